Source: an optimization exercise on an open RTL-to-GDS flow (aim: a short achievable clock period and few clock cycles). Production flows keep margins and buffers that such runs may drop.
Only simulation tests tie the RTL to the original design; equivalence was not proved.
Runs are listed by start time; runs that overlapped did not see each other's results, and the first one shown may already differ from the original design.
Not every run is shown, and edits may drop behaviour that the tests do not exercise.
Power and IR drop assume default switching activity.

<file path="flow/run.sh">
#!/bin/bash
# synth_recipe.tcl (not shown) runs the flow's synth.tcl, then flattens the netlist and writes it again
# the make line also repeats each setting of config.mk as NAME=value (left out here)
make -C /OpenROAD-flow-scripts/flow DESIGN_CONFIG=/design/flow/config.mk WORK_HOME=/design/flow/orfs CLKGATE_MAP_FILE= SYNTH_SCRIPT=/design/flow/synth_recipe.tcl finish
</file>
<file path="flow/config.mk">
export PLATFORM = sky130hd
export DESIGN_NAME = CPU
export DESIGN_NICKNAME = CPU
export VERILOG_FILES = /design/flow/design.v
export SDC_FILE = /design/flow/constraint.sdc
export NUM_CORES = 4
export LEC_CHECK = 0
export CAP_MARGIN = 20
export CORE_AREA = 5 5 415 415
export DIE_AREA = 0 0 420 420
export PLACE_DENSITY = 0.6
export SLEW_MARGIN = 20
</file>
<file path="flow/constraint.sdc">
create_clock -name core_clock -period 12.0 [get_ports {clk}]
set_input_delay 2.4000 -clock core_clock [delete_from_list [all_inputs] [get_ports {clk}]]
set_output_delay 2.4000 -clock core_clock [all_outputs]
set_load 0.01 [all_outputs]
</file>
<file path="flow/design.v">
module programCounter (
  input wire clk,     
  input wire clk_en,  
  input wire rst_n,   
  input wire [31:0] programCounterIn,
  output reg [31:0] programCounterOut
);
always @(posedge clk, posedge rst_n) 
  begin
    if(rst_n)
        programCounterOut <= 0;
    else
        programCounterOut <= programCounterIn;
  end
endmodule
module registerBank (
  input wire clk,     
  input wire rst_n,   
  input wire [4:0] readReg1, 
  input wire [4:0] readReg2,
  output reg [31:0] readData1,
  output reg [31:0] readData2,
  input wire [4:0] writeReg,
  input wire regWrite,
  input wire [31:0] writeData
);
reg [31:0] Reg [31:0];  
integer i;
always @(posedge clk, posedge rst_n)
  begin
    if(rst_n)
      begin
        for(i = 0; i < 32; i = i + 1)
          Reg[i] <= i;
      end
    else 
      begin 
        if(regWrite)
          Reg[writeReg] <= writeData;
      end 
  end 
always @(*)
  begin 
    readData1 = Reg[readReg1];
    readData2 = Reg[readReg2];
  end 
endmodule
module immGen (
  input wire [31:0] instr,
  input wire [1:0] immSel, 
  output wire [31:0] immOut
);
reg [11:0] imm;
localparam [2:0] I_type = 2'b00, S_type = 2'b01, B_type = 2'b10;
always @(*)
  begin
    case(immSel)
      I_type: 
        imm = instr[31:20];
      S_type: 
        imm = {instr[31:25],instr[11:7]};
      B_type: 
        imm = {instr[31],instr[7],instr[30:25],instr[11:8]};
      default: 
        imm = 12'bx;
    endcase
  end
assign immOut = {{20{imm[11]}}, imm[11:0]};
endmodule
module controlUnit (
  input wire [6:0] opcode,
  output reg [1:0] immSel,
  output reg [1:0] aluOp,
  output reg regWrite,
  output reg memToReg,
  output reg aluSrc, 
  output reg memRead, memWrite, 
  output reg branch  
);
localparam [6:0] R_type = 7'b0110011, I_type = 7'b0000011, S_type = 7'b0100011, B_type = 7'b1100011;
always @(*)
  begin
    case(opcode)
      R_type:
        begin
          regWrite = 1'b1;
          aluSrc = 1'b0;
          immSel = 2'bxx;
          aluOp = 2'b10;
          memToReg = 1'b0;
          memWrite = 1'b0;
          memRead = 1'b0;
          branch = 1'b0;
        end 
      I_type:
        begin
          regWrite = 1'b1;
          aluSrc = 1'b1;
          immSel = 2'b00;
          aluOp = 2'b00;
          memToReg = 1'b1;
          memWrite = 1'b0;
          memRead = 1'b1;
          branch = 1'b0;
        end
      S_type:
        begin 
          regWrite = 1'b0;
          aluSrc = 1'b1;
          immSel = 2'b01;
          aluOp = 2'b00;
          memToReg = 1'b1;
          memWrite = 1'b1;
          memRead = 1'b0;
          branch = 1'b0;
        end 
      B_type:
        begin 
          regWrite = 1'b0;
          aluSrc = 1'b0;
          immSel = 2'b10;
          aluOp = 2'b01;
          memToReg = 1'b0;
          memWrite = 1'b0;
          memRead = 1'b0;
          branch = 1'b1;
        end 
      default:
        begin
          regWrite = 1'b1;
          aluSrc = 1'b0;
          immSel = 2'bxx;
          aluOp = 2'b10;
          memToReg = 1'b0;
          memWrite = 1'b0;
          memRead = 1'b0;
          branch = 1'b0; 
        end
    endcase  
  end 
endmodule
module ALUControl (
  input wire [1:0] aluOp,
  input wire [2:0] funct3,
  input wire [6:0] funct7,  
  output reg [3:0] aluControl
);
localparam [3:0] ADD = 4'b0000, SUB = 4'b1000, AND = 4'b0111, OR = 4'b0110;
localparam [1:0] I_type = 2'b00, B_type = 2'b01, R_type = 2'b10;
wire [3:0] funct;
assign funct = {funct7[5], funct3};
always @(*)
  begin 
    case(aluOp)
      I_type:
        aluControl = 4'b0010;
      B_type:
        aluControl = 4'b0110;
      R_type: 
        begin
          case(funct)
            AND: 
              aluControl = 4'b0000;
            OR:
              aluControl = 4'b0001;
            ADD: 
              aluControl = 4'b0010;
            SUB: 
              aluControl = 4'b0110;
            default: 
              aluControl = 4'b0010;
          endcase
        end 
      default: 
        aluControl = 4'bx;
    endcase
  end
endmodule
module ALU (
  input [3:0] aluControl,
  input wire [31:0] data1,
  input wire [31:0] data2,
  output reg [31:0] aluResult,
  output wire zero
);
localparam [3:0] AND = 4'b0000, OR = 4'b0001, ADD = 4'b0010, SUB = 4'b0110, SLT = 4'b1000;
always @(*)
  begin
    case(aluControl)
      AND: 
        aluResult = data1 & data2;
      OR:
        aluResult = data1 | data2;
      ADD:
        aluResult = data1 + data2;
      SUB:
        aluResult = data1 - data2;
      SLT:
        aluResult = (data1 < data2)? 32'b1 : 32'b0;
      default:
        aluResult = 32'bx;
    endcase  
  end
assign zero = (aluResult == 32'b0)? 1'b1 : 1'b0;
endmodule
module CPU (
  input wire clk,     
  input wire rst_n,   
  output wire [31:0] imem_addr,
  input  wire [31:0] imem_rdata,
  output wire [31:0] dmem_addr,
  output wire [31:0] dmem_wdata,
  output wire        dmem_we,
  input  wire [31:0] dmem_rdata
);
wire [31:0] instr;
wire [31:0] pcIn, pcOut;
wire pcSrc, zero, branch;
assign pcSrc = branch & zero;
wire [31:0] readRegData1, readRegData2, writeRegData; 
wire [4:0] rs1, rs2, rd;
wire regWrite;
assign rs1 = instr[19:15];
assign rs2 = instr[24:20];
assign rd = instr[11:7];
wire [31:0] immOut, immShift;
wire [1:0] immSel;
assign immShift= immOut << 1;
wire aluSrc;
wire [3:0] aluCtrl;
wire [31:0] aluResult, aluCtrl2;
wire [1:0] aluOp;
wire [31:0] memData;
wire memToReg;
wire memRead; 
wire memWrite;
assign pcIn = pcSrc? (pcOut + immShift): (pcOut + 4);
programCounter pc (.clk(clk), .clk_en(1'b1), .rst_n(rst_n), .programCounterIn(pcIn), .programCounterOut(pcOut));
assign imem_addr = pcOut;
assign instr = imem_rdata;
controlUnit ctrlUnit (.opcode(instr[6:0]), .immSel(immSel), .aluOp(aluOp), .regWrite(regWrite), .memToReg(memToReg), .aluSrc(aluSrc), .memRead(memRead), .memWrite(memWrite), .branch(branch));
registerBank regFile (.clk(clk), .rst_n(rst_n), .readReg1(rs1), .readReg2(rs2), .readData1(readRegData1), .readData2(readRegData2), .writeReg(rd), .regWrite(regWrite), .writeData(writeRegData));
immGen immgen (.instr(instr), .immSel(immSel), .immOut(immOut));
assign aluCtrl2 = aluSrc? immOut : readRegData2;
ALUControl aluControl (.aluOp(aluOp), .funct3(instr[14:12]), .funct7(instr[31:25]), .aluControl(aluCtrl));
ALU alu (.aluControl(aluCtrl), .data1(readRegData1), .data2(aluCtrl2), .aluResult(aluResult), .zero(zero));
assign dmem_addr = aluResult;
assign dmem_wdata = readRegData2;
assign dmem_we = memWrite;
assign memData = dmem_rdata;
assign writeRegData = memToReg ? memData : aluResult;
endmodule
</file>
==> results of run 1 <==
[power by group through the flow]
| stage | clock network [mW] | registers, mW | logic (mW) |
|---|---|---|---|
| after floorplan | 0 | 6.04 | 3.63 |
| after global placement | 0 | 6.77 | 6.22 |
| after detailed placement | 0 | 6.77 | 6.32 |
| after CTS | 3.81 | 6.73 | 6.34 |
| after global routing | 3.95 | 6.93 | 7.04 |
| final | 3.82 | 6.90 | 6.57 |
[layout make-up]
type / instances / share of cell area
multi-input combinational: 5121 / 0.431
clock buffer: 168 / 0.0492
antenna: 15 / 0.000552
tap: 2204 / 0.0406
inverter: 57 / 0.00320
timing repair buffer: 591 / 0.0754
sequential: 1055 / 0.390
clock inverter: 44 / 0.00978
[layer usage]
layer	wire (um)	up-vias	part of all wire	GRT usage
li1	-	25100	-	-
met1	116000	29600	0.36	0.441
met2	126000	5510	0.39	0.490
met3	50800	1650	0.16	0.145
met4	28300	18	0.088	0.235
met5	116	-	0.00036	0
[state kept, by name, summed over array words and instances (netlist names)]
signal                cells
regFile.Reg            1024
pc.programCounterOut     31
[cells by family after synthesis]
| logic type | Yosys count | share of synthesized area |
|---|---|---|
| DFF | 1055 | 0.458 |
| xor gates and xnor gates | 101 | 0.0154 |
| buffers and inverters | 689 | 0.0484 |
| adders and majority gates | 89 | 0.0187 |
| other | 1 | 0.0000647 |
| AOI/OAI and AO/OA | 2085 | 0.224 |
| muxes | 46 | 0.00834 |
| and+or+nand+nor | 2798 | 0.228 |
[how the worst min path moves through the flow]
stage	start	end	slack (ns)
finish	regFile.Reg[24][4]	regFile.Reg[24][4]	0.50
CTS	regFile.Reg[24][4]	regFile.Reg[24][4]	0.49
detailed placement	regFile.Reg[22][4]	regFile.Reg[22][4]	0.49
global route	regFile.Reg[17][4]	regFile.Reg[17][4]	0.51
floorplan	regFile.Reg[15][6]	regFile.Reg[15][6]	0.46
global placement	regFile.Reg[22][4]	regFile.Reg[22][4]	0.48
[critical path, cell delays in order]
cell and delay [ns]:
clkdlybuf4s50_1 0.91, nor2_1 0.34, and2_2 0.47, a22oi_1 0.25
nand2_1 0.11, a2111oi_0 0.56, nand3_1 0.20, o22ai_1 0.52
buf_4 0.22, inv_1 0.05, ha_1 0.37, and3_1 0.20
and3_1 0.15, a211oi_1 0.05, buf_4 0.17, o211ai_1 0.30
nand4_1 0.15, a21oi_1 0.20, nor2_1 0.07, a211o_1 0.29
xnor2_2 0.22, buf_4 0.16, mux2i_1 0.27, o21ai_2 0.09
clkdlybuf4s50_1 0.51
[layout by cell type, fill, tap and decap left out, types with 62 or more instances in the layout]
cell type and count:
clkbuf_16 114, clkdlybuf4s50_1 154, dfstp_2 80, nor2_1 178, ha_1 68, o21ai_0 1101, a21oi_1 125, nand2_1 1260
dfrtp_1 975, xnor2_1 62, buf_4 405, nand3_1 563, a22oi_1 443, a2111oi_0 64, and3_1 240, nand4_1 194
[through the flow]
stage	worst slack [ns]	hold slack, ns	setup TNS [ns]
floorplan	-4.88	0.455	-4818.12
global placement	0.408	0.479	0
detailed placement	0.378	0.488	0
CTS	0.362	0.493	0
global route	0.0289	0.514	0
finish	0.343	0.495	0
[synth_stat cells, types with 45 or more instances]
library cell	instances	area, um2
nor2_1	203	762
buf_2	78	390
a22oi_1	443	3330
o21ai_0	1108	5550
a21oi_1	131	656
clkbuf_1	492	1850
nand3_1	563	2820
ha_1	68	851
dfrtp_1	975	24400
inv_1	57	214
xnor2_1	62	543
nor3_1	56	280
nand2_1	1294	4860
a221oi_1	45	394
and3_1	240	1500
nand4_1	194	1210
a2111oi_0	67	587
dfstp_2	80	2100
nor4_1	56	350
==> metrics.md, run 1 <==
| Metric | Value |
|---|---|
| Status | no timing/DRC/antenna violations |
| Post-route insts no fill | 9,255 |
| Vias per cell | 6.68 |
| Worst Tran Pin Value | 1.40 ns |
| Warnings from Yosys | 7 |
| Die width | 420 um |
| Die H | 420 um |
| Clk_skew | 0.0835 ns |
| Routed len/inst | 34.7 um |
| Count of cell types in the netlist | 101 |
| Clock Tree Buf Depth | 3 |
| Register share of total power | 0.399 |
| GRT Util Overall | 0.351 |
| WP data required | 9.60 ns |
| Synth async-reset ratio | 1.00 |
| Initial antenna violation count | 24 |
| Area grow syn2layout | 17.3% |
| Final HPWL DP | 211,000 um |
| Peak Freq | 0.0858 GHz |
| Synthesized flop and latch total | 1,055 |
| Core area | 0.167 mm2 |
| Port-buffer cells | 161 |
| Crit-path max FO | 10 |
| R2r endpoint | pc.programCounterOut[9] |
| DRC viols | 0 |
| Clock Pin Slew Worst Setup and Hold Paths | 0.06 ns |
| Post-CTS sizing | 0 |
| Worst-Skew Late Latency | 0.82 ns |
| Switching Share | 0.454 |
| CTS sink cnt | 1,055 |
| Post-layout util | 0.406 |
| Reg2Reg Setup Slack | 4.47 ns |
| Congestion Overflow GR | 0 |
| Lkg Pwr | 30.3 nW |
| Critical R2R Launch | regFile.Reg[2][9] |
| First-pass DRT Iterations | 13 |
| Post-Route WL | 321,000 um |
| Sequential-to-total area share from yosys stat | 0.458 |
| Antenna Violating Nets Remaining | 0 |
| Synth Cell Area | 0.0579 mm2 |
| Setup Fix Bufs, Post-CTS | 0 |
| Hold path cells | 2 |
| Sw Pwr | 7.85 mW |
| Clock power frac | 0.221 |
| Overall power consumption | 17.3 mW |
| Net count, final | 7,075 |
| Critical path endpoint | dmem_addr[31] |
| Vias in the first global route | 56,900 |
| Setup violators final | 0 |
| Via count | 61,800 |
| VDD IR max | 311 uV |
| Global-route wire length before repair | 444,000 um |
| WP data arrival | 9.26 ns |
| Max-cap viol count | 0 |
| Fin. max-slew vios | 0 |
| Placed Instances | 9,026 |
| Die ar. | 0.176 mm2 |
| RSZ-0062 raised after global routing | no |
| Initial Util | 0.346 |
| CTS tree | built |
| Final hold violation count | 0 |
| P_int | 9.43 mW |
| Min-delay worst type | flip-flop to flip-flop |
| Storage cell area | 0.0265 mm2 |
| Total CTS buffers | 113 |
| Multi-input gate area | 0.0293 mm2 |
| Critical path class | primary input to output pin |
| Combinational power share | 0.380 |
| Reg2Reg Depth | 29 |
| Layout cells sized above 1 | 0.128 |
| Largest net degree at the start of global routing | 166 |
| Setup crit start | imem_rdata[19] |
| CP Capture Type | output pin |
| Io pins | 163 |
| Gpl congestion | 1.07 |
| Placed Instance Area | 0.0638 mm2 |
| Ys flop type | dfrtp_1 |
| Period utilization | 0.971 |
| CP Launch Type | primary input |
| Slew margin rel. | 0.0658 |
| Final Critical Period | 11.66 ns |
| Site row count | 150 |
| Detailed Route Iter0 Violations | 11,800 |
| Design area | 0.0679 mm2 |
| CTS Hold Bufs | 0 |
| Pwr dens | 254 mW/mm2 |
| Post-synth EDFFs | 0 |
| Clk Tree Root Cell | clkbuf_16 |
| Syn Inst Count | 6,864 |
| Number of fill cells | 16,700 |
| H-tree level count | 3 |
| Avg Inst Size Synth | 8.44 um2 |
Testbench counts, summed over its fixed seeds: cycles 29,577.
==> run 2: changes to the inputs <==
==> flow/design.v (replaced) <==
module CPU (
  input  wire        clk,
  input  wire        rst_n,    
  output wire [31:0] imem_addr,
  input  wire [31:0] imem_rdata,
  output wire [31:0] dmem_addr,
  output wire [31:0] dmem_wdata,
  output wire        dmem_we,
  input  wire [31:0] dmem_rdata
);
localparam [6:0] OP_LD = 7'b0000011, OP_ST = 7'b0100011, OP_BR = 7'b1100011;
reg  [31:0] pc_f;
reg         v_d;
reg  [31:0] ir_d;
reg  [31:0] pc_d;
reg         v_e;
reg  [31:0] a_e, b_e, imm_e, tgt_e;
reg  [4:0]  rd_e;
reg         ld_e, st_e, br_e, wr_e;    
reg  [1:0]  op_e;                      
reg         wfwd_e;                    
reg  [31:0] addr_m, wdata_m, res_m;
reg         we_m, ld_m, wr_m;
reg  [4:0]  rd_m;
reg  [31:0] val_w;
reg         wr_w;
reg  [4:0]  rd_w;
reg  [31:0] rf [0:31];
assign imem_addr  = pc_f;
assign dmem_addr  = addr_m;
assign dmem_wdata = wdata_m;
assign dmem_we    = we_m;
wire [6:0]  opc_d  = ir_d[6:0];
wire [4:0]  rs1_d  = ir_d[19:15];
wire [4:0]  rs2_d  = ir_d[24:20];
wire [4:0]  rd_d   = ir_d[11:7];
wire        isld_d = opc_d == OP_LD;
wire        isst_d = opc_d == OP_ST;
wire        isbr_d = opc_d == OP_BR;
wire        isal_d = !isld_d && !isst_d && !isbr_d;
wire        same_d = rs1_d == rs2_d;
wire        jmp_d  = v_d && isbr_d && same_d;       
wire        cbr_d  = isbr_d && !same_d;             
wire [31:0] boff_d = {{20{ir_d[31]}}, ir_d[7], ir_d[30:25], ir_d[11:8], 1'b0};
wire [31:0] tgt_d  = pc_d + boff_d;
wire [31:0] imm_d  = isst_d ? {{20{ir_d[31]}}, ir_d[31:25], ir_d[11:7]}
                            : {{20{ir_d[31]}}, ir_d[31:20]};
wire [3:0]  f_d    = {ir_d[30], ir_d[14:12]};
wire [1:0]  aop_d  = (f_d == 4'b1000) ? 2'd1 :
                     (f_d == 4'b0111) ? 2'd2 :
                     (f_d == 4'b0110) ? 2'd3 : 2'd0;
wire        use1_d = !(isbr_d && same_d);
wire        use2_d = isal_d || cbr_d;
wire [31:0] sum_e = a_e + b_e;
wire [31:0] dif_e = a_e - b_e;
reg  [31:0] alu_e;
always @(*)
  case (op_e)
    2'd0: alu_e = sum_e;
    2'd1: alu_e = dif_e;
    2'd2: alu_e = a_e & b_e;
    default: alu_e = a_e | b_e;
  endcase
wire        fe1 = v_e && wr_e && rd_e == rs1_d;
wire        fe2 = v_e && wr_e && rd_e == rs2_d;
wire        le1 = v_e && ld_e && rd_e == rs1_d;
wire        le2 = v_e && ld_e && rd_e == rs2_d;
wire [31:0] val_m = ld_m ? dmem_rdata : res_m;
wire        fm1 = wr_m && rd_m == rs1_d;
wire        fm2 = wr_m && rd_m == rs2_d;
wire        fw1 = wr_w && rd_w == rs1_d;
wire        fw2 = wr_w && rd_w == rs2_d;
wire [31:0] op1_d = fe1 ? alu_e : fm1 ? val_m : fw1 ? val_w : rf[rs1_d];
wire [31:0] op2_d = fe2 ? alu_e : fm2 ? val_m : fw2 ? val_w : rf[rs2_d];
wire stall = v_d && ((use1_d && le1) || (use2_d && le2));
wire [31:0] addr_e  = a_e + imm_e;
wire        redir_e = v_e && br_e && (a_e == b_e);
wire        redir_d = jmp_d && !redir_e;
always @(posedge clk, posedge rst_n)
  if (rst_n) begin
    pc_f <= 32'd0;
    v_d  <= 1'b0;
    v_e  <= 1'b0;
    we_m <= 1'b0;
    wr_m <= 1'b0;
    wr_w <= 1'b0;
  end else begin
    if (redir_e)      pc_f <= tgt_e;
    else if (redir_d) pc_f <= tgt_d;
    else if (!stall)  pc_f <= pc_f + 32'd4;
    if (redir_e || redir_d) v_d <= 1'b0;
    else if (!stall)        v_d <= 1'b1;
    v_e  <= v_d && !stall && !redir_e && !jmp_d;
    we_m <= v_e && st_e;
    wr_m <= v_e && (wr_e || ld_e);
    wr_w <= wr_m;
  end
always @(posedge clk) begin
  if (!stall) begin
    ir_d <= imem_rdata;
    pc_d <= pc_f;
  end
  a_e    <= op1_d;
  b_e    <= op2_d;
  imm_e  <= imm_d;
  tgt_e  <= tgt_d;
  rd_e   <= rd_d;
  ld_e   <= isld_d;
  st_e   <= isst_d;
  br_e   <= cbr_d;
  wr_e   <= isal_d;
  op_e   <= aop_d;
  wfwd_e <= isst_d && le2 && !(use1_d && le1);
  addr_m  <= addr_e;
  wdata_m <= wfwd_e ? dmem_rdata : b_e;
  res_m   <= alu_e;
  ld_m    <= ld_e;
  rd_m    <= rd_e;
  val_w   <= val_m;
  rd_w    <= rd_m;
end
integer i;
always @(posedge clk, posedge rst_n)
  if (rst_n) begin
    for (i = 0; i < 32; i = i + 1)
      rf[i] <= i;
  end else if (wr_w)
    rf[rd_w] <= val_w;
endmodule
==> flow/flow/run.sh (new file) <==
#!/bin/bash
set -euo pipefail
cd "$(dirname "$0")/.."
bash standard.sh SETUP_SLACK_MARGIN=8.3 finish > flow_make.log 2>&1
==> flow/standard.sh (new file) <==
#!/bin/bash
# synth_recipe.tcl (not shown) runs the flow's synth.tcl, then flattens the netlist and writes it again
# the make line also repeats each setting of config.mk as NAME=value (left out here)
make -C /OpenROAD-flow-scripts/flow DESIGN_CONFIG=/design/flow/config.mk WORK_HOME=/design/flow/orfs CLKGATE_MAP_FILE= SYNTH_SCRIPT=/design/flow/synth_recipe.tcl "${@:-finish}"
--- a/flow/config.mk
+++ b/flow/config.mk
@@ -10,2 +10,3 @@
 export DIE_AREA = 0 0 420 420
+export GPL_TIMING_DRIVEN = 1
 export PLACE_DENSITY = 0.6
removed: flow/run.sh
==> metrics.md, run 2 <==
| Metric | Value |
|---|---|
| Status | no timing/DRC/antenna violations |
| Max reg flops | 1,024 (unchanged) |
| First-pass DRT Iterations | 9 (-4) |
| Final Critical Period | 3.85 ns (-7.80 ns) |
| Switching Share | 0.378 (-0.0764) |
| Crit-path max FO | 21 (+11) |
| VDD IR max | 149 uV (-52%) |
| Met2 Wirelength | 130,000 um (+3.1%) |
| Reg2Reg Depth | 11 (-62%) |
| Post-synth EDFFs | 64 (+64) |
| P_int | 12.2 mW (+29%) |
| Detailed Route Iter0 Violations | 11,400 (-3.5%) |
| Clock Pin Slew Worst Setup and Hold Paths | 0.06 ns (about the same) |
| Max-cap viol count | 0 (unchanged) |
| Synth async-reset ratio | 0.767 (-0.233) |
| Core area | 0.167 mm2 (unchanged) |
| Period utilization | 0.321 (-0.650) |
| Antenna Violating Nets Remaining | 0 (unchanged) |
| Initial antenna violation count | 11 (-54%) |
| Area grow syn2layout | 15.2% |
| Highest metal used | met5 |
| Post-synth top area cell | dfrtp_1 |
| Slew margin rel. | 0.181 (+0.115) |
| Clock power frac | 0.251 (+0.030) |
| RSZ-0062 raised after global routing | yes |
| Combinational power share | 0.306 (-0.074) |
| Initial Util | 0.426 (+0.0798) |
| Worst-Skew Late Latency | 0.84 ns (+0.02 ns) |
| Clock Tree Buf Depth | 3 (unchanged) |
| Top cell type's share of synthesized area | 0.344 (-0.0768) |
| Worst path cell trace | buf_4 -> or3b_1 -> nor2_4 -> buf_4 -> a22o_1 -> a221oi_1 -> nand3_1 -> nor4_2 -> o31ai_1 -> a21oi_1 -> o21ai_0 |
| Io pins | 163 (unchanged) |
| Worst path max stage delay | 0.82 ns (-0.09 ns) |
| WP data required | 12.72 ns (+3.12 ns) |
| Syn Inst Count | 6,616 (-3.6%) |
| Vias per cell | 7.05 (+5.5%) |
| Min-Delay Startpoint | pc_d[0] |
| Most instantiated cells after synthesis | mux2_2, dfrtp_1, a22oi_1, nand2_1, clkbuf_1 |
| Via count | 63,600 (+2.9%) |
| Reg2Reg Setup Slack | 8.15 ns (+3.68 ns) |
| Ys flop type | dfrtp_1 |
| Routed len/inst | 36.5 um (+5.2%) |
| Die width | 420 um (unchanged) |
| Fin. max-slew vios | 0 (unchanged) |
| CTS sink cnt | 1,384 (+31%) |
| GRT Util Overall | 0.363 (+0.0123) |
| Peak Freq | 0.259 GHz (+200%) |
| R2r endpoint | b_e[29] |
| Commonest cells after routing, fill and taps aside | mux2_2, dfrtp_1, a22oi_1 |
| Lkg Pwr | 36.1 nW (+19%) |
| Port-buffer cells | 162 (+0.62%) |
| Synthesized flop and latch total | 1,384 (+31%) |
| WP data arrival | 4.58 ns (-4.68 ns) |
| Clk_skew | 0.0431 ns (-0.0404 ns) |
| Largest cells by area after synthesis | dfrtp_1, mux2_2, a22oi_1, dfxtp_1, nand2_1 |
| Layout cells sized above 1 | 0.301 (+0.173) |
| Critical R2R Launch | ir_d[23] |
| Congestion Overflow GR | 0 (unchanged) |
| Final WS setup | 8.15 ns (+7.80 ns) |
| CP Capture Type | flip-flop |
| Post-layout util | 0.491 (+0.0846) |
| Global-route wire length before repair | 458,000 um (+3.2%) |
| Warnings from Yosys | 2 (-5) |
| CP dominant cell by count | buf_4 |
| CP Launch Type | flip-flop |
| Final HPWL DP | 190,000 um (-10%) |
| WP buf/inv | 2 (-4) |
| Register share of total power | 0.443 (+0.044) |
| Crit-path slowest cell | o31ai_1 |
| Top delay family on crit path | compound AO/OA/AOI/OAI gates |
| Site row count | 150 (unchanged) |
| Biggest register | rf |
| Sw Pwr | 7.40 mW (-5.7%) |
| CTS Hold Bufs | 0 (unchanged) |
| Synth Cell Area | 0.0713 mm2 (+23%) |
| Clk Tree Root Cell | clkbuf_16 |
| Setup violators final | 0 (unchanged) |
| Vias in the first global route | 60,100 (+5.7%) |
| Die ar. | 0.176 mm2 (unchanged) |
| Pre-CTS WS | 6.34 ns (+5.96 ns) |
| Total CTS buffers | 150 (+33%) |
| Most frequent cell after synthesis | mux2_2 |
| Worst-case hold path end point | tgt_e[0] |
| Sequential-to-total area share from yosys stat | 0.474 (+0.0161) |
| H-tree level count | 4 (+1) |
| Critical path class | flip-flop to flip-flop |
| Final hold violation count | 0 (unchanged) |
| Die H | 420 um (unchanged) |
| Min-delay worst type | flip-flop to flip-flop |
| Met1 wire length | 126,000 um (+8.6%) |
| Avg Inst Size Synth | 10.8 um2 (+28%) |
| Most common cell after layout, fill and taps aside | mux2_2 |
| CTS tree | built |
| Overall power consumption | 19.6 mW (+13%) |
| Hold path cells | 0 (-2) |
| Pwr dens | 239 mW/mm2 (-6.2%) |
| DRC viols | 0 (unchanged) |
| Fin Hold WS | 0.366 ns (-0.130 ns) |
| Net count, final | 6,917 (-2.2%) |
| Post-Route WL | 329,000 um (+2.6%) |
| Gpl congestion | 0.973 (-9.4%) |
| Largest net degree at the start of global routing | 153 (-7.8%) |
| Metal3 WL | 46,500 um (-8.6%) |
| Worst Tran Pin Value | 1.23 ns (-0.172 ns) |
| Count of cell types in the netlist | 105 (+4.0%) |
[run 2: cell count changes in the layout (fill, tap and decap cells not counted), sizes merged, moves of 213 or more]
cell,delta
mux2,+1048
o21ai,-943
nand2,-729
nand3,-463
a22oi,+413
dfxtp,+259
and3,-213
[run 2: kinds of logic (layout without fill, tap and decap cells)]
logic type                 count (synthesis)  after routing  synth area share
and+or+nand+nor                         1384           1384            0.0913
other                                      0             14                 0
muxes                                   1109           1109             0.174
AOI/OAI and AO/OA                       1778           1778             0.178
xor gates and xnor gates                 121            121            0.0149
adders and majority gates                164            164            0.0292
buffers and inverters                    676            873            0.0383
DFF                                     1384           1384             0.474
[run 2: through the flow]
step | std cells | cell area [um2] | setup TNS [ns]
3_5_place_dp | 8607 | 75400 | 0
5_1_grt | 9017 | 82100 | 0
2_1_floorplan | 6616 | 71300 | -4934.48
6_report | 9031 | 82100 | 0
4_1_cts | 8977 | 81400 | 0
3_3_place_gp | 8607 | 75400 | 0
[run 2: area by class of cell]
type,count,area [um2]
Antenna cell,14,35.0
Clock buffer,232,4590
Clock inverter,46,589
Fill cell,15000,85100
Inverter,136,514
Multi-Input combinational cell,4556,35900
Sequential cell,1384,33800
Tap cell,2204,2760
Timing Repair Buffer,458,3930
Timing Repair inverter,1,5.00
[run 2: routing by layer]
metal | up-vias | track usage
met5 | - | 0.00139
met4 | 11 | 0.225
met3 | 1638 | 0.140
met2 | 5449 | 0.497
met1 | 31600 | 0.479
li1 | 24900 | -
[run 2: power groups by stage]
stage,registers (mW),logic (mW),clock network (mW)
global placement,8.58,5.54,0
global route,8.80,6.40,5.13
CTS,8.54,5.70,4.94
finish,8.69,5.99,4.92
floorplan,7.83,4.06,0
detailed placement,8.61,5.65,0
[run 2: how the worst max path moves through the flow]
| stage | from | end | slack, ns | depth (start not counted) |
|---|---|---|---|---|
| after floorplan | rst_n | pc_f[0] | -4.97 | 1 |
| after global placement | rst_n | rf[10][27] | 6.42 | 5 |
| after detailed placement | rst_n | rf[10][27] | 6.34 | 5 |
| after CTS | pc_f[4] | imem_addr[4] | 8.17 | 1 |
| after global routing | pc_f[28] | imem_addr[28] | 8.17 | 1 |
| final | ir_d[23] | b_e[29] | 8.15 | 11 |
[run 2: repair_timing]
item / 4_1_cts / 5_1_grt
endpoints found under the setup margin: 768 / 99
pin swaps: 36 / 24
gates cloned: 4 / 0
setup buffers: 88 / 40
resized for setup: 523 / 70
Testbench counts for the RTL of run 2, summed over its fixed seeds: cycles 33,871.
==> run 3: changes to the inputs <==
--- a/flow/design.v
+++ b/flow/design.v
@@ -15,2 +15,3 @@
 reg  [31:0] pc_d;
+reg  [31:0] s1_d, s2_d;                
 reg         v_e;
@@ -72,4 +73,14 @@
 wire        fw2 = wr_w && rd_w == rs2_d;
-wire [31:0] op1_d = fe1 ? alu_e : fm1 ? val_m : fw1 ? val_w : rf[rs1_d];
-wire [31:0] op2_d = fe2 ? alu_e : fm2 ? val_m : fw2 ? val_w : rf[rs2_d];
+reg  [31:0] r1_d, r2_d;
+integer k;
+always @(*) begin
+  r1_d = 32'd0;
+  r2_d = 32'd0;
+  for (k = 0; k < 32; k = k + 1) begin
+    r1_d = r1_d | (rf[k] & {32{s1_d[k]}});
+    r2_d = r2_d | (rf[k] & {32{s2_d[k]}});
+  end
+end
+wire [31:0] op1_d = fe1 ? alu_e : fm1 ? val_m : fw1 ? val_w : r1_d;
+wire [31:0] op2_d = fe2 ? alu_e : fm2 ? val_m : fw2 ? val_w : r2_d;
 wire stall = v_d && ((use1_d && le1) || (use2_d && le2));
@@ -101,2 +112,4 @@
     pc_d <= pc_f;
+    s1_d <= 32'd1 << imem_rdata[19:15];
+    s2_d <= 32'd1 << imem_rdata[24:20];
   end
==> metrics.md, run 3 <==
| Metric | Value |
|---|---|
| Multi-input gate area | 0.0340 mm2 (-5.2%) |
| Crit-path max FO | 23 (+9.5%) |
| Gpl congestion | 0.924 (-5.1%) |
| Slew margin rel. | 0.114 (-0.0670) |
| Io pins | 163 (unchanged) |
| Min-delay worst type | flip-flop to flip-flop |
| Combinational power share | 0.296 (-0.010) |
| Pwr dens | 241 mW/mm2 (+0.92%) |
| Most instantiated cells after synthesis | mux2_2, dfrtp_1, a22oi_1, clkbuf_1, nor2_1 |
| Most frequent cell after synthesis | mux2_2 |
| First-pass DRT Iterations | 12 (+3) |
| Via count | 61,000 (-4.1%) |
| CTS tree | built |
| Largest net degree at the start of global routing | 133 (-13%) |
| Sequential-to-total area share from yosys stat | 0.499 (+0.0254) |
| Worst-Skew Late Latency | 0.80 ns (-0.04 ns) |
| VDD IR max | 154 uV (+3.5%) |
| Congestion Overflow GR | 0 (unchanged) |
| Syn Inst Count | 6,347 (-4.1%) |
| Clock Tree Buf Depth | 3 (unchanged) |
| WP data required | 12.65 ns (-0.07 ns) |
| Top cell type's share of synthesized area | 0.343 (-0.00109) |
| CTS Hold Bufs | 0 (unchanged) |
| Final hold violation count | 0 (unchanged) |
| Overall power consumption | 19.7 mW (+0.32%) |
| Min-Delay Startpoint | pc_d[0] |
| Fin. max-slew vios | 0 (unchanged) |
| Max reg flops | 1,024 (unchanged) |
| H-tree level count | 4 (unchanged) |
| Post-layout util | 0.488 (-0.00291) |
| Hold path cells | 0 (unchanged) |
| Switching Share | 0.365 (-0.0125) |
| Initial Util | 0.428 (+0.00135) |
| Critical path class | flip-flop to flip-flop |
| Synthesized flop and latch total | 1,448 (+4.6%) |
| Peak Freq | 0.263 GHz (+1.4%) |
| Biggest register | rf |
| Post-synth EDFFs | 128 (+100%) |
| Fin Hold WS | 0.373 ns (+0.00702 ns) |
| Detailed Route Iter0 Violations | 10,600 (-6.7%) |
| Placed Instance Area | 0.0757 mm2 (+0.39%) |
| Vias in the first global route | 58,700 (-2.4%) |
| Reg2Reg Setup Slack | 8.20 ns (+0.05 ns) |
| Die ar. | 0.176 mm2 (unchanged) |
| Placed Instances | 8,371 (-2.7%) |
| CP Capture Type | flip-flop |
| Clock Pin Slew Worst Setup and Hold Paths | 0.06 ns (about the same) |
| Period utilization | 0.317 (-0.00455) |
| Total CTS buffers | 154 (+2.7%) |
| Largest cells by area after synthesis | dfrtp_1, mux2_2, a22oi_1, dfxtp_1, edfxtp_1 |
| Pre-CTS WS | 6.74 ns (+0.404 ns) |
| R2r endpoint | b_e[16] |
| Worst path max stage delay | 1.06 ns (+0.24 ns) |
| Net count, final | 6,604 (-4.5%) |
| Max-cap viol count | 0 (unchanged) |
| Post-route insts no fill | 8,715 (-3.5%) |
| Final HPWL DP | 175,000 um (-8.2%) |
| WP data arrival | 4.45 ns (-0.13 ns) |
| Port-buffer cells | 162 (unchanged) |
| Status | no timing/DRC/antenna violations |
| P_int | 12.5 mW (+2.3%) |
| Lkg Pwr | 34.7 nW (-4.1%) |
| CP dominant cell by count | a211oi_1 |
| Sw Pwr | 7.18 mW (-3.0%) |
| Commonest cells after routing, fill and taps aside | mux2_2, dfrtp_1, a22oi_1 |
| Register share of total power | 0.454 (+0.011) |
| DRC viols | 0 (unchanged) |
| Synth Cell Area | 0.0715 mm2 (+0.32%) |
| Vias per cell | 7.00 (-0.59%) |
| Post-synth top area cell | dfrtp_1 |
| Initial antenna violation count | 11 (unchanged) |
| Final Critical Period | 3.80 ns (-0.0546 ns) |
| Worst Tran Pin Value | 1.32 ns (+0.0913 ns) |
| Crit-path slowest cell | nor4_1 |
| Ys flop type | dfrtp_1 |
| Number of fill cells | 14,900 (-1.1%) |
| Die width | 420 um (unchanged) |
| Count of cell types in the netlist | 79 (-25%) |
| Site row count | 150 (unchanged) |
| RSZ-0062 raised after global routing | yes |
| Routed len/inst | 36.2 um (-0.70%) |
| Post-Route WL | 315,000 um (-4.2%) |
| Critical R2R Launch | s2_d[18] |
| CP Launch Type | flip-flop |
| Die H | 420 um (unchanged) |
| Warnings from Yosys | 2 (unchanged) |
| Storage cell area | 0.0358 mm2 (+5.7%) |
| Clock power frac | 0.249 (-0.002) |
| Worst-case hold path end point | tgt_e[0] |
| GRT Util Overall | 0.347 (-0.0155) |
| CTS sink cnt | 1,448 (+4.6%) |
| Setup violators final | 0 (unchanged) |
| Avg Inst Size Synth | 11.3 um2 (+4.6%) |
| Antenna Violating Nets Remaining | 0 (unchanged) |
| Final WS setup | 8.20 ns (+0.0546 ns) |
| Clk_skew | 0.0203 ns (-0.0227 ns) |
| Core area | 0.167 mm2 (unchanged) |
| Area grow syn2layout | 14.2% |
| Synth async-reset ratio | 0.733 (-0.0339) |
| Most common cell after layout, fill and taps aside | mux2_2 |
| Sum Neg Setup Slack | 0 ns (unchanged) |
| Worst path cell trace | buf_4 -> a22o_1 -> a221oi_1 -> nand3_1 -> nor4_1 -> a211oi_1 -> a211oi_1 -> a21oi_1 |
| Layout cells sized above 1 | 0.294 (-0.00752) |
| Clk Tree Root Cell | clkbuf_16 |
| Global-route wire length before repair | 439,000 um (-4.2%) |
| Design area | 0.0816 mm2 (-0.59%) |
| Reg2Reg Depth | 8 (-3) |
==> run 3: power groups by stage <==
stage	sequential (mW)	combinational (mW)	clock (mW)
5_1_grt	9.08	6.26	5.14
3_3_place_gp	8.82	5.39	0
2_1_floorplan	8.19	3.94	0
6_report	8.93	5.83	4.90
4_1_cts	8.80	5.54	4.94
3_5_place_dp	8.87	5.52	0
==> run 3: cell families (layout without fill, tap and decap cells) <==
family,Yosys count,after routing,share of synthesized area
AOI/OAI and AO/OA,1783,1783,0.179
DFF,1448,1448,0.499
and+or+nand+nor,1096,1096,0.0748
muxes,1073,1073,0.169
buffers and inverters,673,823,0.0356
adders and majority gates,161,161,0.0286
xor gates and xnor gates,113,113,0.0138
other,0,14,0
==> run 3: cell type report <==
type / count / area share
inverters: 144 / 0.00676
repair inverters: 1 / 0.0000613
multi-input cells: 4226 / 0.417
clock buffers: 219 / 0.0542
repair buffers: 402 / 0.0420
diodes: 14 / 0.000429
clock inverters: 57 / 0.00809
well taps: 2204 / 0.0338
flip-flops and latches: 1448 / 0.438
==> run 3: worst max-delay path by stage <==
stage,from,to,slack [ns]
after CTS,pc_f[21],imem_addr[21],8.16
final,s2_d[18],b_e[16],8.20
after global placement,rst_n,rf[19][24],6.77
after floorplan,rst_n,pc_f[0],-4.97
after detailed placement,rst_n,rf[18][0],6.74
after global routing,pc_f[20],imem_addr[20],8.18
==> run 3: timing repair <==
action                                  in CTS  in global routing
cloned                                       3                  2
endpoints found under the setup margin     918                696
setup buffers                               32                 14
resized for setup                          486                 62
pin swaps                                    2                 12
==> run 3: worst max-delay path: cells and delay by family (launching register included) <==
kind	cells	cell delay, ns
AOI/OAI and AO/OA	5	1.13
DFF	1	0.76
buffers and inverters	1	0.57
and+or+nand+nor	2	1.17
==> run 3: per-layer routing <==
metal / wire length, um / global-route usage / up-vias
li1: - / - / 24200
met1: 117000 / 0.447 / 30400
met2: 127000 / 0.484 / 4987
met3: 45500 / 0.138 / 1463
met4: 26000 / 0.222 / 11
met5: 209 / 0.00306 / -
Testbench counts for the RTL of run 3, summed over its fixed seeds: cycles 33,871.
==> run 4: changes to the inputs <==
--- a/flow/design.v
+++ b/flow/design.v
@@ -1 +1,109 @@
+module jtarget (
+  input  wire [31:0] pc,
+  input  wire [31:0] ir,
+  output wire [11:0] lo,     
+  output wire        cy,     
+  output wire        sg,     
+  output wire [18:0] hip,    
+  output wire [18:0] him     
+);
+wire [12:0] off = {ir[31], ir[7], ir[30:25], ir[11:8], 1'b0};
+ksh #(.W(12)) tadd (.a(pc[12:1]), .b(off[12:1]), .cin(1'b0), .s(lo), .cout(cy));
+incdec #(.W(19)) hid (.x(pc[31:13]), .inc(hip), .dec(him));
+assign sg = off[12];
+endmodule
+module jdet (input wire [31:0] ir, output wire j);
+assign j = ir[6:0] == 7'b1100011 && ir[19:15] == ir[24:20];
+endmodule
+module pcsel (
+  input  wire [31:0] pc,
+  input  wire [11:0] lo,
+  input  wire        cy,
+  input  wire        sg,
+  input  wire [18:0] hip,
+  input  wire [18:0] him,
+  input  wire [31:0] other,
+  input  wire        jsel,
+  output wire [31:0] pc_n
+);
+wire [18:0] hi = pc[31:13];
+wire [18:0] th = cy ? (sg ? hi : hip) : (sg ? him : hi);
+assign pc_n = jsel ? {th, lo, pc[0]} : other;
+endmodule
+module incdec #(parameter W = 19) (
+  input  wire [W-1:0] x,
+  output wire [W-1:0] inc,
+  output wire [W-1:0] dec
+);
+genvar i;
+generate
+  for (i = 0; i < W; i = i + 1) begin : b
+    if (i == 0) begin : lsb
+      assign inc[i] = ~x[i];
+      assign dec[i] = ~x[i];
+    end else begin : upper
+      assign inc[i] = x[i] ^ (&x[i-1:0]);
+      assign dec[i] = x[i] ^ ~(|x[i-1:0]);
+    end
+  end
+endgenerate
+endmodule
+module ksh #(parameter W = 12) (
+  input  wire [W-1:0] a,
+  input  wire [W-1:0] b,
+  input  wire         cin,
+  output wire [W-1:0] s,
+  output wire         cout
+);
+localparam L = (W <= 2) ? 1 : (W <= 4) ? 2 : (W <= 8) ? 3 : (W <= 16) ? 4 : (W <= 32) ? 5 : 6;
+wire [W-1:0] g [0:L];
+wire [W-1:0] p [0:L];
+wire [W-1:0] h;
+genvar l, i;
+generate
+  for (i = 0; i < W; i = i + 1) begin : base
+    if (i == 0) begin : c0
+      gen2c u (.a(a[i]), .b(b[i]), .c(cin), .g(g[0][i]), .t(p[0][i]));
+    end else begin : cn
+      gen2 u (.a(a[i]), .b(b[i]), .g(g[0][i]), .t(p[0][i]));
+    end
+    xr   x (.a(a[i]), .b(b[i]), .y(h[i]));
+  end
+  for (l = 0; l < L; l = l + 1) begin : lvl
+    for (i = 0; i < W; i = i + 1) begin : bt
+      if (i >= (1 << l)) begin : m
+        pgc u (.g(g[l][i]), .p(p[l][i]), .gl(g[l][i-(1<<l)]), .pl(p[l][i-(1<<l)]),
+               .go(g[l+1][i]), .po(p[l+1][i]));
+      end else begin : pass
+        assign g[l+1][i] = g[l][i];
+        assign p[l+1][i] = p[l][i];
+      end
+    end
+  end
+  for (i = 0; i < W; i = i + 1) begin : sm
+    if (i == 0) begin : z
+      xr x (.a(h[i]), .b(cin), .y(s[i]));
+    end else begin : nz
+      xr x (.a(h[i]), .b(g[L][i-1]), .y(s[i]));
+    end
+  end
+endgenerate
+assign cout = g[L][W-1];
+endmodule
+module gen2 (input wire a, input wire b, output wire g, output wire t);
+assign g = a & b;
+assign t = a | b;
+endmodule
+module gen2c (input wire a, input wire b, input wire c, output wire g, output wire t);
+assign g = (a & b) | ((a | b) & c);
+assign t = a | b;
+endmodule
+module pgc (input wire g, input wire p, input wire gl, input wire pl,
+            output wire go, output wire po);
+assign go = g | (p & gl);
+assign po = p & pl;
+endmodule
+module xr (input wire a, input wire b, output wire y);
+assign y = a ^ b;
+endmodule
 module CPU (
@@ -12,2 +120,3 @@
 reg  [31:0] pc_f;
+reg  [31:0] pc_o;                      
 reg         v_d;
@@ -22,2 +131,3 @@
 reg         wfwd_e;                    
+reg         lf1_e, lf2_e;              
 reg  [31:0] addr_m, wdata_m, res_m;
@@ -29,3 +139,3 @@
 reg  [31:0] rf [0:31];
-assign imem_addr  = pc_f;
+assign imem_addr  = pc_o;
 assign dmem_addr  = addr_m;
@@ -41,5 +151,3 @@
 wire        isal_d = !isld_d && !isst_d && !isbr_d;
-wire        same_d = rs1_d == rs2_d;
-wire        jmp_d  = v_d && isbr_d && same_d;       
-wire        cbr_d  = isbr_d && !same_d;             
+wire        cbr_d  = isbr_d;                        
 wire [31:0] boff_d = {{20{ir_d[31]}}, ir_d[7], ir_d[30:25], ir_d[11:8], 1'b0};
@@ -52,6 +160,10 @@
                      (f_d == 4'b0110) ? 2'd3 : 2'd0;
-wire        use1_d = !(isbr_d && same_d);
+wire        use1_d = 1'b1;
 wire        use2_d = isal_d || cbr_d;
-wire [31:0] sum_e = a_e + b_e;
-wire [31:0] dif_e = a_e - b_e;
+wire        late_d = isal_d && aop_d[1];
+wire [31:0] al_e  = lf1_e ? dmem_rdata : a_e;
+wire [31:0] bl_e  = lf2_e ? dmem_rdata : b_e;
+wire [31:0] sum_e, dif_e;
+ksh #(.W(32)) sadd (.a(a_e), .b(b_e),  .cin(1'b0), .s(sum_e), .cout());
+ksh #(.W(32)) dsub (.a(a_e), .b(~b_e), .cin(1'b1), .s(dif_e), .cout());
 reg  [31:0] alu_e;
@@ -61,4 +173,4 @@
     2'd1: alu_e = dif_e;
-    2'd2: alu_e = a_e & b_e;
-    default: alu_e = a_e | b_e;
+    2'd2: alu_e = al_e & bl_e;
+    default: alu_e = al_e | bl_e;
   endcase
@@ -85,6 +197,19 @@
 wire [31:0] op2_d = fe2 ? alu_e : fm2 ? val_m : fw2 ? val_w : r2_d;
-wire stall = v_d && ((use1_d && le1) || (use2_d && le2));
-wire [31:0] addr_e  = a_e + imm_e;
+wire stall = v_d && !late_d && ((use1_d && le1) || (use2_d && le2));
+wire [31:0] addr_e;
+ksh #(.W(32)) aadd (.a(a_e), .b(imm_e), .cin(1'b0), .s(addr_e), .cout());
 wire        redir_e = v_e && br_e && (a_e == b_e);
-wire        redir_d = jmp_d && !redir_e;
+wire        jmp_f;
+jdet jd (.ir(imem_rdata), .j(jmp_f));
+wire [11:0] lo_f;
+wire        cy_f, sg_f;
+wire [18:0] hip_f, him_f;
+wire [31:0] pc_n, pc_n2;
+wire [31:0] pc_oth = redir_e ? tgt_e : stall ? pc_f : pc_f + 32'd4;
+wire        jsel_f = jmp_f && !redir_e && !stall;
+jtarget jt  (.pc(pc_f), .ir(imem_rdata), .lo(lo_f), .cy(cy_f), .sg(sg_f), .hip(hip_f), .him(him_f));
+pcsel   ps  (.pc(pc_f), .lo(lo_f), .cy(cy_f), .sg(sg_f), .hip(hip_f), .him(him_f),
+             .other(pc_oth), .jsel(jsel_f), .pc_n(pc_n));
+pcsel   ps2 (.pc(pc_f), .lo(lo_f), .cy(cy_f), .sg(sg_f), .hip(hip_f), .him(him_f),
+             .other(pc_oth), .jsel(jsel_f), .pc_n(pc_n2));
 always @(posedge clk, posedge rst_n)
@@ -92,2 +217,3 @@
     pc_f <= 32'd0;
+    pc_o <= 32'd0;
     v_d  <= 1'b0;
@@ -98,8 +224,7 @@
   end else begin
-    if (redir_e)      pc_f <= tgt_e;
-    else if (redir_d) pc_f <= tgt_d;
-    else if (!stall)  pc_f <= pc_f + 32'd4;
-    if (redir_e || redir_d) v_d <= 1'b0;
-    else if (!stall)        v_d <= 1'b1;
-    v_e  <= v_d && !stall && !redir_e && !jmp_d;
+    pc_f <= pc_n;
+    pc_o <= pc_n2;
+    if (redir_e)     v_d <= 1'b0;
+    else if (!stall) v_d <= !jmp_f;
+    v_e  <= v_d && !stall && !redir_e;
     we_m <= v_e && st_e;
@@ -126,2 +251,4 @@
   wfwd_e <= isst_d && le2 && !(use1_d && le1);
+  lf1_e  <= late_d && use1_d && le1;
+  lf2_e  <= late_d && use2_d && le2;
   addr_m  <= addr_e;
--- a/flow/config.mk
+++ b/flow/config.mk
@@ -13 +13,3 @@
 export SLEW_MARGIN = 20
+export SYNTH_HIERARCHICAL = 1
+export SYNTH_MINIMUM_KEEP_SIZE = 0
==> metrics.md, run 4 <==
| Metric | Value |
|---|---|
| Clock Tree Buf Depth | 3 (unchanged) |
| Slew margin rel. | 0.0923 (-0.0213) |
| Final hold violation count | 0 (unchanged) |
| H-tree level count | 4 (unchanged) |
| Avg Inst Size Synth | 11.0 um2 (-2.3%) |
| Post-route insts no fill | 9,604 (+10%) |
| Initial Util | 0.473 (+0.0456) |
| Core area | 0.167 mm2 (unchanged) |
| Status | no timing/DRC/antenna violations |
| Placed Instance Area | 0.0833 mm2 (+10%) |
| Area grow syn2layout | 13.5% |
| Crit-path max FO | 23 (unchanged) |
| CTS Hold Bufs | 0 (unchanged) |
| DRC viols | 0 (unchanged) |
| CTS tree | built |
| Final Critical Period | 3.92 ns (+0.118 ns) |
| Pwr dens | 241 mW/mm2 (+0.22%) |
| Fin Hold WS | 0.353 ns (-0.0199 ns) |
| Layout cells sized above 1 | 0.286 (-0.00721) |
| Critical path class | flip-flop to flip-flop |
| Clock Pin Slew Worst Setup and Hold Paths | 0.06 ns (about the same) |
| Gpl congestion | 0.950 (+2.8%) |
| First-pass DRT Iterations | 10 (-2) |
| Worst Tran Pin Value | 1.36 ns (+0.0441 ns) |
| Clk_skew | 0.0323 ns (+0.0119 ns) |
| Final WS setup | 8.08 ns (-0.118 ns) |
| VDD IR max | 213 uV (+38%) |
| Number of fill cells | 14,500 (-2.2%) |
| Setup violators final | 0 (unchanged) |
| Die H | 420 um (unchanged) |
| Period utilization | 0.326 (+0.00981) |
| Pre-CTS WS | 6.14 ns (-0.601 ns) |
| Max-cap viol count | 0 (unchanged) |
| Fin. max-slew vios | 0 (unchanged) |
| Min-delay worst type | flip-flop to flip-flop |
| Lkg Pwr | 40.3 nW (+16%) |
| Biggest register | rf |
| Worst-case hold path end point | tgt_e[0] |
| Warnings from Yosys | 10 (+8) |
| Multi-input gate area | 0.0408 mm2 (+20%) |
| Commonest cells after routing, fill and taps aside | mux2_2, dfrtp_1, a22oi_1 |
| Net count, final | 7,358 (+11%) |
| Post-layout util | 0.537 (+0.0492) |
| RSZ-0062 raised after global routing | yes |
| CTS sink cnt | 1,482 (+2.3%) |
| Total CTS buffers | 162 (+5.2%) |
| Storage cell area | 0.0366 mm2 (+2.2%) |
| Design area | 0.0898 mm2 (+10%) |
| Min-Delay Startpoint | pc_d[0] |
| Vias per cell | 7.06 (+0.77%) |
| Hold path cells | 0 (unchanged) |
| Congestion Overflow GR | 0 (unchanged) |
| Die ar. | 0.176 mm2 (unchanged) |
| Synth Cell Area | 0.0791 mm2 (+11%) |
| Max reg flops | 1,024 (unchanged) |
| Vias in the first global route | 65,600 (+12%) |
| Global-route wire length before repair | 492,000 um (+12%) |
| Overall power consumption | 21.7 mW (+10%) |
| Placed Instances | 9,228 (+10%) |
| Port-buffer cells | 162 (unchanged) |
| Clk Tree Root Cell | clkbuf_16 |
| Final HPWL DP | 200,000 um (+15%) |
| Post-Route WL | 353,000 um (+12%) |
| Site row count | 150 (unchanged) |
| Antenna Violating Nets Remaining | 0 (unchanged) |
| Reg2Reg Setup Slack | 8.08 ns (-0.12 ns) |
| GRT Util Overall | 0.390 (+0.0421) |
| Initial antenna violation count | 8 (-3) |
| Routed len/inst | 36.7 um (+1.4%) |
| Largest net degree at the start of global routing | 166 (+25%) |
| Reg2Reg Depth | 7 (-1) |
| WP data arrival | 4.66 ns (+0.21 ns) |
| Peak Freq | 0.255 GHz (-3.0%) |
| WP data required | 12.74 ns (+0.09 ns) |
| Die width | 420 um (unchanged) |
| Detailed Route Iter0 Violations | 11,400 (+6.9%) |
| CP Capture Type | flip-flop |
| R2r endpoint | a_e[22] |
| Sum Neg Setup Slack | 0 ns (unchanged) |
| Most common cell after layout, fill and taps aside | mux2_2 |
| Worst-Skew Late Latency | 0.84 ns (+0.04 ns) |
| CP Launch Type | flip-flop |
| Via count | 67,800 (+11%) |
| Io pins | 163 (unchanged) |
| Critical R2R Launch | s1_d[11] |
| Syn Inst Count | 7,187 (+13%) |
run 4: changes by cell type in the layout (fill, tap and decap cells not counted), sizes merged, moves of 30 or more:
cell	change
nor2	-104
a21o	+366
o221ai	+30
dfrtp	+32
a21oi	-108
mux2	+89
ha	-116
clkbuf	+44
xor2	+270
or2	+97
a22oi	+33
nand2	+35
and2	+406
inv	-34
run 4: worst max-delay path by stage:
| stage | start | end | slack (ns) | depth (start not counted) |
|---|---|---|---|---|
| after floorplan | rst_n | pc_f[0] | -5.41 | 1 |
| after global placement | imem_rdata[15] | pc_o[31] | 6.14 | 10 |
| after detailed placement | imem_rdata[15] | pc_o[19] | 6.14 | 10 |
| after CTS | pc_o[9] | imem_addr[9] | 8.17 | 1 |
| after global routing | pc_o[5] | imem_addr[5] | 8.19 | 1 |
| final | s1_d[11] | a_e[22] | 8.08 | 7 |
run 4: power by group:
| group | leakage, nW | switching [mW] | internal, mW |
|---|---|---|---|
| clock network | 2.65 | 2.19 | 2.94 |
| registers | 17.4 | 2.37 | 7.18 |
| logic | 20.3 | 3.67 | 3.34 |
| total | 40.3 | 8.23 | 13.5 |
run 4: repair_timing:
item,CTS,global route
setup endpoints to repair,937,780
pin swaps,28,27
cloned,16,2
setup buffers,26,15
resized for setup,577,68
run 4: layer usage:
metal	vias to the layer above	global-route usage	wire (um)
met3	1552	0.148	49100
met1	33800	0.504	132000
li1	27000	-	-
met2	5423	0.550	144000
met5	-	0.00583	144
met4	6	0.238	27500
run 4: area by class of cell:
class / count / share of cell area
antenna: 13 / 0.000362
clock buffer: 256 / 0.0549
tap: 2204 / 0.0307
inverter: 111 / 0.00471
multi-input combinational: 5083 / 0.455
timing repair inverter: 1 / 0.0000557
timing repair buffer: 409 / 0.0425
sequential: 1482 / 0.407
clock inverter: 45 / 0.00519
run 4: worst max-delay path, stage by stage, from the launching register on:
cell	delay, ns
edfxtp_1	1.26
buf_4	0.77
a22oi_1	0.23
nand4_1	0.19
nor4_1	0.08
a211oi_1	0.99
a21oi_1	0.10
o21ai_0	0.19
Testbench counts for the RTL of run 4, summed over its fixed seeds: cycles 31,563.
==> run 5: changes to the inputs <==
--- a/flow/design.v
+++ b/flow/design.v
@@ -16,2 +16,5 @@
 assign j = ir[6:0] == 7'b1100011 && ir[19:15] == ir[24:20];
+endmodule
+module dec5 (input wire [4:0] a, output wire [31:0] y);
+assign y = 32'd1 << a;
 endmodule
@@ -124,3 +127,3 @@
 reg  [31:0] pc_d;
-reg  [31:0] s1_d, s2_d;                
+reg  [31:0] s1l_d, s1h_d, s2l_d, s2h_d;
 reg         v_e;
@@ -191,4 +194,4 @@
   for (k = 0; k < 32; k = k + 1) begin
-    r1_d = r1_d | (rf[k] & {32{s1_d[k]}});
-    r2_d = r2_d | (rf[k] & {32{s2_d[k]}});
+    r1_d = r1_d | (rf[k] & {{16{s1h_d[k]}}, {16{s1l_d[k]}}});
+    r2_d = r2_d | (rf[k] & {{16{s2h_d[k]}}, {16{s2l_d[k]}}});
   end
@@ -201,4 +204,10 @@
 wire        redir_e = v_e && br_e && (a_e == b_e);
-wire        jmp_f;
-jdet jd (.ir(imem_rdata), .j(jmp_f));
+wire [31:0] s1l_f, s1h_f, s2l_f, s2h_f;
+dec5 d1l (.a(imem_rdata[19:15]), .y(s1l_f));
+dec5 d1h (.a(imem_rdata[19:15]), .y(s1h_f));
+dec5 d2l (.a(imem_rdata[24:20]), .y(s2l_f));
+dec5 d2h (.a(imem_rdata[24:20]), .y(s2h_f));
+wire        jmp_f, jmp2_f;
+jdet jd  (.ir(imem_rdata), .j(jmp_f));
+jdet jd2 (.ir(imem_rdata), .j(jmp2_f));
 wire [11:0] lo_f;
@@ -208,3 +217,4 @@
 wire [31:0] pc_oth = redir_e ? tgt_e : stall ? pc_f : pc_f + 32'd4;
-wire        jsel_f = jmp_f && !redir_e && !stall;
+wire        jsel_f  = jmp_f && !redir_e && !stall;
+wire        jsel2_f = jmp2_f && !redir_e && !stall;
 jtarget jt  (.pc(pc_f), .ir(imem_rdata), .lo(lo_f), .cy(cy_f), .sg(sg_f), .hip(hip_f), .him(him_f));
@@ -213,3 +223,3 @@
 pcsel   ps2 (.pc(pc_f), .lo(lo_f), .cy(cy_f), .sg(sg_f), .hip(hip_f), .him(him_f),
-             .other(pc_oth), .jsel(jsel_f), .pc_n(pc_n2));
+             .other(pc_oth), .jsel(jsel2_f), .pc_n(pc_n2));
 always @(posedge clk, posedge rst_n)
@@ -237,4 +247,6 @@
     pc_d <= pc_f;
-    s1_d <= 32'd1 << imem_rdata[19:15];
-    s2_d <= 32'd1 << imem_rdata[24:20];
+    s1l_d <= s1l_f;
+    s1h_d <= s1h_f;
+    s2l_d <= s2l_f;
+    s2h_d <= s2h_f;
   end
==> flow/flow/run.sh (replaced) <==
#!/bin/bash
set -euo pipefail
cd "$(dirname "$0")/.."
bash standard.sh SETUP_SLACK_MARGIN=8.6 finish > flow_make.log 2>&1
==> metrics.md, run 5 <==
| Metric | Value |
|---|---|
| Status | no timing/DRC/antenna violations |
| Post-Route WL | 358,000 um (+1.4%) |
| Io pins | 163 (unchanged) |
| Commonest cells after routing, fill and taps aside | mux2_2, a22oi_1, dfrtp_1 |
| CP Capture Type | output pin |
| Net count, final | 7,627 (+3.7%) |
| Min-delay worst type | flip-flop to flip-flop |
| Crit-path slowest cell | dfrtp_1 |
| Placed Instances | 9,463 (+2.5%) |
| Area grow syn2layout | 14.6% |
| Warnings from Yosys | 10 (unchanged) |
| Setup violators final | 0 (unchanged) |
| Gpl congestion | 0.967 (+1.8%) |
| Avg Inst Size Synth | 11.0 um2 (-0.40%) |
| First-pass DRT Iterations | 10 (unchanged) |
| Largest net degree at the start of global routing | 140 (-16%) |
| Crit-path max FO | 1 (-96%) |
| Worst Tran Pin Value | 1.24 ns (-0.124 ns) |
| Final HPWL DP | 209,000 um (+4.3%) |
| Via count | 69,600 (+2.6%) |
| RSZ-0062 raised after global routing | yes |
| DRC viols | 0 (unchanged) |
| Die H | 420 um (unchanged) |
| CTS Hold Bufs | 0 (unchanged) |
| Clock Tree Buf Depth | 3 (unchanged) |
| Clk_skew | 0.0267 ns (-0.00556 ns) |
| Fin. max-slew vios | 0 (unchanged) |
| Biggest register | rf |
| Synth Cell Area | 0.0819 mm2 (+3.5%) |
| Max-cap viol count | 0 (unchanged) |
| Number of fill cells | 14,200 (-2.4%) |
| CP Launch Type | flip-flop |
| Most common cell after layout, fill and taps aside | mux2_2 |
| Max reg flops | 1,024 (unchanged) |
| Total CTS buffers | 163 (+0.62%) |
| Clk Tree Root Cell | clkbuf_16 |
| Post-route insts no fill | 9,872 (+2.8%) |
| Detailed Route Iter0 Violations | 12,100 (+6.1%) |
| WP data required | 9.60 ns (-3.14 ns) |
| H-tree level count | 4 (unchanged) |
| Final Critical Period | 3.80 ns (-0.113 ns) |
| Peak Freq | 0.263 GHz (+3.0%) |
| Syn Inst Count | 7,470 (+3.9%) |
| Global-route wire length before repair | 500,000 um (+1.6%) |
| Core area | 0.167 mm2 (unchanged) |
| VDD IR max | 175 uV (-18%) |
| Port-buffer cells | 162 (unchanged) |
| Top delay family on crit path | flip-flops |
| Period utilization | 0.317 (-0.00939) |
| Storage cell area | 0.0385 mm2 (+5.4%) |
| Slew margin rel. | 0.170 (+0.0779) |
| Routed len/inst | 36.2 um (-1.4%) |
| GRT Util Overall | 0.394 (+0.00492) |
| Lkg Pwr | 41.4 nW (+2.7%) |
| Vias per cell | 7.05 (-0.14%) |
| Final hold violation count | 0 (unchanged) |
| CTS tree | built |
| Sum Neg Setup Slack | 0 ns (unchanged) |
| Multi-input gate area | 0.0418 mm2 (+2.3%) |
| Post-layout util | 0.561 (+0.0239) |
| Critical path class | flip-flop to output pin |
| Layout cells sized above 1 | 0.298 (+0.0116) |
| Initial antenna violation count | 16 (+8) |
| Initial Util | 0.490 (+0.0167) |
| Antenna Violating Nets Remaining | 0 (unchanged) |
| Site row count | 150 (unchanged) |
| Placed Instance Area | 0.0860 mm2 (+3.2%) |
| Worst path cell trace | buf_2 |
| Vias in the first global route | 66,900 (+1.9%) |
| Overall power consumption | 22.1 mW (+2.1%) |
| Design area | 0.0938 mm2 (+4.5%) |
| WP data arrival | 1.40 ns (-3.26 ns) |
| Worst path max stage delay | 0.43 ns (-0.83 ns) |
| Congestion Overflow GR | 0 (unchanged) |
| Die width | 420 um (unchanged) |
| Pwr dens | 236 mW/mm2 (-2.3%) |
| Clock Pin Slew Worst Setup and Hold Paths | 0.06 ns (about the same) |
| Worst-Skew Late Latency | 0.83 ns (about the same) |
| Die ar. | 0.176 mm2 (unchanged) |
| WP buf/inv | 1 (unchanged) |
| CTS sink cnt | 1,546 (+4.3%) |
## run 5: report_power, final
| part | switching (mW) | internal [mW] |
|---|---|---|
| logic | 3.58 | 3.36 |
| clock network | 2.27 | 3.04 |
| registers | 2.42 | 7.46 |
## run 5: through the flow
| step | setup slack [ns] | hold WS, ns |
|---|---|---|
| floorplan | -5.41 | 0.323 |
| global placement | 5.42 | 0.329 |
| detailed placement | 5.42 | 0.342 |
| CTS | 8.14 | 0.372 |
| global route | 8.18 | 0.385 |
| finish | 8.20 | 0.369 |
## run 5: timing repair
item / in CTS / in global routing
endpoints found under the setup margin: 1067 / 735
gates cloned: 23 / 3
setup buffers: 51 / 17
gates resized for setup: 710 / 138
pin swaps: 48 / 33
## run 5: area by class of cell
class,instances,area share
multi-input combinational,5232,0.445
sequential,1546,0.411
timing repair buffer,470,0.0506
clock buffer,225,0.0492
tap,2204,0.0294
clock inverter,81,0.0103
inverter,105,0.00428
antenna,8,0.000213
timing repair inverter,1,0.0000533
## run 5: per-layer routing
layer	vias up	global-route usage	wire length, um
met5	-	0.00389	142
met4	16	0.231	26200
met3	1551	0.157	49200
met2	5367	0.551	145000
met1	34700	0.515	137000
li1	28000	-	-
## run 5: worst paths after layout
check,start,to,slack (ns),depth (start not counted)
worst max-delay path,pc_o[8],imem_addr[8],8.20,1
worst min-delay path,pc_d[0],tgt_e[0],0.37,0
worst max register to register,a_e[2],pc_f[22],8.40,13
worst min register to register,pc_d[0],tgt_e[0],0.37,0
max in group asynchronous,rst_n,rf[8][25],8.71,5
min in group asynchronous,rst_n,rf[3][10],2.13,2
Testbench counts for the RTL of run 5, summed over its fixed seeds: cycles 31,563.
==> run 6: changes to the inputs <==
--- a/flow/design.v
+++ b/flow/design.v
@@ -204,7 +204,9 @@
 wire        redir_e = v_e && br_e && (a_e == b_e);
+wire [4:0]  rs1_n = stall ? rs1_d : imem_rdata[19:15];
+wire [4:0]  rs2_n = stall ? rs2_d : imem_rdata[24:20];
 wire [31:0] s1l_f, s1h_f, s2l_f, s2h_f;
-dec5 d1l (.a(imem_rdata[19:15]), .y(s1l_f));
-dec5 d1h (.a(imem_rdata[19:15]), .y(s1h_f));
-dec5 d2l (.a(imem_rdata[24:20]), .y(s2l_f));
-dec5 d2h (.a(imem_rdata[24:20]), .y(s2h_f));
+dec5 d1l (.a(rs1_n), .y(s1l_f));
+dec5 d1h (.a(rs1_n), .y(s1h_f));
+dec5 d2l (.a(rs2_n), .y(s2l_f));
+dec5 d2h (.a(rs2_n), .y(s2h_f));
 wire        jmp_f, jmp2_f;
@@ -247,7 +249,7 @@
     pc_d <= pc_f;
-    s1l_d <= s1l_f;
-    s1h_d <= s1h_f;
-    s2l_d <= s2l_f;
-    s2h_d <= s2h_f;
-  end
+  end
+  s1l_d  <= s1l_f;
+  s1h_d  <= s1h_f;
+  s2l_d  <= s2l_f;
+  s2h_d  <= s2h_f;
   a_e    <= op1_d;
==> metrics.md, run 6 <==
| Metric | Value |
|---|---|
| Routed len/inst | 36.4 um (+0.51%) |
| CTS sink cnt | 1,546 (unchanged) |
| GRT Util Overall | 0.393 (-0.00189) |
| Clk Tree Root Cell | clkbuf_16 |
| Combinational power share | 0.322 (+0.008) |
| Fin. max-slew vios | 0 (unchanged) |
| Initial Util | 0.484 (-0.00596) |
| CP Capture Type | output pin |
| WP data arrival | 1.44 ns (+0.04 ns) |
| H-tree level count | 4 (unchanged) |
| Vias in the first global route | 66,900 (+0.037%) |
| Biggest register | rf |
| Syn Inst Count | 7,503 (+0.44%) |
| Die H | 420 um (unchanged) |
| Avg Inst Size Synth | 10.8 um2 (-1.7%) |
| Final HPWL DP | 206,000 um (-1.3%) |
| Worst path max stage delay | 0.43 ns (about the same) |
| Most common cell after layout, fill and taps aside | mux2_2 |
| Warnings from Yosys | 10 (unchanged) |
| CTS Hold Bufs | 0 (unchanged) |
| Global-route wire length before repair | 496,000 um (-0.78%) |
| Pre-CTS WS | 6.36 ns (+0.942 ns) |
| Critical R2R Launch | b_e[19] |
| Period utilization | 0.320 (+0.00272) |
| Fin Hold WS | 0.341 ns (-0.0282 ns) |
| Vias per cell | 7.06 (+0.17%) |
| Crit. path cell count | 1 (unchanged) |
| WP buf/inv | 1 (unchanged) |
| First-pass DRT Iterations | 11 (+1) |
| Clk_skew | 0.0588 ns (+0.0321 ns) |
| Post-layout util | 0.550 (-0.0115) |
| Sw Pwr | 8.66 mW (+4.7%) |
| Commonest cells after routing, fill and taps aside | mux2_2, dfrtp_1, a22oi_1 |
| P_int | 14.1 mW (+1.5%) |
| Core area | 0.167 mm2 (unchanged) |
| Max reg flops | 1,024 (unchanged) |
| Placed Instance Area | 0.0844 mm2 (-1.8%) |
| Worst Tran Pin Value | 1.27 ns (+0.0301 ns) |
| Layout cells sized above 1 | 0.299 (+0.000735) |
| Setup violators final | 0 (unchanged) |
| Number of fill cells | 14,500 (+2.5%) |
| Antenna Violating Nets Remaining | 0 (unchanged) |
| Min-delay worst type | flip-flop to flip-flop |
| Die width | 420 um (unchanged) |
| WP data required | 9.60 ns (about the same) |
| Reg2Reg Depth | 12 (-1) |
| Synth Cell Area | 0.0809 mm2 (-1.2%) |
| Lkg Pwr | 41.0 nW (-0.92%) |
| Crit-path slowest cell | dfrtp_1 |
| Status | no timing/DRC/antenna violations |
| DRC viols | 0 (unchanged) |
| Min-Delay Startpoint | pc_d[0] |
| Gpl congestion | 0.957 (-1.1%) |
| RSZ-0062 raised after global routing | yes |
| Initial antenna violation count | 19 (+3) |
| Critical path class | flip-flop to output pin |
| Site row count | 150 (unchanged) |
| Max-cap viol count | 0 (unchanged) |
| Area grow syn2layout | 13.6% |
| Final hold violation count | 0 (unchanged) |
| Hold path cells | 0 (unchanged) |
| CP Launch Type | flip-flop |
| Crit-path max FO | 1 (unchanged) |
| Top delay family on crit path | flip-flops |
| Port-buffer cells | 162 (unchanged) |
| Final Critical Period | 3.84 ns (+0.0326 ns) |
| Clock Tree Buf Depth | 3 (unchanged) |
| Post-Route WL | 358,000 um (about the same) |
| Congestion Overflow GR | 0 (unchanged) |
| Via count | 69,400 (-0.26%) |
| Sum Neg Setup Slack | 0 ns (unchanged) |
| CTS tree | built |
| Worst-Skew Late Latency | 0.88 ns (+0.05 ns) |
| Total CTS buffers | 167 (+2.5%) |
| Pwr dens | 247 mW/mm2 (+4.9%) |
| Final WS setup | 8.16 ns (-0.0326 ns) |
| Switching Share | 0.381 (+0.00721) |
| Largest net degree at the start of global routing | 94 (-33%) |
| Clock power frac | 0.238 (-0.002) |
| Net count, final | 7,577 (-0.66%) |
| Register share of total power | 0.440 (-0.006) |
| Clock Pin Slew Worst Setup and Hold Paths | 0.06 ns (about the same) |
| Die ar. | 0.176 mm2 (unchanged) |
| Worst path cell trace | buf_2 |
| Setup crit start | pc_o[31] |
| Slew margin rel. | 0.155 (-0.0151) |
| Io pins | 163 (unchanged) |
| Peak Freq | 0.261 GHz (-0.85%) |
| VDD IR max | 159 uV (-8.7%) |
| Design area | 0.0919 mm2 (-2.0%) |
| Detailed Route Iter0 Violations | 10,500 (-13%) |
run 6: area by class of cell:
class | instances | area [um2] | area share
repair inverters | 1 | 5.00 | 0.0000544
repair buffers | 371 | 3630 | 0.0395
multi-input cells | 5274 | 41900 | 0.456
well taps | 2204 | 2760 | 0.0300
diodes | 15 | 37.5 | 0.000408
flip-flops and latches | 1546 | 37400 | 0.407
clock buffers | 235 | 4800 | 0.0522
inverters | 108 | 435 | 0.00474
clock inverters | 76 | 966 | 0.0105
run 6: worst register-to-register path, cell delays in order (launching register included):
cell	delay, ns
dfxtp_1	0.63
inv_1	0.31
or2_1	0.33
and2_1	0.17
and2_1	0.18
and2_1	0.20
and2_1	0.17
a21o_1	0.18
xor2_1	0.16
a211oi_1	0.52
a31oi_1	0.18
nand2_1	0.09
o21ai_0	0.09
run 6: power groups by stage:
stage | sequential, mW | combinational, mW | clock, mW
3_3_place_gp | 9.84 | 6.99 | 0
4_1_cts | 9.83 | 7.10 | 5.44
5_1_grt | 10.2 | 7.87 | 5.66
6_report | 10.0 | 7.32 | 5.42
2_1_floorplan | 8.82 | 5.29 | 0
3_5_place_dp | 9.88 | 7.08 | 0
run 6: what timing repair did:
item	4_1_cts	5_1_grt
cloned	21	13
setup buffers	34	12
pin swaps	28	58
setup endpoints to repair	1087	915
gates resized for setup	582	204
endpoints found under the hold margin	0	0
run 6: through the flow:
stage               instances  total power [mW]
floorplan                7508              14.1
global placement         9423              16.8
detailed placement       9423              17.0
CTS                      9789              22.4
global route             9815              23.7
finish                   9830              22.7
run 6: final timing paths:
check | to | slack (ns)
setup / recovery | imem_addr[31] | 8.16
hold / removal | tgt_e[0] | 0.34
setup reg to reg | b_e[21] | 8.62
hold reg to reg | tgt_e[0] | 0.34
max in group asynchronous | rf[2][24] | 8.63
min in group asynchronous | pc_o[11] | 2.23
run 6: per-layer routing:
metal  track usage  vias up  share of wire
li1              -    27800              -
met1         0.502    34500           0.38
met2         0.557     5314           0.41
met3         0.159     1706           0.14
met4         0.230       14          0.076
met5       0.00750        -        0.00049
Testbench counts for the RTL of run 6, summed over its fixed seeds: cycles 31,563.
==> run 7: changes to the inputs <==
--- a/flow/design.v
+++ b/flow/design.v
@@ -135,2 +135,5 @@
 reg         lf1_e, lf2_e;              
+reg         lsa_e;                     
+reg         lsa_m, lsub_m, lpa_m;      
+reg  [31:0] oth_m;                     
 reg  [31:0] addr_m, wdata_m, res_m;
@@ -165,2 +168,5 @@
 wire        use2_d = isal_d || cbr_d;
+wire        dep1_d = use1_d && le1;
+wire        dep2_d = use2_d && le2;
+wire        lsa_d  = isal_d && !aop_d[1] && (dep1_d ^ dep2_d);
 wire        late_d = isal_d && aop_d[1];
@@ -183,3 +189,6 @@
 wire        le2 = v_e && ld_e && rd_e == rs2_d;
-wire [31:0] val_m = ld_m ? dmem_rdata : res_m;
+wire [31:0] lsum_m, ldif_m;
+ksh #(.W(32)) msadd (.a(val_w),                  .b(oth_m),                   .cin(1'b0), .s(lsum_m), .cout());
+ksh #(.W(32)) mssub (.a(lpa_m ? val_w : oth_m), .b(lpa_m ? ~oth_m : ~val_w), .cin(1'b1), .s(ldif_m), .cout());
+wire [31:0] val_m = ld_m ? dmem_rdata : lsa_m ? (lsub_m ? ldif_m : lsum_m) : res_m;
 wire        fm1 = wr_m && rd_m == rs1_d;
@@ -200,3 +209,3 @@
 wire [31:0] op2_d = fe2 ? alu_e : fm2 ? val_m : fw2 ? val_w : r2_d;
-wire stall = v_d && !late_d && ((use1_d && le1) || (use2_d && le2));
+wire stall = v_d && ((!late_d && !lsa_d && (dep1_d || dep2_d)) || (lsa_e && (fe1 || fe2)));
 wire [31:0] addr_e;
@@ -204,9 +213,7 @@
 wire        redir_e = v_e && br_e && (a_e == b_e);
-wire [4:0]  rs1_n = stall ? rs1_d : imem_rdata[19:15];
-wire [4:0]  rs2_n = stall ? rs2_d : imem_rdata[24:20];
 wire [31:0] s1l_f, s1h_f, s2l_f, s2h_f;
-dec5 d1l (.a(rs1_n), .y(s1l_f));
-dec5 d1h (.a(rs1_n), .y(s1h_f));
-dec5 d2l (.a(rs2_n), .y(s2l_f));
-dec5 d2h (.a(rs2_n), .y(s2h_f));
+dec5 d1l (.a(imem_rdata[19:15]), .y(s1l_f));
+dec5 d1h (.a(imem_rdata[19:15]), .y(s1h_f));
+dec5 d2l (.a(imem_rdata[24:20]), .y(s2l_f));
+dec5 d2h (.a(imem_rdata[24:20]), .y(s2h_f));
 wire        jmp_f, jmp2_f;
@@ -249,7 +256,7 @@
     pc_d <= pc_f;
-  end
-  s1l_d  <= s1l_f;
-  s1h_d  <= s1h_f;
-  s2l_d  <= s2l_f;
-  s2h_d  <= s2h_f;
+    s1l_d <= s1l_f;
+    s1h_d <= s1h_f;
+    s2l_d <= s2l_f;
+    s2h_d <= s2h_f;
+  end
   a_e    <= op1_d;
@@ -265,4 +272,9 @@
   wfwd_e <= isst_d && le2 && !(use1_d && le1);
-  lf1_e  <= late_d && use1_d && le1;
-  lf2_e  <= late_d && use2_d && le2;
+  lf1_e  <= (late_d || lsa_d) && dep1_d;
+  lf2_e  <= late_d && dep2_d;
+  lsa_e  <= lsa_d;
+  lsa_m  <= v_e && lsa_e;
+  lsub_m <= op_e[0];
+  lpa_m  <= lf1_e;
+  oth_m  <= lf1_e ? b_e : a_e;
   addr_m  <= addr_e;
==> metrics.md, run 7 <==
| Metric | Value |
|---|---|
| Status | no timing/DRC/antenna violations |
| Met1 wire length | 152,000 um (+13%) |
| Avg Inst Size Synth | 10.5 um2 (-2.6%) |
| Clk_skew | 0.0433 ns (-0.0155 ns) |
| Detailed Route Iter0 Violations | 13,300 (+26%) |
| Final HPWL DP | 240,000 um (+17%) |
| H-tree level count | 4 (unchanged) |
| Global-route wire length before repair | 560,000 um (+13%) |
| CP Launch Type | flip-flop |
| Die ar. | 0.176 mm2 (unchanged) |
| Initial Util | 0.535 (+0.0510) |
| Port-buffer cells | 162 (unchanged) |
| Slew margin rel. | 0.152 (-0.00364) |
| Gpl congestion | 0.979 (+2.4%) |
| Lkg Pwr | 47.9 nW (+17%) |
| Initial antenna violation count | 9 (-10) |
| Placed Instance Area | 0.0938 mm2 (+11%) |
| Overall power consumption | 26.0 mW (+14%) |
| Most common cell after layout, fill and taps aside | mux2_2 |
| First-pass DRT Iterations | 14 (+3) |
| Congestion Overflow GR | 0 (unchanged) |
| Number of fill cells | 13,900 (-4.8%) |
| Fin. max-slew vios | 0 (unchanged) |
| Io pins | 163 (unchanged) |
| Die width | 420 um (unchanged) |
| Sw Pwr | 10.5 mW (+21%) |
| Period utilization | 0.318 (-0.00146) |
| Syn Inst Count | 8,519 (+14%) |
| Setup violators final | 0 (unchanged) |
| CP Capture Type | flip-flop |
| Biggest register | rf |
| Clock Tree Buf Depth | 3 (unchanged) |
| Worst-Skew Late Latency | 0.87 ns (about the same) |
| WP data arrival | 4.57 ns (+3.13 ns) |
| Min-delay worst type | flip-flop to flip-flop |
| Peak Freq | 0.262 GHz (+0.46%) |
| Met2 Wirelength | 164,000 um (+13%) |
| Largest net degree at the start of global routing | 87 (-7.4%) |
| Max-cap viol count | 0 (unchanged) |
| DRC viols | 0 (unchanged) |
| Clk Tree Root Cell | clkbuf_16 |
| Warnings from Yosys | 10 (unchanged) |
| Post-route insts no fill | 11,100 (+12%) |
| Highest metal used | met5 |
| Pwr dens | 249 mW/mm2 (+0.55%) |
| Layout cells sized above 1 | 0.303 (+0.00402) |
| Design area | 0.104 mm2 (+14%) |
| VDD IR max | 162 uV (+1.6%) |
| Final Critical Period | 3.82 ns (-0.0175 ns) |
| Area grow syn2layout | 16.7% |
| Max reg flops | 1,024 (unchanged) |
| Metal3 WL | 53,500 um (+8.4%) |
| Vias per cell | 7.14 (+1.2%) |
| Post-layout util | 0.624 (+0.0744) |
| Total CTS buffers | 171 (+2.4%) |
| Net count, final | 8,796 (+16%) |
| Combinational power share | 0.410 (+0.088) |
| Via count | 78,900 (+14%) |
| Crit-path max FO | 5 (+4) |
| Site row count | 150 (unchanged) |
| Clock power frac | 0.214 (-0.024) |
| CTS Hold Bufs | 0 (unchanged) |
| RSZ-0062 raised after global routing | yes |
| Vias in the first global route | 75,400 (+13%) |
| Routed len/inst | 36.7 um (+0.85%) |
| Commonest cells after routing, fill and taps aside | mux2_2, a22oi_1, dfrtp_1 |
| P_int | 15.5 mW (+9.9%) |
| Worst Tran Pin Value | 1.26 ns (-0.00617 ns) |
| Switching Share | 0.404 (+0.0229) |
| Core area | 0.167 mm2 (unchanged) |
| Critical path class | flip-flop to flip-flop |
| Register share of total power | 0.376 (-0.064) |
| Post-Route WL | 406,000 um (+13%) |
| CTS tree | built |
| Antenna Violating Nets Remaining | 0 (unchanged) |
| Fin Hold WS | 0.345 ns (+0.00403 ns) |
| WP data required | 12.75 ns (+3.15 ns) |
| Clock Pin Slew Worst Setup and Hold Paths | 0.06 ns (about the same) |
| Synth Cell Area | 0.0894 mm2 (+11%) |
| GRT Util Overall | 0.443 (+0.0503) |
| Placed Instances | 10,500 (+11%) |
| Final hold violation count | 0 (unchanged) |
| Die H | 420 um (unchanged) |
| CTS sink cnt | 1,582 (+2.3%) |
run 7: path summary, 6_finish.rpt:
kind / startpoint / end / slack [ns] / cells after the start
setup / recovery: ir_d[20] / pc_f[20] / 8.18 / 14
hold reg to reg: pc_d[0] / tgt_e[0] / 0.34 / 0
min in group asynchronous: rst_n / rf[9][29] / 2.16 / 3
hold / removal: pc_d[0] / tgt_e[0] / 0.34 / 0
setup reg to reg: ir_d[20] / pc_f[20] / 8.18 / 14
max in group asynchronous: rst_n / rf[14][1] / 8.68 / 5
run 7: layout make-up:
cell class                 instances  area [um2]  area share
sequential                      1582       39300       0.376
tap                             2204        2760      0.0264
multi-input combinational       6192       49400       0.473
timing repair buffer             635        6690      0.0641
inverter                         105         405     0.00388
clock inverter                    61         811     0.00777
antenna                           10        25.0    0.000240
clock buffer                     263        5060      0.0485
run 7: power by group through the flow:
| stage | Sequential (mW) | Clock, mW | Combinational (mW) |
|---|---|---|---|
| after floorplan | 8.90 | 0 | 6.78 |
| after global placement | 9.59 | 0 | 9.70 |
| after detailed placement | 9.63 | 0 | 9.83 |
| after CTS | 9.57 | 5.58 | 9.97 |
| after global routing | 9.88 | 5.79 | 11.3 |
| final | 9.75 | 5.56 | 10.6 |
run 7: what timing repair did:
| item | CTS | global route |
|---|---|---|
| setup endpoints to repair | 1457 | 892 |
| pin swaps | 73 | 136 |
| cloned | 29 | 31 |
| gates resized for setup | 802 | 340 |
| buffers inserted | 92 | 64 |
run 7: worst max-delay path, stage by stage (launching register included):
cell and delay (ns):
edfxtp_1 0.56, xnor2_1 0.22, nand2_1 0.12, nor4b_4 0.31, o21ai_1 0.12, ha_1 0.32, inv_2 0.05, a32oi_4 0.20
nor2_4 0.10, or4_4 0.59, a21o_1 0.23, or4_4 0.44, a31oi_4 0.25, inv_2 0.05, o221ai_2 0.17
run 7: stage by stage:
step                      setup slack, ns  setup TNS, ns
after global routing                 8.09              0
after global placement               5.54              0
after floorplan                     -5.41       -5572.10
after detailed placement             5.55              0
after CTS                            8.13              0
final                                8.18              0
run 7: metal layers:
metal / track usage / vias up
met4: 0.292 / 13
met3: 0.161 / 2006
met2: 0.622 / 6084
met1: 0.572 / 38900
met5: 0.0131 / -
li1: - / 31900
Testbench counts for the RTL of run 7, summed over its fixed seeds: cycles 31,370.
==> run 8: changes to the inputs <==
--- a/flow/design.v
+++ b/flow/design.v
@@ -128,2 +128,3 @@
 reg  [31:0] s1l_d, s1h_d, s2l_d, s2h_d;
+reg         fe1_d, fe2_d, le1_d, le2_d;
 reg         v_e;
@@ -185,6 +186,6 @@
   endcase
-wire        fe1 = v_e && wr_e && rd_e == rs1_d;
-wire        fe2 = v_e && wr_e && rd_e == rs2_d;
-wire        le1 = v_e && ld_e && rd_e == rs1_d;
-wire        le2 = v_e && ld_e && rd_e == rs2_d;
+wire        fe1 = fe1_d;
+wire        fe2 = fe2_d;
+wire        le1 = le1_d;
+wire        le2 = le2_d;
 wire [31:0] lsum_m, ldif_m;
@@ -261,2 +262,6 @@
   end
+  fe1_d  <= !stall && v_d && isal_d && rd_d == imem_rdata[19:15];
+  fe2_d  <= !stall && v_d && isal_d && rd_d == imem_rdata[24:20];
+  le1_d  <= !stall && v_d && isld_d && rd_d == imem_rdata[19:15];
+  le2_d  <= !stall && v_d && isld_d && rd_d == imem_rdata[24:20];
   a_e    <= op1_d;
==> metrics.md, run 8 <==
| Metric | Value |
|---|---|
| Area grow syn2layout | 15.0% |
| Clock Tree Buf Depth | 3 (unchanged) |
| Switching Share | 0.401 (-0.00312) |
| GRT Util Overall | 0.439 (-0.00392) |
| Port-buffer cells | 162 (unchanged) |
| Placed Instances | 10,400 (-0.79%) |
| Biggest register | rf |
| Status | no timing/DRC/antenna violations |
| RSZ-0062 raised after global routing | yes |
| Top delay family on crit path | flip-flops |
| Congestion Overflow GR | 0 (unchanged) |
| Period utilization | 0.318 (about the same) |
| CTS tree | built |
| Critical path class | flip-flop to output pin |
| Design area | 0.103 mm2 (-1.4%) |
| Worst Tran Pin Value | 1.36 ns (+0.0994 ns) |
| Largest net degree at the start of global routing | 89 (+2.3%) |
| Post-Route WL | 399,000 um (-1.6%) |
| Synth Cell Area | 0.0894 mm2 (about the same) |
| Clk Tree Root Cell | clkbuf_16 |
| Worst-Skew Late Latency | 0.89 ns (+0.02 ns) |
| Net count, final | 8,651 (-1.6%) |
| Clk_skew | 0.0735 ns (+0.0302 ns) |
| Most common cell after layout, fill and taps aside | dfrtp_1 |
| Final Critical Period | 3.82 ns (-0.00364 ns) |
| Final HPWL DP | 237,000 um (-1.1%) |
| Lkg Pwr | 47.9 nW (about the same) |
| Syn Inst Count | 8,435 (-0.99%) |
| CTS sink cnt | 1,586 (+0.25%) |
| Global-route wire length before repair | 554,000 um (-1.0%) |
| Die width | 420 um (unchanged) |
| Sum Neg Setup Slack | 0 ns (unchanged) |
| First-pass DRT Iterations | 10 (-4) |
| Via count | 77,400 (-1.9%) |
| Max reg flops | 1,024 (unchanged) |
| Initial antenna violation count | 13 (+4) |
| Combinational power share | 0.408 (-0.002) |
| CP Capture Type | output pin |
| CP Launch Type | flip-flop |
| Core area | 0.167 mm2 (unchanged) |
| Slew margin rel. | 0.0846 (-0.0669) |
| Routed len/inst | 36.6 um (-0.27%) |
| Pwr dens | 253 mW/mm2 (+1.8%) |
| Commonest cells after routing, fill and taps aside | dfrtp_1, mux2_2, a22oi_1 |
| Die H | 420 um (unchanged) |
| Warnings from Yosys | 10 (unchanged) |
| Vias per cell | 7.10 (-0.61%) |
| Placed Instance Area | 0.0936 mm2 (-0.19%) |
| WP buf/inv | 1 (-1) |
| Pre-CTS WS | 6.28 ns (+0.725 ns) |
| Max-cap viol count | 0 (unchanged) |
| Gpl congestion | 0.969 (-1.0%) |
| VDD IR max | 173 uV (+6.9%) |
| Overall power consumption | 26.0 mW (+0.34%) |
| Layout cells sized above 1 | 0.283 (-0.0193) |
| Total CTS buffers | 172 (+0.58%) |
| Vias in the first global route | 74,400 (-1.2%) |
| Fin Hold WS | 0.299 ns (-0.0457 ns) |
| H-tree level count | 4 (unchanged) |
| Final hold violation count | 0 (unchanged) |
| Detailed Route Iter0 Violations | 12,200 (-8.3%) |
| Peak Freq | 0.262 GHz (about the same) |
| Final WS setup | 8.18 ns (+0.00364 ns) |
| Antenna Violating Nets Remaining | 0 (unchanged) |
| WP data arrival | 1.42 ns (-3.15 ns) |
| P_int | 15.6 mW (+0.87%) |
| Fin. max-slew vios | 0 (unchanged) |
| Min-delay worst type | flip-flop to flip-flop |
| Die ar. | 0.176 mm2 (unchanged) |
| Io pins | 163 (unchanged) |
| Post-layout util | 0.615 (-0.00869) |
| Crit-path max FO | 1 (-4) |
| WP data required | 9.60 ns (-3.15 ns) |
| Clock Pin Slew Worst Setup and Hold Paths | 0.06 ns (about the same) |
| Initial Util | 0.535 (about the same) |
| Clock power frac | 0.212 (-0.002) |
| Worst path cell trace | buf_2 |
| Sw Pwr | 10.4 mW (-0.43%) |
| Worst path max stage delay | 0.41 ns (-0.18 ns) |
| Post-route insts no fill | 10,900 (-1.3%) |
| Register share of total power | 0.380 (+0.004) |
| DRC viols | 0 (unchanged) |
| Setup violators final | 0 (unchanged) |
| Site row count | 150 (unchanged) |
| Crit-path slowest cell | dfrtp_1 |
| Avg Inst Size Synth | 10.6 um2 (+0.99%) |
run 8: layout make-up:
cell class / instances / area, um2
inverter: 141 / 533
fill: 13800 / 64300
tap: 2204 / 2760
multi-input combinational: 6069 / 48900
timing repair buffer: 572 / 5560
clock buffer: 240 / 4910
clock inverter: 80 / 875
antenna: 17 / 42.5
sequential: 1586 / 39400
run 8: power groups by stage:
stage          Combinational (mW)  Sequential (mW)  Clock [mW]
4_1_cts                      10.1             9.72        5.51
6_report                     10.6             9.90        5.51
3_3_place_gp                 9.69             9.74           0
3_5_place_dp                 9.80             9.78           0
5_1_grt                      11.3             10.0        5.73
2_1_floorplan                6.85             9.07           0
run 8: worst reg2reg max path, delay by kind of cell (launching register included):
family / cells / cell delay (ns)
xor+xnor: 1 / 0.18
compound gates: 5 / 0.75
mux: 2 / 0.72
simple gates: 6 / 1.07
buf+inv: 2 / 0.29
flops: 1 / 0.46
run 8: timing repair:
action / 4_1_cts / 5_1_grt
setup endpoints to repair: 1060 / 1112
pin swaps: 169 / 101
resized for setup: 827 / 285
setup buffers: 78 / 38
gates cloned: 31 / 6
hold buffers: 0 / 0
run 8: path summary, 6_finish.rpt:
path / from / to / slack, ns / cells past startpoint
max in group asynchronous: rst_n / rf[11][27] / 8.70 / 5
hold reg to reg: ld_e / ld_m / 0.30 / 0
hold / removal: ld_e / ld_m / 0.30 / 0
setup / recovery: pc_o[29] / imem_addr[29] / 8.18 / 1
setup reg to reg: lpa_m / b_e[27] / 8.38 / 16
min in group asynchronous: rst_n / rf[1][4] / 1.82 / 2
run 8: metal layers:
layer,global-route usage,vias up,part of all wire
met3,0.156,1939,0.13
li1,-,31300,-
met5,0.00611,-,0.00040
met4,0.287,12,0.084
met1,0.556,38300,0.37
met2,0.633,5891,0.42
Testbench counts for the RTL of run 8, summed over its fixed seeds: cycles 31,370.
==> run 9: changes to the inputs <==
--- a/flow/design.v
+++ b/flow/design.v
@@ -136,5 +136,2 @@
 reg         lf1_e, lf2_e;              
-reg         lsa_e;                     
-reg         lsa_m, lsub_m, lpa_m;      
-reg  [31:0] oth_m;                     
 reg  [31:0] addr_m, wdata_m, res_m;
@@ -169,5 +166,2 @@
 wire        use2_d = isal_d || cbr_d;
-wire        dep1_d = use1_d && le1;
-wire        dep2_d = use2_d && le2;
-wire        lsa_d  = isal_d && !aop_d[1] && (dep1_d ^ dep2_d);
 wire        late_d = isal_d && aop_d[1];
@@ -190,6 +184,3 @@
 wire        le2 = le2_d;
-wire [31:0] lsum_m, ldif_m;
-ksh #(.W(32)) msadd (.a(val_w),                  .b(oth_m),                   .cin(1'b0), .s(lsum_m), .cout());
-ksh #(.W(32)) mssub (.a(lpa_m ? val_w : oth_m), .b(lpa_m ? ~oth_m : ~val_w), .cin(1'b1), .s(ldif_m), .cout());
-wire [31:0] val_m = ld_m ? dmem_rdata : lsa_m ? (lsub_m ? ldif_m : lsum_m) : res_m;
+wire [31:0] val_m = ld_m ? dmem_rdata : res_m;
 wire        fm1 = wr_m && rd_m == rs1_d;
@@ -210,3 +201,3 @@
 wire [31:0] op2_d = fe2 ? alu_e : fm2 ? val_m : fw2 ? val_w : r2_d;
-wire stall = v_d && ((!late_d && !lsa_d && (dep1_d || dep2_d)) || (lsa_e && (fe1 || fe2)));
+wire stall = v_d && !late_d && ((use1_d && le1) || (use2_d && le2));
 wire [31:0] addr_e;
@@ -277,9 +268,4 @@
   wfwd_e <= isst_d && le2 && !(use1_d && le1);
-  lf1_e  <= (late_d || lsa_d) && dep1_d;
-  lf2_e  <= late_d && dep2_d;
-  lsa_e  <= lsa_d;
-  lsa_m  <= v_e && lsa_e;
-  lsub_m <= op_e[0];
-  lpa_m  <= lf1_e;
-  oth_m  <= lf1_e ? b_e : a_e;
+  lf1_e  <= late_d && use1_d && le1;
+  lf2_e  <= late_d && use2_d && le2;
   addr_m  <= addr_e;
==> metrics.md, run 9 <==
| Metric | Value |
|---|---|
| Worst path max stage delay | 0.47 ns (+0.06 ns) |
| Net count, final | 7,524 (-13%) |
| Initial Util | 0.489 (-0.0459) |
| WP buf/inv | 1 (unchanged) |
| Vias in the first global route | 67,000 (-10%) |
| Io pins | 163 (unchanged) |
| WP data required | 9.60 ns (about the same) |
| Clock Tree Buf Depth | 3 (unchanged) |
| Reg2Reg Depth | 4 (-12) |
| Clk_skew | 0.0508 ns (-0.0227 ns) |
| Global-route wire length before repair | 495,000 um (-11%) |
| WP data arrival | 1.44 ns (+0.02 ns) |
| Status | no timing/DRC/antenna violations |
| CP Launch Type | flip-flop |
| Crit-path slowest cell | dfrtp_2 |
| Min-delay worst type | flip-flop to flip-flop |
| Via count | 69,300 (-11%) |
| Total CTS buffers | 167 (-2.9%) |
| CTS tree | built |
| Clock power frac | 0.240 (+0.028) |
| Warnings from Yosys | 10 (unchanged) |
| Worst path cell trace | buf_6 |
| Register share of total power | 0.449 (+0.069) |
| Final hold violation count | 0 (unchanged) |
| Max-cap viol count | 0 (unchanged) |
| CP Capture Type | output pin |
| Gpl congestion | 0.955 (-1.5%) |
| Sw Pwr | 8.36 mW (-20%) |
| Top delay family on crit path | flip-flops |
| Worst-case hold path end point | rd_m[0] |
| Die H | 420 um (unchanged) |
| Clock Pin Slew Worst Setup and Hold Paths | 0.06 ns (about the same) |
| Die ar. | 0.176 mm2 (unchanged) |
| Crit-path max FO | 1 (unchanged) |
| Switching Share | 0.371 (-0.0293) |
| Synth Cell Area | 0.0818 mm2 (-8.6%) |
| Setup violators final | 0 (unchanged) |
| Critical R2R Launch | wr_w |
| DRC viols | 0 (unchanged) |
| CTS Hold Bufs | 0 (unchanged) |
| H-tree level count | 4 (unchanged) |
| Port-buffer cells | 162 (unchanged) |
| Critical path class | flip-flop to output pin |
| Largest net degree at the start of global routing | 136 (+53%) |
| Hold path cells | 0 (unchanged) |
| P_int | 14.2 mW (-9.3%) |
| Placed Instance Area | 0.0858 mm2 (-8.3%) |
| Combinational power share | 0.311 (-0.097) |
| Pwr dens | 242 mW/mm2 (-4.4%) |
| Vias per cell | 7.09 (-0.11%) |
| Area grow syn2layout | 13.7% |
| Clk Tree Root Cell | clkbuf_16 |
| Avg Inst Size Synth | 11.1 um2 (+4.4%) |
| Layout cells sized above 1 | 0.303 (+0.0194) |
| Post-Route WL | 355,000 um (-11%) |
| Reg2Reg Setup Slack | 8.50 ns (+0.12 ns) |
| Initial antenna violation count | 15 (+2) |
| Detailed Route Iter0 Violations | 11,400 (-6.9%) |
| Period utilization | 0.320 (+0.00236) |
| Lkg Pwr | 41.0 nW (-14%) |
| Core area | 0.167 mm2 (unchanged) |
| Antenna Violating Nets Remaining | 0 (unchanged) |
| Worst-Skew Late Latency | 0.84 ns (-0.05 ns) |
| Syn Inst Count | 7,386 (-12%) |
| Final Critical Period | 3.84 ns (+0.0283 ns) |
| Setup crit start | we_m |
| Min-Delay Startpoint | rd_e[0] |
| Congestion Overflow GR | 0 (unchanged) |
| Routed len/inst | 36.3 um (-0.81%) |
| Slew margin rel. | 0.0427 (-0.0419) |
| Number of fill cells | 14,300 (+3.6%) |
| Die width | 420 um (unchanged) |
| CTS sink cnt | 1,550 (-2.3%) |
| RSZ-0062 raised after global routing | yes |
| R2r endpoint | rf[15][10] |
| Design area | 0.0930 mm2 (-9.6%) |
| VDD IR max | 159 uV (-7.9%) |
| Worst Tran Pin Value | 1.42 ns (+0.0623 ns) |
| Fin. max-slew vios | 0 (unchanged) |
| Peak Freq | 0.260 GHz (-0.74%) |
| Commonest cells after routing, fill and taps aside | mux2_2, a22oi_1, dfrtp_1 |
| First-pass DRT Iterations | 11 (+1) |
| Max reg flops | 1,024 (unchanged) |
| Most common cell after layout, fill and taps aside | mux2_2 |
| Biggest register | rf |
| GRT Util Overall | 0.390 (-0.0485) |
| Final HPWL DP | 206,000 um (-13%) |
| Site row count | 150 (unchanged) |
| Overall power consumption | 22.5 mW (-14%) |
==> run 9: worst max path at each step <==
stage	to	slack, ns	cells past startpoint
after CTS	dmem_we	8.12	1
after global routing	dmem_we	8.13	1
final	dmem_we	8.16	1
after global placement	pc_o[29]	6.38	9
after floorplan	pc_f[0]	-5.41	1
after detailed placement	pc_o[29]	6.26	9
==> run 9: through the flow <==
step	TNS (ns)	setup WS (ns)	instances	utilization	hold WS, ns
detailed placement	0	6.26	9382	0.513	0.314
floorplan	-5572.10	-5.41	7391	-	0.310
global route	0	8.13	9762	0.556	0.297
CTS	0	8.12	9747	0.552	0.295
finish	0	8.16	9769	0.556	0.294
global placement	0	6.38	9382	0.513	0.309
==> run 9: cell type report <==
cell class | instances | area [um2] | share of cell area
Multi-Input combinational cell | 5144 | 41600 | 0.447
Sequential cell | 1550 | 38600 | 0.415
Clock buffer | 258 | 5030 | 0.0541
Timing Repair Buffer | 429 | 3930 | 0.0422
Tap cell | 2204 | 2760 | 0.0296
Clock inverter | 52 | 623 | 0.00670
Inverter | 124 | 469 | 0.00504
Antenna cell | 8 | 20.0 | 0.000215
==> run 9: metal layers <==
layer | vias to the layer above | GRT usage | wire length (um)
met3 | 1589 | 0.171 | 51000
met5 | - | 0.00806 | 205
li1 | 27600 | - | -
met1 | 34400 | 0.505 | 136000
met4 | 18 | 0.207 | 24000
met2 | 5579 | 0.549 | 144000
==> run 9: what timing repair did <==
item / CTS / global route
pin swaps: 48 / 44
cloned: 21 / 5
setup endpoints to repair: 1065 / 580
gates resized for setup: 669 / 160
buffers inserted: 34 / 7
==> run 9: power groups by stage <==
stage / clock (mW) / combinational (mW) / sequential [mW]
global route: 5.63 / 7.50 / 10.3
finish: 5.40 / 7.01 / 10.1
floorplan: 0 / 5.05 / 8.96
detailed placement: 0 / 6.75 / 9.98
global placement: 0 / 6.64 / 9.93
CTS: 5.42 / 6.80 / 9.92
Testbench counts for the RTL of run 9, summed over its fixed seeds: cycles 31,563.

[static timing again, ports no longer ideal]
No port has a modelled driver above. Below, the same layouts with a new extraction and two added sets of constraints.
Step 1, drivers: a clkbuf_16 drives clk and a buf_2 each remaining input, both assumed.
Step 2 adds t to the input delays and takes it off the output delays; t is the mean of the earliest and latest rising clock arrival at the registers after step 1. Input paths then give back, and output paths get back, about the clock's delay inside the block.
Three values: ideal, step 1, step 2; two values: the first two.
run | shift t [ns] | slack for setup (ns) | hold WS [ns] | worst setup path at the end | worst register clock-pin slew, ns
run 1 | 0.869 | 0.343 / 0.272 / 0.272 | 0.495 / 0.495 / 0.495 | input to output | 0.08 / 0.08
run 2 | 0.912 | 8.146 / 8.113 / 7.630 | 0.366 / 0.366 / 0.366 | input, reset recovery | 0.07 / 0.07
run 3 | 0.875 | 8.200 / 8.137 / 7.563 | 0.373 / 0.373 / 0.373 | input, reset recovery | 0.07 / 0.07
run 4 | 0.907 | 8.082 / 8.082 / 7.358 | 0.353 / 0.353 / 0.353 | input to register | 0.07 / 0.07
run 5 | 0.887 | 8.195 / 8.117 / 7.430 | 0.369 / 0.369 / 0.369 | input to register | 0.07 / 0.07
run 6 | 0.929 | 8.162 / 8.080 / 7.605 | 0.341 / 0.341 / 0.341 | input to register | 0.07 / 0.07
run 7 | 0.938 | 8.180 / 8.092 / 7.438 | 0.345 / 0.345 / 0.345 | input to register | 0.07 / 0.07
run 8 | 0.941 | 8.184 / 8.096 / 7.451 | 0.299 / 0.299 / 0.299 | input to register | 0.07 / 0.07
run 9 | 0.896 | 8.155 / 8.071 / 7.582 | 0.294 / 0.294 / 0.294 | input to register | 0.07 / 0.07
After both steps every run listed still meets setup and hold. For run 5, which loses most, drivers alone change the setup slack by -0.078 ns; drivers and shift together by -0.765 ns. The worst setup slack also covers recovery checks on asynchronous resets.
